Context: an optimization exercise on an open-source flow, tuned for small area. The choices shown serve that exercise and are no tape-out recipe.
Function was checked by simulation only, so behaviour that the tests miss may differ from the original.
The runs stand in the order in which they began. Some may have run side by side, so a run need not build on the results above it, and the first need not be the original design.
Not every run is shown, and edits may drop behaviour that the tests do not exercise.
Power is estimated from default activity; no workload was simulated.

File: flow/constraint.sdc
create_clock -name core_clock -period 10.0 [get_ports {clk}]
set_input_delay 2.0000 -clock core_clock [delete_from_list [all_inputs] [get_ports {clk}]]
set_output_delay 2.0000 -clock core_clock [all_outputs]
set_load 0.01 [all_outputs]
File: flow/run.sh
#!/bin/bash
# synth_recipe.tcl (not shown) runs the flow's synth.tcl, then flattens the netlist and writes it again
# the make line also repeats each setting of config.mk as NAME=value (left out here)
make -C /OpenROAD-flow-scripts/flow DESIGN_CONFIG=/design/flow/config.mk WORK_HOME=/design/flow/orfs CLKGATE_MAP_FILE= SYNTH_SCRIPT=/design/flow/synth_recipe.tcl finish
File: flow/config.mk
export PLATFORM = sky130hd
export DESIGN_NAME = top
export DESIGN_NICKNAME = top
export VERILOG_FILES = /design/flow/design.v
export SDC_FILE = /design/flow/constraint.sdc
export NUM_CORES = 4
export LEC_CHECK = 0
export CAP_MARGIN = 20
export CORE_MARGIN = 2
export CORE_UTILIZATION = 40
export SLEW_MARGIN = 20
File: flow/design.v
module controller #(
    parameter [19:0] IDLE_CYCLES = 20'd351832    
)(
    input logic clk, 
    input logic rst, 
    output logic load_sreg, 
    output logic transmit_pixel, 
    output logic [5:0] pixel, 
    output logic [4:0] frame,
    output logic idle
);
    localparam TRANSMIT_FRAME       = 1'b0;
    localparam IDLE                 = 1'b1;
    localparam [2:0] READ_CH_VALS   = 3'b001;
    localparam [2:0] LOAD_SREG      = 3'b010;
    localparam [2:0] TRANSMIT_PIXEL = 3'b100;
    localparam [8:0] TRANSMIT_CYCLES    = 9'd360;        
    logic state;
    logic next_state;
    logic [2:0] transmit_phase;
    logic [2:0] next_transmit_phase;
    logic [5:0] pixel_counter;
    logic [4:0] frame_counter;
    logic [8:0] transmit_counter;
    logic [19:0] idle_counter;
    logic transmit_pixel_done;
    logic idle_done;
    assign transmit_pixel_done = (transmit_counter == TRANSMIT_CYCLES - 1);
    assign idle_done = (idle_counter == IDLE_CYCLES - 1);
    always_ff @(negedge clk) begin
        if (rst) begin
            state <= TRANSMIT_FRAME;
            transmit_phase <= READ_CH_VALS;
        end
        else begin
            state <= next_state;
            transmit_phase <= next_transmit_phase;
        end
    end
    always_comb begin
        next_state = 1'bx;
        unique case (state)
            TRANSMIT_FRAME:
                if ((pixel_counter == 6'd0) && (transmit_pixel_done))
                    next_state = IDLE;
                else
                    next_state = TRANSMIT_FRAME;
            IDLE:
                if (idle_done)
                    next_state = TRANSMIT_FRAME;
                else
                    next_state = IDLE;
        endcase
    end
    always_comb begin
        next_transmit_phase = READ_CH_VALS;
        if (state == TRANSMIT_FRAME) begin
            case (transmit_phase)
                READ_CH_VALS:
                    next_transmit_phase = LOAD_SREG;
                LOAD_SREG:
                    next_transmit_phase = TRANSMIT_PIXEL;
                TRANSMIT_PIXEL:
                    next_transmit_phase = transmit_pixel_done ? READ_CH_VALS : TRANSMIT_PIXEL;
            endcase
        end
    end
    always_ff @(negedge clk) begin
        if (rst) begin
            pixel_counter <= 6'd63;
        end
        else if ((state == TRANSMIT_FRAME) && transmit_pixel_done) begin
            pixel_counter <= pixel_counter - 1;
        end
    end
    always_ff @(negedge clk) begin
        if (rst) begin
            frame_counter <= 5'd0;
        end
        else if (idle_done) begin
            frame_counter <= frame_counter + 1;
        end
    end
    always_ff @(negedge clk) begin
        if (rst) begin
            transmit_counter <= 9'd0;
        end
        else if (transmit_phase == TRANSMIT_PIXEL) begin
            transmit_counter <= transmit_counter + 1;
        end
        else begin
            transmit_counter <= 9'd0;
        end
    end
    always_ff @(negedge clk) begin
        if (rst) begin
            idle_counter <= 20'd0;
        end
        else if (state == IDLE) begin
            idle_counter <= idle_counter + 1;
        end
        else begin
            idle_counter <= 20'd0;
        end
    end
    assign pixel = pixel_counter;
    assign frame = frame_counter;
    assign load_sreg = (transmit_phase == LOAD_SREG);
    assign transmit_pixel = (transmit_phase == TRANSMIT_PIXEL);
    assign idle = (state == IDLE);
endmodule
module ws2812b(
    input logic clk, 
    input logic rst, 
    input logic serial_in, 
    input logic transmit, 
    output logic ws2812b_out, 
    output logic shift
);
    localparam IDLE = 1'b0;
    localparam TRANSMITTING = 1'b1;
    localparam T0_CYCLE_COUNT = 4'd5;
    localparam T1_CYCLE_COUNT = 4'd10;
    localparam MAX_CYCLE_COUNT = 4'd15;
    logic state;
    logic [3:0] cycle_count;
    logic bit_being_sent;
    always_ff @(posedge clk) begin
        if (rst) begin
            state <= IDLE;
            cycle_count <= 4'd0;
            bit_being_sent <= 1'b0;
        end
        else unique case (state)
            IDLE:
                if (transmit == 1'b1) begin
                    state <= TRANSMITTING;
                    cycle_count <= 4'd0;
                    bit_being_sent <= serial_in;
                end
            TRANSMITTING:
                if (transmit == 1'b0) begin
                    state <= IDLE;
                end
                else if (cycle_count == MAX_CYCLE_COUNT - 1) begin
                    cycle_count <= 4'd0;
                    bit_being_sent <= serial_in;
                end
                else begin
                    cycle_count <= cycle_count + 1;
                end
        endcase
    end
    always_comb begin
        if (state == TRANSMITTING)
            if (bit_being_sent == 1'b0)
                ws2812b_out = (cycle_count < T0_CYCLE_COUNT);
            else
                ws2812b_out = (cycle_count < T1_CYCLE_COUNT);
        else
            ws2812b_out = 1'b0;
    end
    assign shift = (state == TRANSMITTING) && (cycle_count == 4'd0);
endmodule
module game_of_life (
    input logic clk,
    input logic update,
    input logic [63:0] current_bits,
    output logic [63:0] next_bits
);
    localparam num_rows = 8;
    localparam num_cols = 8;
    int idx;
    int neighbors;
    logic alive;
    int neighbor_row;
    int neighbor_col;
    int nidx;
    always_ff @(posedge clk) begin
        if (update) begin
            for (int row = 0; row < num_rows; row++) begin
                for (int col = 0; col < num_cols; col++) begin
                    idx = row * num_cols + col;
                    neighbors = 0;
                    for (int delta_row = -1; delta_row <= 1; delta_row++) begin
                        for (int delta_col = -1; delta_col <= 1; delta_col++) begin
                            if (!(delta_row == 0 && delta_col == 0)) begin
                                neighbor_row = (row + delta_row + num_rows) % num_rows;
                                neighbor_col = (col + delta_col + num_cols) % num_cols;
                                nidx = neighbor_row * num_cols + neighbor_col;
                                if (current_bits[nidx])
                                    neighbors = neighbors + 1;
                            end
                        end
                    end
                    alive = current_bits[idx];
                    if (alive) begin
                        if ((neighbors == 2) || (neighbors == 3))
                            next_bits[idx] <= 1'b1;
                        else
                            next_bits[idx] <= 1'b0;
                    end
                    else begin
                        if (neighbors == 3)
                            next_bits[idx] <= 1'b1;
                        else
                            next_bits[idx] <= 1'b0;
                    end
                end
            end
        end
    end
endmodule
module top(
    input logic clk,
    input logic rst,
    input logic [63:0] init_r,
    input logic [63:0] init_g,
    input logic [63:0] init_b,
    output logic _48b,
    output logic _45a
);
    logic [5:0] pixel;
    logic [4:0] frame;
    logic [10:0] address;
    logic [23:0] shift_reg;
    logic load_sreg;
    logic transmit_pixel;
    logic shift;
    logic ws2812b_out;
    logic ctrl_idle;
    localparam clock_rate = 12000000;
    assign address = { 5'd0, pixel };
    logic [7:0] frame_buffer_R [0:63];
    logic [7:0] frame_buffer_G [0:63];
    logic [7:0] frame_buffer_B [0:63];
    ws2812b u_ws (
        .clk                (clk),
        .rst                (rst),
        .serial_in          (shift_reg[23]),
        .transmit           (transmit_pixel),
        .ws2812b_out        (ws2812b_out),
        .shift              (shift)
    );
    controller #(
        .IDLE_CYCLES        (20'd1000)
    ) u_ctrl (
        .clk                (clk),
        .rst                (rst),
        .load_sreg          (load_sreg),
        .transmit_pixel     (transmit_pixel),
        .pixel              (pixel),
        .frame              (frame),
        .idle               (ctrl_idle)
    );
    localparam UPDATE_CYCLES = 30000;
    localparam logic [7:0] BRIGHTNESS = 8'h05;
    logic [63:0] frame_bits_R, frame_bits_G, frame_bits_B;
    logic [63:0] next_bits_R, next_bits_G, next_bits_B;
    logic auto_update_sig;
    always_comb begin
        for (int i = 0; i < 64; i++) begin
            frame_bits_R[i] = frame_buffer_R[i];
            frame_bits_G[i] = frame_buffer_G[i];
            frame_bits_B[i] = frame_buffer_B[i];
        end
    end
    game_of_life u_gol_R (
        .clk            (clk),
        .update         (auto_update_sig),
        .current_bits   (frame_bits_R),
        .next_bits      (next_bits_R)
    );
    game_of_life u_gol_G (
        .clk            (clk),
        .update         (auto_update_sig),
        .current_bits   (frame_bits_G),
        .next_bits      (next_bits_G)
    );
    game_of_life u_gol_B (
        .clk            (clk),
        .update         (auto_update_sig),
        .current_bits   (frame_bits_B),
        .next_bits      (next_bits_B)
    );
    logic [$clog2(clock_rate) - 1:0] copy_counter;
    logic update_pending;
    always_ff @(posedge clk) begin
        if (rst) begin
            copy_counter <= 0;
            auto_update_sig <= 1'b0;
            update_pending <= 1'b0;
            for (int i = 0; i < 64; i++) begin
                frame_buffer_R[i] <= init_r[i] ? BRIGHTNESS : 8'h00;
                frame_buffer_G[i] <= init_g[i] ? BRIGHTNESS : 8'h00;
                frame_buffer_B[i] <= init_b[i] ? BRIGHTNESS : 8'h00;
            end
        end
        else begin
            if (UPDATE_CYCLES != 0) begin
                if (copy_counter == UPDATE_CYCLES - 1) begin
                    copy_counter <= 0;
                    auto_update_sig <= 1'b1;
                    update_pending <= 1'b1;
                end else begin
                    copy_counter <= copy_counter + 1;
                    auto_update_sig <= 1'b0;
                end
            end else begin
                auto_update_sig <= 1'b0;
            end
            if (update_pending && ctrl_idle && !auto_update_sig) begin
                update_pending <= 1'b0;
                for (int i = 0; i < 64; i++) begin
                    frame_buffer_R[i] <= next_bits_R[i] ? BRIGHTNESS : 8'h00;
                    frame_buffer_G[i] <= next_bits_G[i] ? BRIGHTNESS : 8'h00;
                    frame_buffer_B[i] <= next_bits_B[i] ? BRIGHTNESS : 8'h00;
                end
            end
        end
    end
    always_ff @(posedge clk) begin
        if (rst) begin
            shift_reg <= 24'd0;
        end
        else if (load_sreg) begin
            shift_reg <= { frame_buffer_G[address], frame_buffer_R[address], frame_buffer_B[address] };
        end
        else if (shift) begin
            shift_reg <= { shift_reg[22:0], 1'b0 };
        end
    end
    assign _48b = ws2812b_out;
    assign _45a = ~ws2812b_out;
endmodule
==> out/qor.txt, run 1 <==
largest net degree at the start of global routing = 109
Final Net Count = 13600
Slew Viols, Final = 0
Synthesis Warnings = 7
global placement routability congestion = 0.869
post-synthesis register bit count = 479
Worst-Margin Slew = 1.06 ns
max-cap viol count = 0
Initial Util = 40.2%
I/O pin count = 196
Post-synth EDFFs = 384
Worst EP arrival = 9.05 ns
switch share = 45.7%
Req. time, crit path = 10.60 ns
syn_nets = 13700
Compound-Gate Fraction of Synth Area = 14.2%
DR pass1 iterations = 6
Critical Path Sink Type = flop
Syn Inst Count = 12200
Adder-Cell Fraction of Synth Area = 17.4%
main combinational cell family by area after synthesis = XOR/XNOR gates
die footprint = 0.248 mm²
DRC Markers = 0
Setup-failing EPs final = 0
Synth Area in Simple Gates = 20.1%
Final Hold Vio Count = 0
status = timing/DRC/antenna clean
cell total after placement = 15200
P_sw = 7.53 mW
post-synthesis xor/xnor area fraction = 21.1%
Pleak = 42.7 nW
initial drt markers = 6595
non-filler cells, final = 15300
# clock sinks = 479
Overall Power = 16.5 mW
Die W = 498 µm
Avg Cell Area, Syn = 8.01 µm²
type of origin of the critical path = flop
post-route cell area = 0.105 mm²
Die Y = 498 µm
fillers = 24400
Reg area = 0.0134 mm²
CTS Hold Bufs = 0
commonest non-fill, non-tap cell in the layout = nand2_1
Multi-input gate area = 0.0791 mm²
pwr dens = 156 mW/mm²
VDD IR-drop max = 0.119 mV
Worst-Skew Late Latency = 0.75 ns
gr usage total = 22.7%
dpl hpwl = 212 mm
Via Count = 86900
site row count = 181
register area share after synthesis = 13.8%
Placed Area = 0.103 mm²
Detail Route Antenna Nets = 0
vias in the first global route = 79900
mux cell area share after synthesis = 8.38%
Routed WL = 292 mm
first-pass GRT wire length = 454 mm
RSZ-0062 raised after global routing = false
htree depth = 3
CP Max Fanout = 73
Logic pwr share = 67.9%
clock tree root buffer cell = clkbuf_16
Slew HR = 29.6%
CTS tree = yes
Worst Hold Class = flop to flop
P&R area growth vs syn = 8.08%
TNS Setup = 0 ns
IO Port Bufs = 195
CTS buffer count = 74
ys flop type = edfxtp_1
Clk pwr share = 17.8%
Synth async-reset ratio = 0%
share of cells above drive strength 1 = 9.20%
setup repair bufs after CTS = 0
Seq pwr share = 14.3%
synthesized area = 0.0975 mm²
post-CTS sizing = 0
DR vias/cell = 5.66
most frequent cells in the layout = 1653 x nand2_1, 1386 x xnor2_1, 1348 x ha_1, 715 x nor2_1, 684 x xor2_1
clk buf depth = 3
total core area = 0.243 mm²
Worst-path clk slew = 0.06 ns
initial antenna violation count = 19
synth unique cells = 98
WL/cell = 19.0 µm
critical path class = flop to flop
cell-internal power = 8.96 mW
skew final = 0.0590 ns
total gr overflow = 0
==> layout make-up <==
type,instances,area share [%]
clock inverters,84,0.652
repair buffers,411,3.43
flip-flops and latches,479,12.8
clock buffers,91,1.93
well taps,3202,3.80
inverters,662,2.36
multi-input cells,10400,75.1
diodes,2,0.00475
==> power by group through the flow <==
| stage | sequential (mW) | clock (mW) | combinational [mW] |
|---|---|---|---|
| 2_1_floorplan | 2.44 | 0.0244 | 8.99 |
| 3_3_place_gp | 2.40 | 0.0244 | 10.9 |
| 3_5_place_dp | 2.40 | 0.0244 | 11.1 |
| 4_1_cts | 2.36 | 3.01 | 11.1 |
| 5_1_grt | 2.37 | 3.07 | 12.7 |
| 6_report | 2.36 | 2.93 | 11.2 |
==> critical path, cell delays in order (launching register included) <==
cell,delay [ns]
dfxtp_4,0.79
nor2b_2,0.75
nand2_1,0.17
a21oi_1,0.19
a2111oi_0,0.08
o2111ai_1,0.65
o2111ai_1,0.34
o211ai_1,0.19
o21ai_0,0.12
==> metal layers <==
metal	GRT usage [%]	vias to the layer above	wire length [µm]	share of wire, %
li1	-	43200	-	-
met1	31.6	41100	137000	47
met2	37.0	2208	129000	44
met3	2.11	361	15600	5.4
met4	7.06	2	9520	3.3
met5	0	-	13	0.0045
==> cells in the mapped netlist, types with 75 or more instances <==
cell type	number	area [µm²]
nand2_1	1653	6200
xnor2_1	1386	12100
ha_1	1352	16900
nor2_1	715	2680
xor2_1	684	5990
mux2_2	523	5890
inv_1	520	1950
nand3_1	485	2430
edfxtp_1	384	11500
clkbuf_1	338	1270
o21ai_0	335	1680
a21oi_1	294	1470
o31ai_1	231	1730
nor3_1	225	1130
mux2i_1	223	2230
nand4_1	172	1080
a31oi_1	171	1070
and2_1	169	1060
buf_1	147	552
nand2b_1	133	832
buf_2	123	616
nor2b_1	121	757
and3_1	115	719
inv_2	97	364
dfxtp_1	95	1900
a211oi_1	87	653
o211ai_1	76	571
nor4_1	75	469
==> cell families (layout without fill, tap and decap cells) <==
logic type	count (synthesis)	count (layout)
flip-flops	479	479
multiplexers	748	748
AO/OA/AOI/OAI	1972	1972
XOR/XNOR	2180	2180
other	0	2
AND/OR/NAND/NOR	4162	4162
adder cells (fa/ha/maj)	1354	1354
buffers and inverters	1280	1248
==> path summary, 6_finish.rpt <==
check / startpoint / slack, ns / cells past startpoint / endpoint
hold / removal: u_ctrl.transmit_counter[0]$_SDFF_NP0_ / 0.44 / 1 / u_ctrl.transmit_counter[0]$_SDFF_NP0_
hold reg to reg: u_ctrl.transmit_counter[0]$_SDFF_NP0_ / 0.44 / 1 / u_ctrl.transmit_counter[0]$_SDFF_NP0_
setup / recovery: u_ctrl.pixel_counter[5]$_SDFFE_NP1P_ / 1.55 / 8 / shift_reg[0]$_SDFFE_PP0P_
setup reg to reg: u_ctrl.pixel_counter[5]$_SDFFE_NP1P_ / 1.55 / 8 / shift_reg[0]$_SDFFE_PP0P_
==> per-stage QoR <==
step / hold slack [ns] / utilization, % / setup WS (ns)
4_1_cts: 0.445 / 43.4 / 1.70
2_1_floorplan: 0.418 / - / -5.03
3_3_place_gp: 0.430 / 42.3 / 1.39
3_5_place_dp: 0.438 / 42.3 / 1.34
5_1_grt: 0.466 / 43.4 / 1.38
6_report: 0.444 / 43.4 / 1.55
==> inputs of run 2 (changes only) <==
==> flow/design.v (replaced) <==
module top(
    input  logic        clk,
    input  logic        rst,
    input  logic [63:0] init_r,
    input  logic [63:0] init_g,
    input  logic [63:0] init_b,
    output logic        _48b,
    output logic        _45a
);
    logic [3:0] m;       
    logic [4:0] b;       
    logic [5:0] p;       
    logic       idle;
    logic m_end, b_last, jump;
    assign m_end  = (m == 4'd14);
    assign b_last = (b == 5'd23);
    assign jump   = idle && (p == 6'd61) && (b == 5'd18) && (m == 4'd3);
    always_ff @(posedge clk) begin
        if (rst || jump) begin
            m <= 4'd13; b <= 5'd24; p <= 6'd63; idle <= 1'b0;
        end else if (m_end) begin
            if (b_last) begin
                m <= 4'd13; b <= 5'd24; p <= p - 6'd1;
                if (p == 6'd0) idle <= 1'b1;
            end else begin
                m <= 4'd0;
                b <= (b == 5'd24) ? 5'd0 : b + 5'd1;
            end
        end else begin
            m <= m + 4'd1;
        end
    end
    logic [14:0] uc;
    logic pend, nxt, w;
    logic uc_end;
    assign uc_end = (uc == 15'd29999);
    logic [5:0] ct;
    logic wr;
    assign wr = nxt && idle && (w || ct == 6'd63);
    always_ff @(posedge clk) begin
        if (rst) begin
            uc <= 15'd0; pend <= 1'b0; nxt <= 1'b0; w <= 1'b0; ct <= 6'd63;
        end else begin
            uc <= uc_end ? 15'd0 : uc + 15'd1;
            ct <= ct - 6'd1;
            w  <= wr && (ct != 6'd0);
            if (uc_end) pend <= 1'b1;
            else if (jump) pend <= 1'b0;
            if (jump) nxt <= pend;
            else if (wr && ct == 6'd0) nxt <= 1'b0;
        end
    end
    logic [2:0] k, r;
    assign k = ct[2:0];
    assign r = ct[5:3];
    logic [63:0] S  [3];
    logic [14:0] D  [3];
    logic [7:0]  R8 [3];
    logic [2:0]  nw;         
    logic [2:0]  L;          
    logic [63:0] init [3];
    assign init[0] = init_g;
    assign init[1] = init_r;
    assign init[2] = init_b;
    for (genvar c = 0; c < 3; c++) begin : ch
        logic n1, n2, n3, n4, n5, n6, n7, n8;
        assign n1 = (k == 3'd0) ? D[c][6]  : S[c][62];
        assign n2 = (k == 3'd7) ? S[c][56] : D[c][0];
        assign n3 = D[c][7];
        assign n4 = (k == 3'd0) ? D[c][14] : D[c][6];
        assign n5 = (k == 3'd7) ? D[c][0]  : D[c][8];
        assign n6 = (r == 3'd0) ? R8[c][7] : S[c][55];
        assign n7 = (r == 3'd0) ? R8[c][6] : ((k == 3'd0) ? S[c][62] : S[c][54]);
        assign n8 = (r == 3'd0) ? R8[c][0] : ((k == 3'd7) ? S[c][48] : S[c][56]);
        logic [3:0] cnt;
        assign cnt = n1 + n2 + n3 + n4 + n5 + n6 + n7 + n8;
        assign nw[c] = (cnt == 4'd3) || (S[c][63] && cnt == 4'd2);
        always_ff @(posedge clk) begin
            if (rst) S[c] <= init[c];
            else     S[c] <= {S[c][62:0], wr ? nw[c] : S[c][63]};
            D[c]  <= {D[c][13:0], S[c][63]};
            R8[c] <= {R8[c][6:0], (r == 3'd7) ? S[c][63] : R8[c][7]};
            if (ct == p) L[c] <= nxt ? nw[c] : S[c][63];
        end
    end
    logic bitval, o;
    always_comb begin
        case (b[4:3])
            2'd0:    bitval = L[0];
            2'd1:    bitval = L[1];
            default: bitval = L[2];
        endcase
        bitval = bitval && b[2] && b[0];
        o = !idle && (b != 5'd24) && ((m < 4'd5) || ((m < 4'd10) && bitval));
    end
    assign _48b = o;
    assign _45a = ~o;
endmodule
==> out/qor.txt, run 2 <==
DR pass1 iterations = 4 (was 6)
Die W = 166 µm (was 498 µm)
VDD IR-drop max = 0.148 mV (was 0.119 mV)
total core area = 0.0260 mm² (was 0.243 mm²)
dpl hpwl = 14.2 mm (was 212 mm)
Worst EP arrival = 5.20 ns (was 9.05 ns)
fillers = 2286 (was 24400)
Detail Route Antenna Nets = 0 (unchanged)
initial antenna violation count = 1 (was 19)
dpl ws = 4.83 ns (was 1.34 ns)
Max Clk Rate = 0.209 GHz
most frequent cells in the layout = 301 x dfxtp_1, 210 x mux2_2, 194 x clkdlybuf4s50_1, 35 x clkbuf_16, 28 x nor2_1 (was 1653 x nand2_1, 1386 x xnor2_1, 1348 x ha_1, 715 x nor2_1, 684 x xor2_1)
gr usage total = 15.0% (was 22.7%)
post-CTS sizing = 0 (unchanged)
max-cap viol count = 0 (unchanged)
ys flop type = dfxtp_1 (was edfxtp_1)
site row count = 59 (was 181)
Reg area = 0.00612 mm² (was 0.0134 mm²)
I/O pin count = 196 (unchanged)
share of cells above drive strength 1 = 26.6% (was 9.20%)
Via Count = 6327 (was 86900)
biggest regs = S (192), D (45), R8 (24)
post-route cell area = 0.0139 mm² (was 0.105 mm²)
Synth top area share = 57.2% (was 17.4%)
first-pass GRT wire length = 33.8 mm (was 454 mm)
Core Util, Final = 53.6% (was 43.4%)
pwr dens = 217 mW/mm² (was 156 mW/mm²)
synth unique cells = 52 (was 98)
Worst-path clk slew = 0.06 ns (about the same)
Clk pwr share = 42.3% (was 17.8%)
setup repair bufs after CTS = 0 (unchanged)
fin crit share = 47.9%
initial drt markers = 230 (was 6595)
Synthesis Warnings = 5 (was 7)
RSZ-0062 raised after global routing = false (unchanged)
clk buf depth = 3 (unchanged)
Synth async-reset ratio = 0% (unchanged)
total gr overflow = 0 (unchanged)
synthesized area = 0.0105 mm² (was 0.0975 mm²)
cell-internal power = 2.36 mW (was 8.96 mW)
clock tree root buffer cell = clkbuf_16 (unchanged)
number of flip-flops in the largest register = 192
Initial Util = 40.5% (was 40.2%)
Final min period = 4.79 ns
Final Hold Vio Count = 0 (unchanged)
global placement routability congestion = 0.784 (was 0.869)
Req. time, crit path = 10.41 ns (was 10.60 ns)
Hold Crit Start = R8[0][2]$_DFF_P_ (was u_ctrl.transmit_counter[0]$_SDFF_NP0_)
vias in the first global route = 6698 (was 79900)
TNS Setup = 0 ns (unchanged)
# clock sinks = 304 (was 479)
Syn Inst Count = 811 (was 12200)
Worst R2R Path Depth = 15 (was 8)
die footprint = 0.0276 mm² (was 0.248 mm²)
DRC Markers = 0 (unchanged)
Critical Path Sink Type = flop (unchanged)
htree depth = 2 (was 3)
switch share = 21.8% (was 45.7%)
Logic pwr share = 12.0% (was 67.9%)
largest net degree at the start of global routing = 138 (was 109)
DR vias/cell = 4.62 (was 5.66)
RR Endpoint = S[2][0]$_DFF_P_ (was shift_reg[0]$_SDFFE_PP0P_)
post-synthesis register bit count = 304 (was 479)
synth top area cells = dfxtp_1 57%, mux2_2 22%, ha_1 2.5% (was ha_1 17%, xnor2_1 12%, edfxtp_1 12%)
Commonest cells post-synth = 301 x dfxtp_1, 210 x mux2_2, 28 x nor2_1 (was 1653 x nand2_1, 1386 x xnor2_1, 1352 x ha_1)
IO Port Bufs = 195 (unchanged)
cell taking the most area after synthesis = dfxtp_1 (was ha_1)
commonest non-fill, non-tap cell in the layout = dfxtp_1 (was nand2_1)
reg-to-reg startpoint = ct[0]$_SDFF_PP1_ (was u_ctrl.pixel_counter[5]$_SDFFE_NP1P_)
final setup margin = 5.21 ns (was 1.55 ns)
Seq pwr share = 45.7% (was 14.3%)
Hold Path Depth = 0 (was 1)
Avg Cell Area, Syn = 13.0 µm² (was 8.01 µm²)
syn_nets = 1038 (was 13700)
most flop-heavy register = S
status = timing/DRC/antenna clean (unchanged)
P_sw = 659 µW (was 7.53 mW)
critical path class = flop to flop (unchanged)
P&R area growth vs syn = 32.3% (was 8.08%)
Final Net Count = 1237 (was 13600)
Slew Viols, Final = 0 (unchanged)
Post-synth EDFFs = 3 (was 384)
Slew HR = 27.8% (was 29.6%)
type of origin of the critical path = flop (unchanged)
CP Max Fanout = 11 (was 73)
skew final = 0.0197 ns (was 0.0590 ns)
Worst-Margin Slew = 1.08 ns (was 1.06 ns)
R2R setup slack = 5.21 ns (was 1.55 ns)
register area share after synthesis = 58.1% (was 13.8%)
Overall Power = 3.02 mW (was 16.5 mW)
Multi-input gate area = 0.00417 mm² (was 0.0791 mm²)
Placed Area = 0.0128 mm² (was 0.103 mm²)
CTS Hold Bufs = 0 (unchanged)
Die Y = 166 µm (was 498 µm)
Worst Hold Class = flop to flop (unchanged)
Setup-failing EPs final = 0 (unchanged)
WL/cell = 15.0 µm (was 19.0 µm)
Pleak = 5.49 nW (was 42.7 nW)
Routed WL = 20.5 mm (was 292 mm)
Worst-Skew Late Latency = 0.50 ns (was 0.75 ns)
CTS buffer count = 34 (was 74)
top-count cell post-synth = dfxtp_1 (was nand2_1)
CTS tree = yes (unchanged)
hold path endpoint = R8[0][3]$_DFF_P_ (was u_ctrl.transmit_counter[0]$_SDFF_NP0_)
==> run 2: kinds of logic after synthesis <==
| logic type | count (synthesis) | synth area share (%) |
|---|---|---|
| DFF | 304 | 58.1 |
| muxes | 216 | 23.0 |
| and+or+nand+nor | 125 | 6.48 |
| buffers and inverters | 56 | 2.37 |
| AOI/OAI and AO/OA | 50 | 3.01 |
| adders and majority gates | 33 | 4.78 |
| xor gates and xnor gates | 27 | 2.25 |
==> run 2: power by group through the flow <==
stage | Combinational (mW) | Sequential (mW) | Clock, mW
detailed placement | 0.363 | 1.41 | 0
finish | 0.362 | 1.38 | 1.28
global route | 0.414 | 1.39 | 1.37
floorplan | 0.250 | 1.38 | 0
global placement | 0.352 | 1.41 | 0
CTS | 0.366 | 1.38 | 1.31
==> run 2: critical path, cell delays in order (launching register included) <==
cell      delay, ns
dfxtp_1        0.35
inv_1          0.09
ha_1           0.14
nor2b_2        0.56
mux2_2         0.42
fa_1           0.54
inv_1          0.06
fa_1           0.52
inv_1          0.05
fa_1           0.45
ha_1           0.24
fa_1           0.40
or2_2          0.31
a211oi_1       0.31
mux2i_1        0.12
o21ai_0        0.15
==> run 2: metrics by stage <==
step,hold WS (ns),std cells
floorplan,0.310,811
global placement,0.310,1309
detailed placement,0.312,1309
CTS,0.310,1369
global route,0.317,1370
finish,0.312,1370
==> run 2: area by class of cell <==
cell class	count	share of cell area, %
repair buffers	197	14.2
inverters	22	0.593
well taps	335	3.01
diodes	1	0.0180
flip-flops and latches	304	43.9
multi-input cells	451	29.9
clock buffers	49	7.24
clock inverters	11	1.14
==> run 2: metal layers <==
layer | track usage [%] | vias up | wire [µm]
li1 | - | 3224 | -
met1 | 18.0 | 2922 | 8840
met2 | 24.5 | 149 | 9490
met3 | 6.24 | 32 | 1780
met4 | 5.06 | 0 | 426
met5 | 0 | - | 0
==> run 2: worst max-delay path by stage <==
stage / cells past startpoint / end / slack (ns) / from
4_1_cts: 15 / S[2][0]$_DFF_P_ / 4.84 / ct[0]$_SDFF_PP1_
6_report: 15 / S[2][0]$_DFF_P_ / 5.21 / ct[0]$_SDFF_PP1_
5_1_grt: 15 / S[2][0]$_DFF_P_ / 4.95 / ct[0]$_SDFF_PP1_
3_3_place_gp: 15 / S[1][0]$_DFF_P_ / 5.04 / ct[0]$_SDFF_PP1_
2_1_floorplan: 15 / L[2]$_DFFE_PN_ / 5.53 / ct[0]$_SDFF_PP1_
3_5_place_dp: 15 / S[2][0]$_DFF_P_ / 4.83 / ct[0]$_SDFF_PP1_
==> inputs of run 3 (changes only) <==
==> flow/design.v (replaced) <==
module top(
    input  logic        clk,
    input  logic        rst,
    input  logic [63:0] init_r,
    input  logic [63:0] init_g,
    input  logic [63:0] init_b,
    output logic        _48b,
    output logic        _45a
);
    logic [3:0] m;       
    logic [4:0] b;       
    logic [5:0] p;       
    logic       idle;
    logic jump, frame_end;
    assign jump = idle && (p == 6'd61) && (b == 5'd18) && (m == 4'd3);
    assign frame_end = !idle && (p == 6'd0) && (b == 5'd23) && (m == 4'd14);
    always_ff @(posedge clk) begin
        if (rst || jump) begin
            m <= 4'd13; b <= 5'd24; p <= 6'd63; idle <= 1'b0;
        end else if (m == 4'd14) begin
            if (b == 5'd23) begin
                m <= 4'd13; b <= 5'd24; p <= p - 6'd1;
                if (p == 6'd0) idle <= 1'b1;
            end else begin
                m <= 4'd0;
                b <= (b == 5'd24) ? 5'd0 : b + 5'd1;
            end
        end else begin
            m <= m + 4'd1;
        end
    end
    logic [14:0] uc;
    logic uc_end;
    assign uc_end = (uc == 15'h32a6);
    logic due;           
    logic a;             
    logic [2:0] q;       
    logic [5:0] ct;      
    always_ff @(posedge clk) begin
        if (rst) begin
            uc <= 15'h4cf5; due <= 1'b0; a <= 1'b0; q <= 3'd0;
            ct <= 6'd63;
        end else begin
            uc <= uc_end ? 15'd0 : {uc[13:0], ~(uc[14] ^ uc[13])};
            ct <= ct - 6'd1;
            if (frame_end && due) begin
                due <= 1'b0;
                a <= 1'b1;
                q <= 3'd1;
            end else begin
                if (uc_end) due <= 1'b1;
                if (a && ct == 6'd0) begin
                    if (q == 3'd7) a <= 1'b0;
                    q <= q + 3'd1;
                end
            end
        end
    end
    localparam logic [63:0] POL = 64'hAAAA_AAAA_AAAA_AAAA;
    logic [2:0] k, r;
    assign k = ct[2:0];
    assign r = ct[5:3];
    logic [2:0] sel;
    logic wr;
    assign sel = {q[2] & q[1], q[2] & ~q[1], ~q[2] & q[1]};
    assign wr  = a && q[0] && (q[2] || q[1]);
    logic [63:0] Sp [3];     
    logic [63:0] S  [3];     
    logic [63:0] Ss;         
    logic [63:0] init [3];
    assign init[0] = init_g;
    assign init[1] = init_r;
    assign init[2] = init_b;
    logic nw;                
    logic [2:0] L;           
    for (genvar c = 0; c < 3; c++) begin : ch
        assign S[c] = Sp[c] ^ POL;
        logic feed;
        assign feed = (wr && sel[c]) ? nw : S[c][63];
        ring64 u_ring (
            .clk(clk), .rst(rst), .rstn(~rst), .init(init[c]), .feed(feed), .Sp(Sp[c])
        );
        always_ff @(posedge clk) begin
            if (ct == p) L[c] <= S[c][63];
        end
    end
    assign Ss = ({64{sel[0]}} & S[0]) | ({64{sel[1]}} & S[1]) | ({64{sel[2]}} & S[2]);
    logic [8:0] D;
    logic E1, E2;
    logic [7:0] R8;
    always_ff @(posedge clk) begin
        D  <= {D[7:0], Ss[63]};
        R8 <= {R8[6:0], (r == 3'd7) ? Ss[63] : R8[7]};
        if (k == 3'd7) begin
            E1 <= Ss[63];
            E2 <= E1;
        end
    end
    logic n1, n2, n3, n4, n5, n6, n7, n8;
    logic r0;
    assign r0 = (r == 3'd0);
    assign n1 = (k == 3'd0) ? D[6] : Ss[62];
    assign n2 = (k == 3'd7) ? Ss[56] : D[0];
    assign n3 = D[7];
    assign n4 = (k == 3'd0) ? E2 : D[6];
    assign n5 = (k == 3'd7) ? D[0] : D[8];
    assign n6 = r0 ? R8[7] : Ss[55];
    assign n7 = r0 ? R8[6] : ((k == 3'd0) ? Ss[62] : Ss[54]);
    assign n8 = r0 ? R8[0] : ((k == 3'd7) ? Ss[48] : Ss[56]);
    logic [3:0] cnt;
    assign cnt = n1 + n2 + n3 + n4 + n5 + n6 + n7 + n8;
    assign nw = (cnt == 4'd3) || (Ss[63] && cnt == 4'd2);
    logic bitval, o;
    always_comb begin
        case (b[4:3])
            2'd0:    bitval = L[0];
            2'd1:    bitval = L[1];
            default: bitval = L[2];
        endcase
        bitval = bitval && b[2] && b[0];
        o = !idle && (b != 5'd24) && ((m < 4'd5) || ((m < 4'd10) && bitval));
    end
    assign _48b = o;
    assign _45a = ~o;
endmodule
module ring64 (
    input  logic        clk,
    input  logic        rst,
    input  logic        rstn,
    input  logic [63:0] init,
    input  logic        feed,
    output logic [63:0] Sp
);
    logic [63:0] d;
    always_comb begin
        d[0] = rst ? init[0] : feed;
        for (int i = 1; i < 64; i++) begin
            if (i % 2 == 1)
                d[i] = ~((rst | Sp[i-1]) & (rstn | init[i]));
            else
                d[i] = (rst & init[i]) | ~(rst | Sp[i-1]);
        end
    end
    always_ff @(posedge clk) Sp <= d;
endmodule
==> flow/flow/run.sh (new file) <==
#!/bin/bash
# Layout: the standard flow (standard.sh: standard synthesis, floorplan,
# placement, CTS, routing), with two changes to how cells are chosen:
#  - the buffer that every input and output port gets is buf_1;
#  - CTS clusters up to 10 sinks within 50 um per clkbuf_4 and adds no
#    dummy loads.
# make's full output goes to flow_make.log in this folder; ORFS's per-step
# logs stay under orfs/logs/.
set -euo pipefail
bash standard.sh \
  "BUFFER_PORTS_ARGS=-buffer_cell sky130_fd_sc_hd__buf_1" \
  "CTS_ARGS=-sink_clustering_enable -repair_clock_nets -dont_use_dummy_load -sink_clustering_size 10 -sink_clustering_max_diameter 50 -buf_list sky130_fd_sc_hd__clkbuf_4" \
  finish > flow_make.log 2>&1
==> flow/standard.sh (new file) <==
#!/bin/bash
# synth_recipe.tcl (not shown) runs the flow's synth.tcl, then flattens the netlist and writes it again
# the make line also repeats each setting of config.mk as NAME=value (left out here)
make -C /OpenROAD-flow-scripts/flow DESIGN_CONFIG=/design/flow/config.mk WORK_HOME=/design/flow/orfs CLKGATE_MAP_FILE= SYNTH_SCRIPT=/design/flow/synth_recipe.tcl "${@:-finish}"
--- a/flow/config.mk
+++ b/flow/config.mk
@@ -9,3 +9,4 @@
 export CORE_MARGIN = 2
 export CORE_UTILIZATION = 40
 export SLEW_MARGIN = 20
+export SYNTH_HIERARCHICAL = 1
removed: flow/run.sh
==> out/qor.txt, run 3 <==
status = timing/DRC/antenna clean (unchanged)
Synth async-reset ratio = 0% (unchanged)
DR vias/cell = 4.82 (was 4.62)
ys flop type = dfxtp_1 (unchanged)
Die W = 150 µm (was 166 µm)
biggest regs = ch.u_ring.Sp (192), uc (15), D (9) (was S (192), D (45), R8 (24))
post-CTS sizing = 0 (unchanged)
Logic pwr share = 8.0% (was 12.0%)
M2 GR Usage = 24.1% (was 24.5%)
pwr dens = 181 mW/mm² (was 217 mW/mm²)
total core area = 0.0210 mm² (was 0.0260 mm²)
CP Max Fanout = 12 (was 11)
Worst-path clk slew = 0.10 ns (was 0.06 ns)
Placed Area = 0.00927 mm² (was 0.0128 mm²)
number of flip-flops in the largest register = 192 (unchanged)
# clock sinks = 256 (was 304)
non-filler cells, final = 1262 (was 1370)
most flop-heavy register = ch.u_ring.Sp (was S)
busiest grt layer = met2 (unchanged)
vias in the first global route = 5740 (was 6698)
Slew Viols, Final = 0 (unchanged)
final setup margin = 5.39 ns (was 5.21 ns)
site row count = 53 (was 59)
Multi-input gate area = 0.00290 mm² (was 0.00417 mm²)
Commonest cells post-synth = 251 x dfxtp_1, 125 x nand2_1, 96 x o22ai_1 (was 301 x dfxtp_1, 210 x mux2_2, 28 x nor2_1)
die footprint = 0.0225 mm² (was 0.0276 mm²)
grt met3 use = 5.15% (was 6.24%)
Pleak = 3.69 nW (was 5.49 nW)
skew final = 0.0567 ns (was 0.0197 ns)
CTS buffer count = 31 (was 34)
crit-path most repeated cell = fa_1 (unchanged)
cell total after placement = 1230 (was 1309)
cell taking the most area after synthesis = dfxtp_1 (unchanged)
CTS tree = yes (unchanged)
Avg Cell Area, Syn = 10.6 µm² (was 13.0 µm²)
VDD IR-drop max = 0.0963 mV (was 0.148 mV)
post-synthesis register bit count = 256 (was 304)
total gr overflow = 0 (unchanged)
initial drt markers = 247 (was 230)
clk buf depth = 3 (unchanged)
post-route cell area = 0.00952 mm² (was 0.0139 mm²)
gr usage total = 15.4% (was 15.0%)
type of origin of the critical path = flop (unchanged)
htree depth = 1 (was 2)
clock tree root buffer cell = clkbuf_4 (was clkbuf_16)
most frequent cells in the layout = 251 x dfxtp_1, 194 x buf_1, 125 x nand2_1, 96 x o22ai_1, 85 x o21ai_0 (was 301 x dfxtp_1, 210 x mux2_2, 194 x clkdlybuf4s50_1, 35 x clkbuf_16, 28 x nor2_1)
critical path cell sequence = nor2b_1, a22oi_1, mux2_2, fa_1, fa_1, fa_1, inv_1, ha_1, fa_1, and3_1, o221ai_1, o21ai_0, mux2_2 (was inv_1, ha_1, nor2b_2, mux2_2, fa_1, inv_1, fa_1, inv_1, fa_1, ha_1, fa_1, or2_2, a211oi_1, mux2i_1, o21ai_0)
DR pass1 iterations = 5 (was 4)
largest net degree at the start of global routing = 130 (was 138)
Bufs and invs on worst path = 1 (was 3)
GR Util met1 = 20.1% (was 18.0%)
WL/cell = 13.9 µm (was 15.0 µm)
share of cells above drive strength 1 = 5.98% (was 26.6%)
cell-internal power = 1.32 mW (was 2.36 mW)
dpl ws = 5.42 ns (was 4.83 ns)
RSZ-0062 raised after global routing = false (unchanged)
P_sw = 409 µW (was 659 µW)
Detail Route Antenna Nets = 0 (unchanged)
synth top area cells = dfxtp_1 59%, o22ai_1 7.0%, nand2_1 5.5% (was dfxtp_1 57%, mux2_2 22%, ha_1 2.5%)
critical path's largest stage delay = 0.60 ns (was 0.56 ns)
Worst-Margin Slew = 1.04 ns (was 1.08 ns)
Clk pwr share = 25.8% (was 42.3%)
Worst EP arrival = 5.18 ns (was 5.20 ns)
I/O pin count = 196 (unchanged)
Setup-failing EPs final = 0 (unchanged)
register area share after synthesis = 60.6% (was 58.1%)
Seq pwr share = 66.2% (was 45.7%)
initial antenna violation count = 2 (was 1)
setup repair bufs after CTS = 0 (unchanged)
Initial Util = 40.7% (was 40.5%)
CTS Hold Bufs = 0 (unchanged)
switch share = 23.7% (was 21.8%)
Slowest-stage cell, CP = dfxtp_1 (was nor2b_2)
TNS Setup = 0 ns (unchanged)
Via Count = 6088 (was 6327)
Worst Hold Class = flop to flop (unchanged)
P&R area growth vs syn = 11.5% (was 32.3%)
syn_nets = 1023 (was 1038)
synth unique cells = 54 (was 52)
first-pass GRT wire length = 28.1 mm (was 33.8 mm)
critical path class = flop to flop (unchanged)
crit-path leading delay family = adder cells (unchanged)
DRC Markers = 0 (unchanged)
Synthesis Warnings = 13 (was 5)
synthesized area = 0.00854 mm² (was 0.0105 mm²)
fin crit share = 46.1% (was 47.9%)
dpl hpwl = 11.7 mm (was 14.2 mm)
Max Clk Rate = 0.217 GHz (was 0.209 GHz)
top-count cell post-synth = dfxtp_1 (unchanged)
Final Hold Vio Count = 0 (unchanged)
Post-synth EDFFs = 5 (was 3)
Synth top area share = 58.9% (was 57.2%)
commonest non-fill, non-tap cell in the layout = dfxtp_1 (unchanged)
max-cap viol count = 0 (unchanged)
Reg area = 0.00517 mm² (was 0.00612 mm²)
Final min period = 4.61 ns (was 4.79 ns)
Core Util, Final = 45.4% (was 53.6%)
Syn Inst Count = 809 (was 811)
Routed WL = 17.5 mm (was 20.5 mm)
Worst-Skew Late Latency = 0.68 ns (was 0.50 ns)
Final Net Count = 1202 (was 1237)
global placement routability congestion = 0.756 (was 0.784)
Critical Path Sink Type = flop (unchanged)
Slew HR = 30.6% (was 27.8%)
fillers = 2130 (was 2286)
IO Port Bufs = 195 (unchanged)
Die Y = 150 µm (was 166 µm)
Req. time, crit path = 10.57 ns (was 10.41 ns)
==> run 3: final timing paths <==
path / start / end / slack, ns / cells after the start
worst max register to register: q[2]$_SDFFE_PP0P_ / ch[1].u_ring.Sp[0]$_DFF_P_ / 5.39 / 13
worst min register to register: R8[5]$_DFF_P_ / R8[6]$_DFF_P_ / 0.34 / 0
worst min-delay path: R8[5]$_DFF_P_ / R8[6]$_DFF_P_ / 0.34 / 0
worst max-delay path: q[2]$_SDFFE_PP0P_ / ch[1].u_ring.Sp[0]$_DFF_P_ / 5.39 / 13
==> run 3: stage by stage <==
| stage | total power, mW | hold WS [ns] |
|---|---|---|
| after CTS | 1.76 | 0.336 |
| after floorplan | 1.25 | 0.310 |
| after detailed placement | 1.31 | 0.312 |
| final | 1.73 | 0.336 |
| after global placement | 1.30 | 0.310 |
| after global routing | 1.83 | 0.329 |
==> run 3: modules after synthesis (local to each module, per instance) <==
module,copies in the design,cells,flip-flops and latches
ring64,3,172,64
top,1,293,64
==> run 3: metal layers <==
metal	wire (µm)	vias to the layer above	share of wire [%]
met2	7600	146	43
met4	340	2	1.9
met1	8220	2724	47
met5	13	-	0.074
met3	1360	29	7.8
li1	-	3187	-
==> run 3: final cells by class <==
class / count / area share (%)
Clock buffer: 31 / 2.45
Antenna cell: 1 / 0.0263
Inverter: 22 / 0.881
Sequential cell: 256 / 54.4
Timing Repair Buffer: 199 / 8.13
Tap cell: 275 / 3.62
Multi-Input combinational cell: 478 / 30.5
==> run 3: logic make-up after synthesis <==
logic type / count (synthesis) / synth area share (%)
AO/OA/AOI/OAI: 228 / 15.6
XOR/XNOR: 17 / 1.74
adder cells (fa/ha/maj): 20 / 3.28
buffers and inverters: 75 / 5.35
flip-flops: 256 / 60.6
multiplexers: 17 / 2.14
AND/OR/NAND/NOR: 196 / 11.3
==> run 3: power groups by stage <==
stage	sequential [mW]	clock, mW	combinational [mW]
after CTS	1.14	0.473	0.140
after global placement	1.17	0	0.137
final	1.14	0.446	0.138
after detailed placement	1.17	0	0.140
after floorplan	1.15	0	0.103
after global routing	1.15	0.514	0.159
==> run 3: worst register-to-register path: stages, from the launching register on <==
cell      delay [ns]
dfxtp_1         0.60
nor2b_1         0.40
a22oi_1         0.17
mux2_2          0.30
fa_1            0.49
fa_1            0.53
fa_1            0.55
inv_1           0.04
ha_1            0.21
fa_1            0.38
and3_1          0.18
o221ai_1        0.25
o21ai_0         0.15
mux2_2          0.27
==> inputs of run 4 (changes only) <==
--- a/flow/design.v
+++ b/flow/design.v
@@ -11,20 +11,19 @@
     logic [4:0] b;       
     logic [5:0] p;       
     logic       idle;
-    logic jump, frame_end;
-    assign jump = idle && (p == 6'd61) && (b == 5'd18) && (m == 4'd3);
-    assign frame_end = !idle && (p == 6'd0) && (b == 5'd23) && (m == 4'd14);
+    logic jump, bend, pend, frame_end;
+    assign jump = idle && !p[1] && b[4] && b[1] && (m == 4'd3);
+    assign bend = (m == 4'd14);                  
+    assign pend = bend && (b == 5'd23);          
+    assign frame_end = pend && !idle && (p == 6'd0);
     always_ff @(posedge clk) begin
         if (rst || jump) begin
-            m <= 4'd13; b <= 5'd24; p <= 6'd63; idle <= 1'b0;
-        end else if (m == 4'd14) begin
-            if (b == 5'd23) begin
-                m <= 4'd13; b <= 5'd24; p <= p - 6'd1;
-                if (p == 6'd0) idle <= 1'b1;
-            end else begin
-                m <= 4'd0;
-                b <= (b == 5'd24) ? 5'd0 : b + 5'd1;
-            end
+            m <= 4'd13; b <= 5'd31; p <= 6'd63; idle <= 1'b0;
+        end else if (pend) begin
+            m <= 4'd13; b <= 5'd31; p <= p - 6'd1;
+            if (p == 6'd0) idle <= 1'b1;
+        end else if (bend) begin
+            m <= 4'd0; b <= b + 5'd1;
         end else begin
             m <= m + 4'd1;
         end
@@ -33,26 +32,21 @@
     logic uc_end;
     assign uc_end = (uc == 15'h32a6);
     logic due;           
-    logic a;             
     logic [2:0] q;       
     logic [5:0] ct;      
     always_ff @(posedge clk) begin
         if (rst) begin
-            uc <= 15'h4cf5; due <= 1'b0; a <= 1'b0; q <= 3'd0;
+            uc <= 15'h4cf5; due <= 1'b0; q <= 3'd0;
             ct <= 6'd63;
         end else begin
             uc <= uc_end ? 15'd0 : {uc[13:0], ~(uc[14] ^ uc[13])};
             ct <= ct - 6'd1;
             if (frame_end && due) begin
                 due <= 1'b0;
-                a <= 1'b1;
                 q <= 3'd1;
             end else begin
                 if (uc_end) due <= 1'b1;
-                if (a && ct == 6'd0) begin
-                    if (q == 3'd7) a <= 1'b0;
-                    q <= q + 3'd1;
-                end
+                if (q != 3'd0 && ct == 6'd0) q <= q + 3'd1;
             end
         end
     end
@@ -63,7 +57,7 @@
     logic [2:0] sel;
     logic wr;
     assign sel = {q[2] & q[1], q[2] & ~q[1], ~q[2] & q[1]};
-    assign wr  = a && q[0] && (q[2] || q[1]);
+    assign wr  = q[0] && (q[2] || q[1]);
     logic [63:0] Sp [3];     
     logic [63:0] S  [3];     
     logic [63:0] Ss;         
@@ -118,7 +112,7 @@
             default: bitval = L[2];
         endcase
         bitval = bitval && b[2] && b[0];
-        o = !idle && (b != 5'd24) && ((m < 4'd5) || ((m < 4'd10) && bitval));
+        o = !idle && ((m < 4'd5) || ((m < 4'd10) && bitval));    
     end
     assign _48b = o;
     assign _45a = ~o;
==> out/qor.txt, run 4 <==
status = timing/DRC/antenna clean (unchanged)
crit-path leading delay family = adder cells (unchanged)
Adder-Cell Fraction of Synth Area = 2.90% (was 3.28%)
Max Clk Rate = 0.213 GHz (was 0.217 GHz)
Routed WL = 17.8 mm (was 17.5 mm)
die footprint = 0.0221 mm² (was 0.0225 mm²)
total gr overflow = 0 (unchanged)
reg-to-reg startpoint = q[2]$_SDFFE_PP0P_ (unchanged)
Synth async-reset ratio = 0% (unchanged)
Worst Hold Class = flop to flop (unchanged)
WL/cell = 14.4 µm (was 13.9 µm)
Slowest-stage cell, CP = dfxtp_1 (unchanged)
Pleak = 3.65 nW (was 3.69 nW)
max-cap viol count = 0 (unchanged)
Overall Power = 1.73 mW (about the same)
P_sw = 415 µW (was 409 µW)
vias in the first global route = 5907 (was 5740)
I/O pin count = 196 (unchanged)
Slew HR = 38.3% (was 30.6%)
site row count = 52 (was 53)
ys flop type = dfxtp_1 (unchanged)
P&R area growth vs syn = 11.9% (was 11.5%)
Clk pwr share = 25.5% (was 25.8%)
initial antenna violation count = 1 (was 2)
dpl hpwl = 12.1 mm (was 11.7 mm)
syn_nets = 998 (was 1023)
Syn Inst Count = 787 (was 809)
Req. time, crit path = 10.57 ns (about the same)
gr usage total = 16.1% (was 15.4%)
total core area = 0.0204 mm² (was 0.0210 mm²)
commonest non-fill, non-tap cell in the layout = dfxtp_1 (unchanged)
synth top area cells = dfxtp_1 60%, o22ai_1 7.2%, o21ai_0 5.3% (was dfxtp_1 59%, o22ai_1 7.0%, nand2_1 5.5%)
Slew Viols, Final = 0 (unchanged)
Worst-Margin Slew = 0.925 ns (was 1.04 ns)
Logic pwr share = 8.4% (was 8.0%)
critical path class = flop to flop (unchanged)
critical path's largest stage delay = 0.62 ns (was 0.60 ns)
CP Max Fanout = 13 (was 12)
critical path cell sequence = nor2b_1, a22oi_1, mux2_2, fa_1, fa_1, fa_1, inv_1, ha_1, fa_1, and3_1, o221ai_1, o21ai_0, mux2_2 (unchanged)
cell-internal power = 1.31 mW (was 1.32 mW)
Final min period = 4.69 ns (was 4.61 ns)
Seq pwr share = 66.1% (was 66.2%)
clk buf depth = 3 (unchanged)
crit path from = q[2]$_SDFFE_PP0P_ (unchanged)
top-count cell post-synth = dfxtp_1 (unchanged)
post-synthesis register bit count = 255 (was 256)
Critical Path Sink Type = flop (unchanged)
Placed Area = 0.00913 mm² (was 0.00927 mm²)
main combinational cell family by area after synthesis = compound AO/OA/AOI/OAI gates (unchanged)
DR vias/cell = 4.84 (was 4.82)
Die W = 149 µm (was 150 µm)
Detail Route Antenna Nets = 0 (unchanged)
Crit. path cell count = 13 (unchanged)
Worst-path clk slew = 0.11 ns (was 0.10 ns)
mux cell area share after synthesis = 2.29% (was 2.14%)
biggest regs = ch.u_ring.Sp (192), uc (15), D (9) (unchanged)
Critical Path End = ch[0].u_ring.Sp[0]$_DFF_P_ (was ch[1].u_ring.Sp[0]$_DFF_P_)
Compound-Gate Fraction of Synth Area = 16.0% (was 15.6%)
R2R setup slack = 5.31 ns (was 5.39 ns)
htree depth = 1 (unchanged)
skew final = 0.0474 ns (was 0.0567 ns)
Synth Area in Simple Gates = 10.3% (was 11.3%)
setup repair bufs after CTS = 0 (unchanged)
most flop-heavy register = ch.u_ring.Sp (unchanged)
fin crit share = 46.9% (was 46.1%)
# clock sinks = 255 (was 256)
register area share after synthesis = 61.6% (was 60.6%)
VDD IR-drop max = 0.107 mV (was 0.0963 mV)
CTS tree = yes (unchanged)
Bufs and invs on worst path = 1 (unchanged)
switch share = 24.0% (was 23.7%)
Avg Cell Area, Syn = 10.6 µm² (about the same)
first-pass GRT wire length = 29.1 mm (was 28.1 mm)
Worst EP arrival = 5.27 ns (was 5.18 ns)
TNS Setup = 0 ns (unchanged)
Setup-failing EPs final = 0 (unchanged)
Via Count = 5982 (was 6088)
fillers = 2011 (was 2130)
RR Endpoint = ch[0].u_ring.Sp[0]$_DFF_P_ (was ch[1].u_ring.Sp[0]$_DFF_P_)
Die Y = 149 µm (was 150 µm)
Worst-Skew Late Latency = 0.67 ns (was 0.68 ns)
share of cells above drive strength 1 = 5.49% (was 5.98%)
synth unique cells = 50 (was 54)
DRC Markers = 0 (unchanged)
most frequent cells in the layout = 250 x dfxtp_1, 194 x buf_1, 112 x nand2_1, 96 x o22ai_1, 88 x o21ai_0 (was 251 x dfxtp_1, 194 x buf_1, 125 x nand2_1, 96 x o22ai_1, 85 x o21ai_0)
CTS buffer count = 30 (was 31)
number of flip-flops in the largest register = 192 (unchanged)
Initial Util = 41.1% (was 40.7%)
type of origin of the critical path = flop (unchanged)
post-route cell area = 0.00936 mm² (was 0.00952 mm²)
crit-path most repeated cell = fa_1 (unchanged)
Synthesis Warnings = 13 (unchanged)
post-synthesis xor/xnor area fraction = 1.89% (was 1.74%)
Worst R2R Path Depth = 13 (unchanged)
Synth top area share = 59.8% (was 58.9%)
global placement routability congestion = 0.783 (was 0.756)
largest net degree at the start of global routing = 111 (was 130)
pwr dens = 185 mW/mm² (was 181 mW/mm²)
synthesized area = 0.00836 mm² (was 0.00854 mm²)
clock tree root buffer cell = clkbuf_4 (unchanged)
DR pass1 iterations = 4 (was 5)
Post-synth EDFFs = 5 (unchanged)
Commonest cells post-synth = 250 x dfxtp_1, 112 x nand2_1, 96 x o22ai_1 (was 251 x dfxtp_1, 125 x nand2_1, 96 x o22ai_1)
post-CTS sizing = 0 (unchanged)
cell taking the most area after synthesis = dfxtp_1 (unchanged)
Final Net Count = 1179 (was 1202)
RSZ-0062 raised after global routing = false (unchanged)
CTS Hold Bufs = 0 (unchanged)
Final Hold Vio Count = 0 (unchanged)
initial drt markers = 265 (was 247)
IO Port Bufs = 195 (unchanged)
[run 4: through the flow]
stage               hold WS [ns]  cells  setup WS [ns]  util [%]
finish                     0.327   1237           5.31      45.9
floorplan                  0.310    787           5.85         -
detailed placement         0.314   1206           4.97      44.8
global route               0.343   1237           5.04      45.9
CTS                        0.333   1236           5.31      45.9
global placement           0.311   1206           5.00      44.8
[run 4: metal layers]
metal	wire length (µm)	GRT usage [%]	vias up
met5	0	0	-
met2	7490	24.2	176
met1	8270	21.9	2665
li1	-	-	3107
met4	337	4.43	0
met3	1680	6.01	34
[run 4: worst min-delay path by stage]
stage,startpoint,cells after the start,endpoint,slack (ns)
after floorplan,D[1]$_DFF_P_,0,D[2]$_DFF_P_,0.31
after global placement,R8[3]$_DFF_P_,0,R8[4]$_DFF_P_,0.31
after detailed placement,D[5]$_DFF_P_,0,D[6]$_DFF_P_,0.31
after CTS,D[5]$_DFF_P_,0,D[6]$_DFF_P_,0.33
after global routing,R8[4]$_DFF_P_,0,R8[5]$_DFF_P_,0.34
final,D[3]$_DFF_P_,0,D[4]$_DFF_P_,0.33
[run 4: per-module statistics from Yosys, one instance, submodules excluded]
module | cells | flops+latches
top | 271 | 63
ring64 | 172 | 64
[run 4: cell families after synthesis]
logic type      after synthesis
flops                       255
compound gates              230
simple gates                177
buf+inv                      72
xor+xnor                     18
mux                          18
fa+ha+maj                    17
[run 4: final cells by class]
type | count | area [µm²] | share of cell area [%]
antenna | 1 | 2.50 | 0.0267
clock buffer | 30 | 225 | 2.41
sequential | 255 | 5150 | 55.1
multi-input combinational | 460 | 2790 | 29.8
tap | 270 | 338 | 3.61
timing repair buffer | 199 | 766 | 8.19
inverter | 22 | 83.8 | 0.896
[run 4: power by group through the flow]
stage	logic, mW	registers [mW]	clock network [mW]
after detailed placement	0.146	1.17	0
after CTS	0.147	1.14	0.469
final	0.144	1.14	0.441
after global placement	0.143	1.17	0
after global routing	0.169	1.15	0.511
after floorplan	0.105	1.15	0
==> inputs of run 5 (changes only) <==
--- a/flow/design.v
+++ b/flow/design.v
@@ -50,29 +50,28 @@
             end
         end
     end
-    localparam logic [63:0] POL = 64'hAAAA_AAAA_AAAA_AAAA;
     logic [2:0] k, r;
-    assign k = ct[2:0];
-    assign r = ct[5:3];
+    logic ph;            
+    assign k  = ct[2:0];
+    assign r  = ct[5:3];
+    assign ph = ct[0];
     logic [2:0] sel;
     logic wr;
     assign sel = {q[2] & q[1], q[2] & ~q[1], ~q[2] & q[1]};
     assign wr  = q[0] && (q[2] || q[1]);
-    logic [63:0] Sp [3];     
-    logic [63:0] S  [3];     
+    logic [63:0] S [3];      
     logic [63:0] Ss;         
     logic [63:0] init [3];
     assign init[0] = init_g;
     assign init[1] = init_r;
     assign init[2] = init_b;
-    logic nw;                
+    logic xw;                
     logic [2:0] L;           
     for (genvar c = 0; c < 3; c++) begin : ch
-        assign S[c] = Sp[c] ^ POL;
         logic feed;
-        assign feed = (wr && sel[c]) ? nw : S[c][63];
+        assign feed = (wr && sel[c]) ? xw : S[c][63];
         ring64 u_ring (
-            .clk(clk), .rst(rst), .rstn(~rst), .init(init[c]), .feed(feed), .Sp(Sp[c])
+            .clk(clk), .rst(rst), .rstn(~rst), .init(init[c]), .feed(feed), .S(S[c])
         );
         always_ff @(posedge clk) begin
             if (ct == p) L[c] <= S[c][63];
@@ -90,20 +89,24 @@
             E2 <= E1;
         end
     end
-    logic n1, n2, n3, n4, n5, n6, n7, n8;
+    logic n1, n2, n3, n4, n5, n6, n7, n8, ns;
     logic r0;
     assign r0 = (r == 3'd0);
-    assign n1 = (k == 3'd0) ? D[6] : Ss[62];
-    assign n2 = (k == 3'd7) ? Ss[56] : D[0];
+    assign n1 = (k == 3'd0) ? ~D[6] : Ss[62];
+    assign n2 = (k == 3'd7) ? Ss[56] : ~D[0];
     assign n3 = D[7];
-    assign n4 = (k == 3'd0) ? E2 : D[6];
-    assign n5 = (k == 3'd7) ? D[0] : D[8];
+    assign n4 = (k == 3'd0) ? ~E2 : ~D[6];
+    assign n5 = (k == 3'd7) ? ~D[0] : ~D[8];
     assign n6 = r0 ? R8[7] : Ss[55];
-    assign n7 = r0 ? R8[6] : ((k == 3'd0) ? Ss[62] : Ss[54]);
-    assign n8 = r0 ? R8[0] : ((k == 3'd7) ? Ss[48] : Ss[56]);
+    assign n7 = r0 ? ~R8[6] : ((k == 3'd0) ? Ss[62] : Ss[54]);
+    assign n8 = r0 ? ~R8[0] : ((k == 3'd7) ? Ss[48] : Ss[56]);
+    assign ns = Ss[63];
     logic [3:0] cnt;
+    logic nw0, nw1;
     assign cnt = n1 + n2 + n3 + n4 + n5 + n6 + n7 + n8;
-    assign nw = (cnt == 4'd3) || (Ss[63] && cnt == 4'd2);
+    assign nw0 = (cnt == 4'd3) || ( ns && cnt == 4'd2);
+    assign nw1 = (cnt == 4'd5) || (!ns && cnt == 4'd6);
+    assign xw = ph ? ~nw1 : nw0;
     logic bitval, o;
     always_comb begin
         case (b[4:3])
@@ -111,7 +114,7 @@
             2'd1:    bitval = L[1];
             default: bitval = L[2];
         endcase
-        bitval = bitval && b[2] && b[0];
+        bitval = (bitval ^ p[0]) && b[2] && b[0];
         o = !idle && ((m < 4'd5) || ((m < 4'd10) && bitval));    
     end
     assign _48b = o;
@@ -123,17 +126,9 @@
     input  logic        rstn,
     input  logic [63:0] init,
     input  logic        feed,
-    output logic [63:0] Sp
+    output logic [63:0] S
 );
     logic [63:0] d;
-    always_comb begin
-        d[0] = rst ? init[0] : feed;
-        for (int i = 1; i < 64; i++) begin
-            if (i % 2 == 1)
-                d[i] = ~((rst | Sp[i-1]) & (rstn | init[i]));
-            else
-                d[i] = (rst & init[i]) | ~(rst | Sp[i-1]);
-        end
-    end
-    always_ff @(posedge clk) Sp <= d;
+    assign d = ~((({64{rst}}) | {S[62:0], feed}) & (({64{rstn}}) | init));
+    always_ff @(posedge clk) S <= d;
 endmodule
==> flow/flow/run.sh (replaced) <==
#!/bin/bash
# Layout: the standard flow (standard.sh: standard synthesis, floorplan,
# placement, CTS, routing), with three changes to how cells are chosen:
#  - after floorplanning, combinational cells that synthesis sized up are
#    put back at their smallest drive strength (flow/downsize.tcl); the
#    later repair steps size up again where slew or load needs it;
#  - the buffer that every input and output port gets is buf_1;
#  - CTS clusters up to 10 sinks within 50 um per clkbuf_4 and adds no
#    dummy loads.
# make's full output goes to flow_make.log in this folder; ORFS's per-step
# logs stay under orfs/logs/.
set -euo pipefail
bash standard.sh \
  "POST_FLOORPLAN_TCL=$PWD/flow/downsize.tcl" \
  "BUFFER_PORTS_ARGS=-buffer_cell sky130_fd_sc_hd__buf_1" \
  "CTS_ARGS=-sink_clustering_enable -repair_clock_nets -dont_use_dummy_load -sink_clustering_size 10 -sink_clustering_max_diameter 50 -buf_list sky130_fd_sc_hd__clkbuf_4" \
  finish > flow_make.log 2>&1
==> flow/flow/downsize.tcl (new file) <==
# Swap each combinational cell that synthesis gave a larger drive strength
# for the same function at its smallest drive strength; flip-flops keep
# theirs. Later repair steps size cells up again where slew or load needs it.
set db [ord::get_db]
set lib [lindex [$db getLibs] 0]
set n 0
foreach inst [[ord::get_db_block] getInsts] {
  set mname [[$inst getMaster] getName]
  if {![regexp {^(sky130_fd_sc_hd__([a-z0-9]+))_([0-9]+)$} $mname -> base func drive]} { continue }
  if {[regexp {^(df|edf|sdf|sedf|dl|sdl|clk|tap|fill|decap|diode|conb|lpflow|macro|probe)} $func]} { continue }
  set best ""
  foreach d {0 1 2} {
    if {$d >= $drive} { break }
    set cand [$db findMaster ${base}_$d]
    if {$cand != "NULL"} { set best $cand; break }
  }
  if {$best != ""} {
    set lc [get_lib_cells */[$best getName]]
    if {[llength $lc] > 0} {
      replace_cell [get_cells [$inst getName]] [lindex $lc 0]
      incr n
    }
  }
}
puts "downsize: $n cells swapped to a smaller drive strength"
==> out/qor.txt, run 5 <==
most flop-heavy register = ch.u_ring.S (was ch.u_ring.Sp)
top-count cell post-synth = dfxtp_1 (unchanged)
non-filler cells, final = 1156 (was 1237)
max-cap viol count = 0 (unchanged)
Worst-Skew Late Latency = 0.71 ns (was 0.67 ns)
Core Util, Final = 43.8% (was 45.9%)
Hold Path Depth = 0 (unchanged)
number of flip-flops in the largest register = 192 (unchanged)
most frequent cells in the layout = 250 x dfxtp_1, 194 x buf_1, 192 x o22ai_1, 31 x clkbuf_4, 25 x nand2_1 (was 250 x dfxtp_1, 194 x buf_1, 112 x nand2_1, 96 x o22ai_1, 88 x o21ai_0)
Via Count = 5861 (was 5982)
syn_nets = 917 (was 998)
Worst-Margin Slew = 0.970 ns (was 0.925 ns)
TNS Setup = 0 ns (unchanged)
Synth top area share = 59.2% (was 59.8%)
Worst Hold Class = flop to flop (unchanged)
CTS buffer count = 30 (unchanged)
RR Endpoint = ch[0].u_ring.S[0]$_DFF_P_ (was ch[0].u_ring.Sp[0]$_DFF_P_)
Routed WL = 18.1 mm (was 17.8 mm)
Initial Util = 40.4% (was 41.1%)
die footprint = 0.0223 mm² (was 0.0221 mm²)
site row count = 53 (was 52)
htree depth = 1 (unchanged)
first-pass GRT wire length = 28.3 mm (was 29.1 mm)
Critical Path Sink Type = flop (unchanged)
Detail Route Antenna Nets = 0 (unchanged)
Die Y = 149 µm (about the same)
Final min period = 5.23 ns (was 4.69 ns)
Avg Cell Area, Syn = 12.0 µm² (was 10.6 µm²)
global placement routability congestion = 0.798 (was 0.783)
Req. time, crit path = 10.48 ns (was 10.57 ns)
cell total after placement = 1125 (was 1206)
type of origin of the critical path = flop (unchanged)
share of cells above drive strength 1 = 3.98% (was 5.49%)
synthesized area = 0.00845 mm² (was 0.00836 mm²)
I/O pin count = 196 (unchanged)
P&R area growth vs syn = 8.21% (was 11.9%)
skew final = 0.116 ns (was 0.0474 ns)
CP Max Fanout = 14 (was 13)
vias in the first global route = 5654 (was 5907)
Post-synth EDFFs = 5 (unchanged)
initial antenna violation count = 3 (was 1)
critical path class = flop to flop (unchanged)
final setup margin = 4.77 ns (was 5.31 ns)
hold path endpoint = R8[3]$_DFF_P_ (was D[4]$_DFF_P_)
CTS tree = yes (unchanged)
Die W = 149 µm (about the same)
DR pass1 iterations = 6 (was 4)
Commonest cells post-synth = 250 x dfxtp_1, 159 x o22ai_1, 33 x o22ai_2 (was 250 x dfxtp_1, 112 x nand2_1, 96 x o22ai_1)
ys flop type = dfxtp_1 (unchanged)
status = timing/DRC/antenna clean (unchanged)
clk buf depth = 3 (unchanged)
# clock sinks = 255 (unchanged)
dpl ws = 4.85 ns (was 4.97 ns)
DRC Markers = 0 (unchanged)
total core area = 0.0209 mm² (was 0.0204 mm²)
largest net degree at the start of global routing = 121 (was 111)
crit path from = q[2]$_SDFFE_PP0P_ (unchanged)
Worst EP arrival = 5.71 ns (was 5.27 ns)
biggest regs = ch.u_ring.S (192), uc (15), D (9) (was ch.u_ring.Sp (192), uc (15), D (9))
fin crit share = 52.3% (was 46.9%)
post-synthesis register bit count = 255 (unchanged)
Worst-path clk slew = 0.11 ns (about the same)
Synth async-reset ratio = 0% (unchanged)
WL/cell = 15.7 µm (was 14.4 µm)
Final Hold Vio Count = 0 (unchanged)
Reg area = 0.00515 mm² (unchanged)
Synthesis Warnings = 11 (was 13)
Multi-input gate area = 0.00257 mm² (was 0.00279 mm²)
VDD IR-drop max = 0.110 mV (was 0.107 mV)
Worst R2R Path Depth = 14 (was 13)
Hold Crit Start = R8[2]$_DFF_P_ (was D[3]$_DFF_P_)
Final Net Count = 1093 (was 1179)
Slew Viols, Final = 0 (unchanged)
Syn Inst Count = 706 (was 787)
gr usage total = 15.6% (was 16.1%)
clock tree root buffer cell = clkbuf_4 (unchanged)
commonest non-fill, non-tap cell in the layout = dfxtp_1 (unchanged)
Setup-failing EPs final = 0 (unchanged)
Worst Hold Slack = 0.329 ns (was 0.327 ns)
Pleak = 3.40 nW (was 3.65 nW)
synth top area cells = dfxtp_1 59%, o22ai_1 12%, o22ai_2 4.9% (was dfxtp_1 60%, o22ai_1 7.2%, o21ai_0 5.3%)
setup repair bufs after CTS = 0 (unchanged)
Slew HR = 35.3% (was 38.3%)
RSZ-0062 raised after global routing = false (unchanged)
CTS Hold Bufs = 0 (unchanged)
reg-to-reg startpoint = q[2]$_SDFFE_PP0P_ (unchanged)
post-CTS sizing = 0 (unchanged)
fillers = 2025 (was 2011)
register area share after synthesis = 61.0% (was 61.6%)
initial drt markers = 243 (was 265)
DR vias/cell = 5.07 (was 4.84)
Max Clk Rate = 0.191 GHz (was 0.213 GHz)
synth unique cells = 57 (was 50)
dpl hpwl = 12.2 mm (was 12.1 mm)
pwr dens = 190 mW/mm² (was 185 mW/mm²)
IO Port Bufs = 195 (unchanged)
R2R setup slack = 4.77 ns (was 5.31 ns)
cell taking the most area after synthesis = dfxtp_1 (unchanged)
total gr overflow = 0 (unchanged)
==> run 5: cell types whose count changed after synthesis, sizes merged, moves of 3 or more <==
cell and delta:
o22ai +96, and3 -3, o21ai -92, clkbuf -13, nand3 +3, o2bb2ai +3
nand2 -87, buf +17, a21o -3
==> run 5: cell type report <==
type	count	area share (%)
Sequential cell	255	56.4
Multi-Input combinational cell	377	28.1
Timing Repair Buffer	198	8.34
Tap cell	275	3.76
Clock buffer	30	2.46
Inverter	20	0.876
Antenna cell	1	0.0274
==> run 5: per-layer routing <==
layer / wire [µm] / GRT usage, %
met1: 8010 / 20.4
met2: 8300 / 24.8
met3: 1270 / 4.89
met4: 479 / 5.19
met5: 30 / 0
==> run 5: report_power, final <==
group	leakage, nW	internal, mW	switching (mW)
registers	2.14	1.11	0.0380
logic	1.12	0.0758	0.0772
clock network	0.138	0.137	0.305
total	3.40	1.32	0.420
==> run 5: stage by stage <==
step | area, µm² | power, mW
finish | 9140 | 1.74
global route | 9140 | 1.83
detailed placement | 8910 | 1.32
global placement | 8910 | 1.32
CTS | 9140 | 1.76
floorplan | 8450 | 1.28
==> run 5: worst max-delay path by stage <==
stage	to	cells after the start	slack (ns)
after floorplan	ch[1].u_ring.S[0]$_DFF_P_	16	5.27
after detailed placement	ch[0].u_ring.S[0]$_DFF_P_	15	4.85
after global routing	ch[0].u_ring.S[0]$_DFF_P_	14	4.40
final	ch[0].u_ring.S[0]$_DFF_P_	14	4.77
after global placement	ch[0].u_ring.S[0]$_DFF_P_	14	4.95
after CTS	ch[0].u_ring.S[0]$_DFF_P_	14	4.78
==> run 5: cells by family after synthesis <==
kind of cell / synth area share (%)
flops: 61.0
compound gates: 20.0
fa+ha+maj: 2.87
xor+xnor: 1.97
buf+inv: 5.88
mux: 2.00
simple gates: 6.28
==> run 5: critical path, cell delays in order, from the launching register on <==
cell	delay (ns)
dfxtp_1	0.65
nor2b_1	0.40
o2bb2ai_1	0.18
o21ai_0	0.14
fa_1	0.52
fa_1	0.54
fa_1	0.55
inv_1	0.04
ha_1	0.21
fa_1	0.56
nor3b_1	0.07
and3_1	0.18
or4_1	0.47
o41ai_1	0.37
o22ai_1	0.11
==> run 5: modules after synthesis (local to each module, per instance) <==
module | copies in the design | cells inside | area (µm²)
ring64 | 3 | 142 | 1870
top | 1 | 280 | 2840
==> inputs of run 6 (changes only) <==
--- a/flow/design.v
+++ b/flow/design.v
@@ -30,23 +30,30 @@
     end
     logic [14:0] uc;
     logic uc_end;
-    assign uc_end = (uc == 15'h32a6);
+    assign uc_end = (uc == 15'h5589);
     logic due;           
-    logic [2:0] q;       
+    logic wb;            
+    logic w;             
+    logic [5:0] cu;      
     logic [5:0] ct;      
+    assign ct = ~cu;
+    logic win, wr;
+    assign win = (b[4:2] == 3'b001) || (b == 5'd8 && m[3:2] == 2'b00);
+    assign wr  = idle && wb && (w || (win && ct == 6'd63));
     always_ff @(posedge clk) begin
         if (rst) begin
-            uc <= 15'h4cf5; due <= 1'b0; q <= 3'd0;
-            ct <= 6'd63;
+            uc <= 15'h0e0a; due <= 1'b0; wb <= 1'b0; w <= 1'b0;
+            cu <= 6'd0;
         end else begin
-            uc <= uc_end ? 15'd0 : {uc[13:0], ~(uc[14] ^ uc[13])};
-            ct <= ct - 6'd1;
+            uc <= uc_end ? 15'h2e0a : {uc[13:0], ~(uc[14] ^ uc[13])};
+            cu <= cu + 6'd1;
+            w  <= wr && (ct != 6'd0);
             if (frame_end && due) begin
                 due <= 1'b0;
-                q <= 3'd1;
+                wb <= 1'b1;
             end else begin
                 if (uc_end) due <= 1'b1;
-                if (q != 3'd0 && ct == 6'd0) q <= q + 3'd1;
+                if (jump) wb <= 1'b0;
             end
         end
     end
@@ -56,9 +63,7 @@
     assign r  = ct[5:3];
     assign ph = ct[0];
     logic [2:0] sel;
-    logic wr;
-    assign sel = {q[2] & q[1], q[2] & ~q[1], ~q[2] & q[1]};
-    assign wr  = q[0] && (q[2] || q[1]);
+    assign sel = {~p[1], p[1] & ~p[0], p[1] & p[0]};
     logic [63:0] S [3];      
     logic [63:0] Ss;         
     logic [63:0] init [3];
@@ -90,16 +95,18 @@
         end
     end
     logic n1, n2, n3, n4, n5, n6, n7, n8, ns;
-    logic r0;
+    logic r0, k0, k7;
     assign r0 = (r == 3'd0);
-    assign n1 = (k == 3'd0) ? ~D[6] : Ss[62];
-    assign n2 = (k == 3'd7) ? Ss[56] : ~D[0];
-    assign n3 = D[7];
-    assign n4 = (k == 3'd0) ? ~E2 : ~D[6];
-    assign n5 = (k == 3'd7) ? ~D[0] : ~D[8];
-    assign n6 = r0 ? R8[7] : Ss[55];
-    assign n7 = r0 ? ~R8[6] : ((k == 3'd0) ? Ss[62] : Ss[54]);
-    assign n8 = r0 ? ~R8[0] : ((k == 3'd7) ? Ss[48] : Ss[56]);
+    assign k0 = (k == 3'd0);
+    assign k7 = (k == 3'd7);
+    assign n1 = ~D[6];
+    assign n2 = r0 ? ~R8[6] : Ss[62];
+    assign n3 = k0 ? ~E2 : (r0 ? Ss[62] : Ss[54]);
+    assign n4 = D[7];
+    assign n5 = r0 ? R8[7] : Ss[55];
+    assign n6 = ~D[0];
+    assign n7 = r0 ? ~R8[0] : Ss[56];
+    assign n8 = k7 ? (r0 ? Ss[56] : Ss[48]) : ~D[8];
     assign ns = Ss[63];
     logic [3:0] cnt;
     logic nw0, nw1;
==> out/qor.txt, run 6 <==
Commonest cells post-synth = 249 x dfxtp_1, 159 x o22ai_1, 33 x o22ai_2 (was 250 x dfxtp_1, 159 x o22ai_1, 33 x o22ai_2)
CTS tree = yes (unchanged)
synth top area cells = dfxtp_1 60%, o22ai_1 12%, o22ai_2 4.9% (was dfxtp_1 59%, o22ai_1 12%, o22ai_2 4.9%)
global placement routability congestion = 0.838 (was 0.798)
Clk pwr share = 23.9% (was 25.4%)
Max Clk Rate = 0.200 GHz (was 0.191 GHz)
Post-synth EDFFs = 5 (unchanged)
Reg area = 0.00513 mm² (was 0.00515 mm²)
Routed WL = 18.1 mm (about the same)
initial antenna violation count = 1 (was 3)
Die Y = 149 µm (about the same)
CP Max Fanout = 11 (was 14)
R2R setup slack = 5.00 ns (was 4.77 ns)
post-synthesis register bit count = 254 (was 255)
final setup margin = 5.00 ns (was 4.77 ns)
cell taking the most area after synthesis = dfxtp_1 (unchanged)
Critical Path Sink Type = flop (unchanged)
total core area = 0.0204 mm² (was 0.0209 mm²)
RR Endpoint = ch[1].u_ring.S[0]$_DFF_P_ (was ch[0].u_ring.S[0]$_DFF_P_)
Pleak = 3.43 nW (was 3.40 nW)
die footprint = 0.0221 mm² (was 0.0223 mm²)
post-CTS sizing = 0 (unchanged)
Final Net Count = 1089 (was 1093)
P_sw = 454 µW (was 420 µW)
Worst-Margin Slew = 1.08 ns (was 0.970 ns)
most frequent cells in the layout = 249 x dfxtp_1, 194 x buf_1, 192 x o22ai_1, 30 x clkbuf_4, 22 x inv_1 (was 250 x dfxtp_1, 194 x buf_1, 192 x o22ai_1, 31 x clkbuf_4, 25 x nand2_1)
fin crit share = 50.0% (was 52.3%)
crit-path leading delay family = adder cells (unchanged)
Worst Hold Slack = 0.326 ns (was 0.329 ns)
clk buf depth = 3 (unchanged)
dpl ws = 5.01 ns (was 4.85 ns)
Syn Inst Count = 700 (was 706)
Synthesis Warnings = 11 (unchanged)
switch share = 25.2% (was 24.2%)
IO Port Bufs = 195 (unchanged)
Die W = 149 µm (about the same)
Avg Cell Area, Syn = 11.9 µm² (was 12.0 µm²)
post-route cell area = 0.00907 mm² (was 0.00914 mm²)
Worst-path clk slew = 0.11 ns (about the same)
Worst Hold Class = flop to flop (unchanged)
RSZ-0062 raised after global routing = false (unchanged)
Critical Path End = ch[1].u_ring.S[0]$_DFF_P_ (was ch[0].u_ring.S[0]$_DFF_P_)
DR vias/cell = 5.11 (was 5.07)
fillers = 2000 (was 2025)
Slowest-stage cell, CP = dfxtp_1 (unchanged)
Via Count = 5851 (was 5861)
number of flip-flops in the largest register = 192 (unchanged)
critical path's largest stage delay = 0.59 ns (was 0.65 ns)
Seq pwr share = 64.0% (was 65.8%)
DR pass1 iterations = 7 (was 6)
site row count = 52 (was 53)
Detail Route Antenna Nets = 0 (unchanged)
CTS buffer count = 29 (was 30)
critical path cell sequence = ha_1, a222oi_1, mux2i_1, o21ai_0, fa_1, inv_1, fa_1, inv_1, fa_1, inv_1, ha_1, fa_1, nor3b_1, a31o_1, a211o_1, o41ai_1, o22ai_1 (was nor2b_1, o2bb2ai_1, o21ai_0, fa_1, fa_1, fa_1, inv_1, ha_1, fa_1, nor3b_1, and3_1, or4_1, o41ai_1, o22ai_1)
Crit. path cell count = 17 (was 14)
Setup-failing EPs final = 0 (unchanged)
Synth top area share = 59.6% (was 59.2%)
critical path class = flop to flop (unchanged)
most flop-heavy register = ch.u_ring.S (unchanged)
Slew Viols, Final = 0 (unchanged)
top-count cell post-synth = dfxtp_1 (unchanged)
ys flop type = dfxtp_1 (unchanged)
register area share after synthesis = 61.4% (was 61.0%)
Placed Area = 0.00884 mm² (was 0.00891 mm²)
skew final = 0.0761 ns (was 0.116 ns)
Worst EP arrival = 5.52 ns (was 5.71 ns)
Worst R2R Path Depth = 17 (was 14)
TNS Setup = 0 ns (unchanged)
synthesized area = 0.00836 mm² (was 0.00845 mm²)
VDD IR-drop max = 0.101 mV (was 0.110 mV)
Slew HR = 27.1% (was 35.3%)
max-cap viol count = 0 (unchanged)
Synth async-reset ratio = 0% (unchanged)
htree depth = 1 (unchanged)
synth unique cells = 55 (was 57)
setup repair bufs after CTS = 0 (unchanged)
type of origin of the critical path = flop (unchanged)
I/O pin count = 196 (unchanged)
Bufs and invs on worst path = 3 (was 1)
vias in the first global route = 5793 (was 5654)
syn_nets = 913 (was 917)
cell-internal power = 1.35 mW (was 1.32 mW)
Logic pwr share = 12.1% (was 8.8%)
Overall Power = 1.80 mW (was 1.74 mW)
crit-path most repeated cell = fa_1 (unchanged)
status = timing/DRC/antenna clean (unchanged)
P&R area growth vs syn = 8.39% (was 8.21%)
WL/cell = 15.8 µm (was 15.7 µm)
DRC Markers = 0 (unchanged)
Final min period = 5.00 ns (was 5.23 ns)
dpl hpwl = 12.3 mm (was 12.2 mm)
total gr overflow = 0 (unchanged)
gr usage total = 15.9% (was 15.6%)
clock tree root buffer cell = clkbuf_4 (unchanged)
# clock sinks = 254 (was 255)
biggest regs = ch.u_ring.S (192), uc (15), D (9) (unchanged)
reg-to-reg startpoint = p[1]$_SDFFE_PP1P_ (was q[2]$_SDFFE_PP0P_)
share of cells above drive strength 1 = 3.89% (was 3.98%)
largest net degree at the start of global routing = 106 (was 121)
first-pass GRT wire length = 28.8 mm (was 28.3 mm)
commonest non-fill, non-tap cell in the layout = dfxtp_1 (unchanged)
Worst-Skew Late Latency = 0.67 ns (was 0.71 ns)
CTS Hold Bufs = 0 (unchanged)
initial drt markers = 239 (was 243)
pwr dens = 199 mW/mm² (was 190 mW/mm²)
Final Hold Vio Count = 0 (unchanged)
Multi-input gate area = 0.00252 mm² (was 0.00257 mm²)
Req. time, crit path = 10.52 ns (was 10.48 ns)
crit path from = p[1]$_SDFFE_PP1P_ (was q[2]$_SDFFE_PP0P_)
Initial Util = 41.1% (was 40.4%)
[run 6: cell count changes in the layout (fill, tap and decap cells not counted), moves of 3 or more]
cell / previous run / this run
xnor2_1: 11 / 7
or3_1: 2 / 6
inv_1: 19 / 22
nor2_1: 4 / 9
o2bb2ai_1: 3 / 0
nand2_1: 25 / 20
a222oi_1: 0 / 5
mux2i_1: 9 / 5
a21o_1: 4 / 0
xor2_1: 8 / 11
mux2_1: 7 / 1
[run 6: final cells by class]
class / count / share of cell area (%)
multi-input combinational: 370 / 27.8
clock buffer: 29 / 2.40
sequential: 254 / 56.6
antenna: 2 / 0.0552
inverter: 23 / 1.01
tap: 270 / 3.73
timing repair buffer: 198 / 8.36
[run 6: how the worst min path moves through the flow]
stage	from	end	slack, ns	cells after the start
floorplan	D[1]$_DFF_P_	D[2]$_DFF_P_	0.31	0
CTS	D[5]$_DFF_P_	D[6]$_DFF_P_	0.33	0
detailed placement	D[4]$_DFF_P_	D[5]$_DFF_P_	0.31	0
finish	D[5]$_DFF_P_	D[6]$_DFF_P_	0.33	0
global route	D[5]$_DFF_P_	D[6]$_DFF_P_	0.33	0
global placement	R8[5]$_DFF_P_	R8[6]$_DFF_P_	0.31	0
[run 6: logic make-up after synthesis]
group | Yosys count | synth area share [%]
fa+ha+maj | 19 | 3.20
xor+xnor | 18 | 1.88
mux | 6 | 0.733
compound gates | 239 | 20.8
buf+inv | 76 | 5.80
flops | 254 | 61.4
simple gates | 88 | 6.22
[run 6: Yosys stat by module, one instance, submodules excluded]
module | cells | copies in the design | flops+latches | cell area [µm²]
top | 274 | 1 | 62 | 2760
ring64 | 142 | 3 | 64 | 1870
[run 6: power by group through the flow]
stage | Combinational [mW] | Sequential [mW] | Clock [mW]
after floorplan | 0.176 | 1.16 | 0
after global placement | 0.210 | 1.18 | 0
after detailed placement | 0.215 | 1.18 | 0
after CTS | 0.217 | 1.15 | 0.453
after global routing | 0.247 | 1.16 | 0.491
final | 0.217 | 1.15 | 0.431
[run 6: per-stage QoR]
stage / util (%) / std cells
2_1_floorplan: - / 700
3_3_place_gp: 43.4 / 1115
3_5_place_dp: 43.4 / 1115
4_1_cts: 44.5 / 1144
5_1_grt: 44.5 / 1145
6_report: 44.5 / 1146
[run 6: layer usage]
metal  routed length (µm)  vias up  global-route usage (%)
li1                     -     2957                       -
met1                 8130     2687                    21.3
met2                 8070      176                    24.4
met3                 1500       31                    5.18
met4                  388        0                    5.19
met5                    0        -                       0
==> inputs of run 7 (changes only) <==
--- a/flow/design.v
+++ b/flow/design.v
@@ -71,16 +71,12 @@
     assign init[1] = init_r;
     assign init[2] = init_b;
     logic xw;                
-    logic [2:0] L;           
     for (genvar c = 0; c < 3; c++) begin : ch
         logic feed;
         assign feed = (wr && sel[c]) ? xw : S[c][63];
         ring64 u_ring (
             .clk(clk), .rst(rst), .rstn(~rst), .init(init[c]), .feed(feed), .S(S[c])
         );
-        always_ff @(posedge clk) begin
-            if (ct == p) L[c] <= S[c][63];
-        end
     end
     assign Ss = ({64{sel[0]}} & S[0]) | ({64{sel[1]}} & S[1]) | ({64{sel[2]}} & S[2]);
     logic [8:0] D;
@@ -114,16 +110,20 @@
     assign nw0 = (cnt == 4'd3) || ( ns && cnt == 4'd2);
     assign nw1 = (cnt == 4'd5) || (!ns && cnt == 4'd6);
     assign xw = ph ? ~nw1 : nw0;
-    logic bitval, o;
+    logic L, tap;
     always_comb begin
         case (b[4:3])
-            2'd0:    bitval = L[0];
-            2'd1:    bitval = L[1];
-            default: bitval = L[2];
+            2'd0:    tap = S[0][63];
+            2'd1:    tap = S[1][63];
+            default: tap = S[2][63];
         endcase
-        bitval = (bitval ^ p[0]) && b[2] && b[0];
-        o = !idle && ((m < 4'd5) || ((m < 4'd10) && bitval));    
     end
+    always_ff @(posedge clk) begin
+        if (ct == p && !(b[2] && (b[1] || b[0]))) L <= tap;
+    end
+    logic bitval, o;
+    assign bitval = (L ^ p[0]) && b[2] && b[0];
+    assign o = !idle && ((m < 4'd5) || ((m < 4'd10) && bitval));    
     assign _48b = o;
     assign _45a = ~o;
 endmodule
==> out/qor.txt, run 7 <==
Overall Power = 1.79 mW (was 1.80 mW)
WL/cell = 15.9 µm (was 15.8 µm)
Worst-path clk slew = 0.11 ns (about the same)
die footprint = 0.0219 mm² (was 0.0221 mm²)
initial antenna violation count = 1 (unchanged)
VDD IR-drop max = 0.107 mV (was 0.101 mV)
RR Endpoint = ch[2].u_ring.S[0]$_DFF_P_ (was ch[1].u_ring.S[0]$_DFF_P_)
post-CTS sizing = 0 (unchanged)
syn_nets = 913 (unchanged)
Synthesis Warnings = 11 (unchanged)
Pleak = 3.40 nW (was 3.43 nW)
first-pass GRT wire length = 28.9 mm (was 28.8 mm)
non-filler cells, final = 1148 (was 1146)
Synth top area share = 60.1% (was 59.6%)
pwr dens = 198 mW/mm² (was 199 mW/mm²)
Die W = 148 µm (was 149 µm)
synthesized area = 0.00830 mm² (was 0.00836 mm²)
total gr overflow = 0 (unchanged)
max-cap viol count = 0 (unchanged)
Final Hold Vio Count = 0 (unchanged)
CTS buffer count = 29 (unchanged)
Worst-Skew Late Latency = 0.70 ns (was 0.67 ns)
Worst Hold Class = flop to flop (unchanged)
vias in the first global route = 5706 (was 5793)
biggest regs = ch.u_ring.S (192), uc (15), D (9) (unchanged)
total core area = 0.0203 mm² (was 0.0204 mm²)
type of origin of the critical path = flop (unchanged)
clock tree root buffer cell = clkbuf_4 (unchanged)
Detail Route Antenna Nets = 0 (unchanged)
Critical Path Sink Type = flop (unchanged)
CTS tree = yes (unchanged)
site row count = 52 (unchanged)
initial drt markers = 303 (was 239)
synth top area cells = dfxtp_1 60%, o22ai_1 12%, o22ai_2 5.0% (was dfxtp_1 60%, o22ai_1 12%, o22ai_2 4.9%)
Hold Crit Start = R8[3]$_DFF_P_ (was D[5]$_DFF_P_)
R2R setup slack = 4.85 ns (was 5.00 ns)
status = timing/DRC/antenna clean (unchanged)
clk buf depth = 3 (unchanged)
commonest non-fill, non-tap cell in the layout = dfxtp_1 (unchanged)
Die Y = 148 µm (was 149 µm)
DR pass1 iterations = 6 (was 7)
Post-synth EDFFs = 3 (was 5)
Hold Path Depth = 0 (unchanged)
register area share after synthesis = 61.1% (was 61.4%)
largest net degree at the start of global routing = 108 (was 106)
cell total after placement = 1116 (was 1115)
IO Port Bufs = 195 (unchanged)
Worst Hold Slack = 0.325 ns (was 0.326 ns)
Worst-Margin Slew = 1.08 ns (about the same)
RSZ-0062 raised after global routing = false (unchanged)
reg-to-reg startpoint = p[0]$_SDFFE_PP1P_ (was p[1]$_SDFFE_PP1P_)
ys flop type = dfxtp_1 (unchanged)
Syn Inst Count = 700 (unchanged)
Via Count = 5803 (was 5851)
Multi-input gate area = 0.00251 mm² (was 0.00252 mm²)
Req. time, crit path = 10.54 ns (was 10.52 ns)
Slew HR = 28.2% (was 27.1%)
P&R area growth vs syn = 8.47% (was 8.39%)
htree depth = 1 (unchanged)
post-synthesis register bit count = 252 (was 254)
TNS Setup = 0 ns (unchanged)
I/O pin count = 196 (unchanged)
Core Util, Final = 44.4% (was 44.5%)
Final Net Count = 1090 (was 1089)
cell taking the most area after synthesis = dfxtp_1 (unchanged)
Avg Cell Area, Syn = 11.9 µm² (about the same)
Slew Viols, Final = 0 (unchanged)
CTS Hold Bufs = 0 (unchanged)
DR vias/cell = 5.05 (was 5.11)
critical path class = flop to flop (unchanged)
global placement routability congestion = 0.811 (was 0.838)
Reg area = 0.00507 mm² (was 0.00513 mm²)
Routed WL = 18.3 mm (was 18.1 mm)
most flop-heavy register = ch.u_ring.S (unchanged)
DRC Markers = 0 (unchanged)
number of flip-flops in the largest register = 192 (unchanged)
Final min period = 5.15 ns (was 5.00 ns)
Initial Util = 40.9% (was 41.1%)
fin crit share = 51.5% (was 50.0%)
Max Clk Rate = 0.194 GHz (was 0.200 GHz)
share of cells above drive strength 1 = 3.89% (about the same)
Setup-failing EPs final = 0 (unchanged)
dpl hpwl = 12.3 mm (about the same)
gr usage total = 16.1% (was 15.9%)
setup repair bufs after CTS = 0 (unchanged)
top-count cell post-synth = dfxtp_1 (unchanged)
skew final = 0.0906 ns (was 0.0761 ns)
most frequent cells in the layout = 249 x dfxtp_1, 194 x buf_1, 192 x o22ai_1, 30 x clkbuf_4, 24 x inv_1 (was 249 x dfxtp_1, 194 x buf_1, 192 x o22ai_1, 30 x clkbuf_4, 22 x inv_1)
Worst EP arrival = 5.69 ns (was 5.52 ns)
CP Max Fanout = 7 (was 11)
Worst R2R Path Depth = 18 (was 17)
fillers = 1994 (was 2000)
Synth async-reset ratio = 0% (unchanged)
hold path endpoint = R8[4]$_DFF_P_ (was D[6]$_DFF_P_)
# clock sinks = 252 (was 254)
synth unique cells = 57 (was 55)
Commonest cells post-synth = 249 x dfxtp_1, 159 x o22ai_1, 33 x o22ai_2 (unchanged)
==> run 7: power by group <==
part / total [mW] / switching [mW] / internal, mW
registers: 1.14 / 0.0416 / 1.10
logic: 0.208 / 0.109 / 0.0985
clock network: 0.436 / 0.303 / 0.133
total: 1.79 / 0.454 / 1.33
==> run 7: Yosys stat by module, one instance, submodules excluded <==
| module | flops+latches | cells inside | area [µm²] |
|---|---|---|---|
| ring64 | 64 | 142 | 1870 |
| top | 60 | 274 | 2690 |
==> run 7: layout make-up <==
class / instances / share of cell area, %
Clock buffer: 29 / 2.42
Tap cell: 270 / 3.75
Antenna cell: 3 / 0.0834
Sequential cell: 252 / 56.4
Inverter: 25 / 1.10
Timing Repair Buffer: 198 / 8.42
Multi-Input combinational cell: 371 / 27.9
==> run 7: critical path, stage by stage (launching register included) <==
cell      delay, ns
dfxtp_1        0.49
inv_1          0.15
ha_1           0.31
a222oi_1       0.46
mux2i_1        0.14
o21ai_0        0.21
fa_1           0.20
inv_1          0.05
fa_1           0.49
inv_1          0.05
fa_1           0.53
inv_1          0.04
ha_1           0.22
fa_1           0.58
nor3b_1        0.07
and3_1         0.18
or4_1          0.46
o41ai_1        0.30
o22ai_1        0.13
==> run 7: cell families after synthesis <==
kind of cell	synth area share, %
AOI/OAI and AO/OA	20.8
muxes	0.739
DFF	61.1
adders and majority gates	3.23
buffers and inverters	5.92
and+or+nand+nor	6.59
xor gates and xnor gates	1.58
==> run 7: how the worst max path moves through the flow <==
stage                                      endpoint  cells past startpoint  slack (ns)               from
after floorplan           ch[0].u_ring.S[0]$_DFF_P_                     18        5.46  p[0]$_SDFFE_PP1P_
after global placement    ch[2].u_ring.S[0]$_DFF_P_                     18        5.00  p[0]$_SDFFE_PP1P_
after detailed placement  ch[2].u_ring.S[0]$_DFF_P_                     18        4.86  p[0]$_SDFFE_PP1P_
after CTS                 ch[2].u_ring.S[0]$_DFF_P_                     18        4.91  p[0]$_SDFFE_PP1P_
after global routing      ch[2].u_ring.S[0]$_DFF_P_                     18        4.52  p[0]$_SDFFE_PP1P_
final                     ch[2].u_ring.S[0]$_DFF_P_                     18        4.85  p[0]$_SDFFE_PP1P_
==> run 7: metal layers <==
metal / up-vias / part of all wire, % / track usage, %
li1: 2949 / - / -
met2: 171 / 44 / 24.8
met5: - / 0 / 0
met3: 34 / 8.5 / 6.07
met1: 2649 / 44 / 20.8
met4: 0 / 2.8 / 5.95
==> run 7: through the flow <==
stage | worst slack [ns] | cell area [µm²]
after floorplan | 5.46 | 8300
after global placement | 5.00 | 8780
after detailed placement | 4.86 | 8780
after CTS | 4.91 | 9000
after global routing | 4.52 | 9000
final | 4.85 | 9000
==> inputs of run 8 (changes only) <==
--- a/flow/design.v
+++ b/flow/design.v
@@ -80,15 +80,12 @@
     end
     assign Ss = ({64{sel[0]}} & S[0]) | ({64{sel[1]}} & S[1]) | ({64{sel[2]}} & S[2]);
     logic [8:0] D;
-    logic E1, E2;
+    logic Z;
     logic [7:0] R8;
     always_ff @(posedge clk) begin
         D  <= {D[7:0], Ss[63]};
         R8 <= {R8[6:0], (r == 3'd7) ? Ss[63] : R8[7]};
-        if (k == 3'd7) begin
-            E1 <= Ss[63];
-            E2 <= E1;
-        end
+        if (k == 3'd6) Z <= D[8];
     end
     logic n1, n2, n3, n4, n5, n6, n7, n8, ns;
     logic r0, k0, k7;
@@ -97,7 +94,7 @@
     assign k7 = (k == 3'd7);
     assign n1 = ~D[6];
     assign n2 = r0 ? ~R8[6] : Ss[62];
-    assign n3 = k0 ? ~E2 : (r0 ? Ss[62] : Ss[54]);
+    assign n3 = k0 ? ~Z : (r0 ? Ss[62] : Ss[54]);
     assign n4 = D[7];
     assign n5 = r0 ? R8[7] : Ss[55];
     assign n6 = ~D[0];
==> out/qor.txt, run 8 <==
status = timing/DRC/antenna clean (unchanged)
biggest regs = ch.u_ring.S (192), uc (15), D (9) (unchanged)
synth top area cells = dfxtp_1 60%, o22ai_1 12%, o22ai_2 5.0% (unchanged)
reg-to-reg startpoint = p[0]$_SDFFE_PP1P_ (unchanged)
Worst Hold Class = flop to flop (unchanged)
Synthesis Warnings = 11 (unchanged)
clock tree root buffer cell = clkbuf_4 (unchanged)
most flop-heavy register = ch.u_ring.S (unchanged)
DRC Markers = 0 (unchanged)
fin crit share = 49.2% (was 51.5%)
WL/cell = 15.7 µm (was 15.9 µm)
Via Count = 5778 (was 5803)
cell total after placement = 1104 (was 1116)
Detail Route Antenna Nets = 0 (unchanged)
Die W = 148 µm (about the same)
setup repair bufs after CTS = 0 (unchanged)
synthesized area = 0.00825 mm² (was 0.00830 mm²)
initial antenna violation count = 1 (unchanged)
total gr overflow = 0 (unchanged)
dpl hpwl = 12.1 mm (was 12.3 mm)
final setup margin = 5.08 ns (was 4.85 ns)
Slew Viols, Final = 0 (unchanged)
initial drt markers = 347 (was 303)
I/O pin count = 196 (unchanged)
type of origin of the critical path = flop (unchanged)
dpl ws = 5.05 ns (was 4.86 ns)
Max Clk Rate = 0.203 GHz (was 0.194 GHz)
first-pass GRT wire length = 28.4 mm (was 28.9 mm)
share of cells above drive strength 1 = 4.49% (was 3.89%)
htree depth = 2 (was 1)
cell taking the most area after synthesis = dfxtp_1 (unchanged)
Routed WL = 17.9 mm (was 18.3 mm)
P&R area growth vs syn = 9.03% (was 8.47%)
# clock sinks = 251 (was 252)
IO Port Bufs = 195 (unchanged)
Hold Crit Start = D[2]$_DFF_P_ (was R8[3]$_DFF_P_)
Post-synth EDFFs = 2 (was 3)
crit path from = p[0]$_SDFFE_PP1P_ (unchanged)
Critical Path Sink Type = flop (unchanged)
site row count = 52 (unchanged)
Commonest cells post-synth = 249 x dfxtp_1, 159 x o22ai_1, 33 x o22ai_2 (unchanged)
post-CTS sizing = 0 (unchanged)
non-filler cells, final = 1139 (was 1148)
Final Net Count = 1084 (was 1090)
Syn Inst Count = 688 (was 700)
Req. time, crit path = 10.46 ns (was 10.54 ns)
Worst-Skew Late Latency = 0.59 ns (was 0.70 ns)
Setup-failing EPs final = 0 (unchanged)
total core area = 0.0202 mm² (was 0.0203 mm²)
top-count cell post-synth = dfxtp_1 (unchanged)
largest net degree at the start of global routing = 113 (was 108)
commonest non-fill, non-tap cell in the layout = dfxtp_1 (unchanged)
max-cap viol count = 0 (unchanged)
die footprint = 0.0218 mm² (was 0.0219 mm²)
vias in the first global route = 5683 (was 5706)
most frequent cells in the layout = 249 x dfxtp_1, 194 x buf_1, 192 x o22ai_1, 35 x clkbuf_4, 23 x inv_1 (was 249 x dfxtp_1, 194 x buf_1, 192 x o22ai_1, 30 x clkbuf_4, 24 x inv_1)
Final Hold Vio Count = 0 (unchanged)
DR pass1 iterations = 4 (was 6)
Worst-Margin Slew = 0.899 ns (was 1.08 ns)
Worst-path clk slew = 0.11 ns (about the same)
CTS buffer count = 34 (was 29)
DR vias/cell = 5.07 (was 5.05)
gr usage total = 16.0% (was 16.1%)
Final min period = 4.92 ns (was 5.15 ns)
pwr dens = 200 mW/mm² (was 198 mW/mm²)
Core Util, Final = 44.4% (about the same)
number of flip-flops in the largest register = 192 (unchanged)
Synth async-reset ratio = 0% (unchanged)
Avg Cell Area, Syn = 12.0 µm² (was 11.9 µm²)
TNS Setup = 0 ns (unchanged)
Die Y = 148 µm (about the same)
Pleak = 3.39 nW (was 3.40 nW)
CTS tree = yes (unchanged)
syn_nets = 902 (was 913)
fillers = 1949 (was 1994)
clk buf depth = 3 (unchanged)
Synth top area share = 60.5% (was 60.1%)
Slew HR = 40.0% (was 28.2%)
VDD IR-drop max = 0.117 mV (was 0.107 mV)
skew final = 0.0579 ns (was 0.0906 ns)
RSZ-0062 raised after global routing = false (unchanged)
critical path class = flop to flop (unchanged)
global placement routability congestion = 0.856 (was 0.811)
post-synthesis register bit count = 251 (was 252)
Initial Util = 40.7% (was 40.9%)
register area share after synthesis = 61.2% (was 61.1%)
CP Max Fanout = 7 (unchanged)
ys flop type = dfxtp_1 (unchanged)
Worst EP arrival = 5.38 ns (was 5.69 ns)
synth unique cells = 52 (was 57)
CTS Hold Bufs = 0 (unchanged)
==> run 8: per-stage QoR <==
stage | hold slack, ns | total power, mW | cell area [µm²]
after floorplan | 0.310 | 1.31 | 8250
after global placement | 0.311 | 1.35 | 8730
after detailed placement | 0.312 | 1.36 | 8730
after CTS | 0.326 | 1.82 | 8980
after global routing | 0.337 | 1.90 | 8990
final | 0.325 | 1.80 | 8990
==> run 8: power by group <==
group          switching (mW)  total, mW  internal [mW]
registers              0.0414       1.14           1.09
logic                   0.103      0.198         0.0953
clock network           0.305      0.462          0.157
total                   0.449       1.80           1.35
==> run 8: area by class of cell <==
cell class / count / area, µm² / area share [%]
Clock buffer: 34 / 255 / 2.84
Multi-Input combinational cell: 361 / 2490 / 27.7
Sequential cell: 251 / 5040 / 56.1
Inverter: 24 / 95.1 / 1.06
Antenna cell: 1 / 2.50 / 0.0278
Timing Repair Buffer: 198 / 762 / 8.48
Tap cell: 270 / 338 / 3.76
==> run 8: cell families (layout without fill, tap and decap cells) <==
group	count (synthesis)	after routing	share of synthesized area [%]
other	0	1	0
AND/OR/NAND/NOR	82	82	5.81
multiplexers	6	6	0.744
adder cells (fa/ha/maj)	20	20	3.40
flip-flops	251	251	61.2
AO/OA/AOI/OAI	237	237	21.2
XOR/XNOR	16	16	1.70
buffers and inverters	76	256	5.99
==> run 8: worst max-delay path: stages, from the launching register on <==
cell and delay, ns:
dfxtp_1 0.44, inv_1 0.14, ha_1 0.31, a222oi_1 0.42
mux2i_1 0.13, o21ai_0 0.21, fa_1 0.44, inv_1 0.09
fa_1 0.42, inv_1 0.10, fa_1 0.38, inv_1 0.07
ha_1 0.19, fa_1 0.44, nor2_1 0.15, nor3b_1 0.07
o31a_1 0.31, o41ai_1 0.37, o22ai_1 0.11
==> run 8: routing by layer <==
metal  vias up  wire (µm)  GRT usage [%]  part of all wire (%)
li1       2912          -              -                     -
met2       152       8010           24.3                    45
met4         0        631           7.16                   3.5
met1      2670       8070           21.0                    45
met3        44       1150           4.91                   6.4
met5         -          0              0                     0
==> run 8: final timing paths <==
check        slack, ns  depth (start not counted)                         to
min reg2reg       0.33                          0               D[3]$_DFF_P_
max reg2reg       5.08                         18  ch[1].u_ring.S[0]$_DFF_P_
max               5.08                         18  ch[1].u_ring.S[0]$_DFF_P_
min               0.33                          0               D[3]$_DFF_P_
==> run 8: modules after synthesis, one instance, submodules excluded <==
module	cell area [µm²]	times used	cells
top	2640	1	262
ring64	1870	3	142

port drivers added, routing unchanged:
No port has a modelled driver above. Below, the same layouts with a new extraction and two added sets of constraints.
Step 1 (the two cells are an assumption about what drives the block):
set clk [get_ports {clk}]
set_driving_cell -lib_cell sky130_fd_sc_hd__clkbuf_16 $clk
set_driving_cell -lib_cell sky130_fd_sc_hd__buf_2 [delete_from_list [all_inputs] $clk]
Step 2 times the ports against the registers' clock, not the clock port: input delays grow and output delays shrink by t, the midpoint of the rising clock arrivals with the driver on.
a / b / c = no drivers / after step 1 / after step 2; a / b = the first two.
| run | t, ns | slack for setup (ns) | latest minus earliest clock arrival (ns) |
|---|---|---|---|
| run 2 | 0.535 | 5.207 / 5.207 / 5.207 | 0.021 / 0.022 |
| run 3 | 0.679 | 5.390 / 5.390 / 5.390 | 0.070 / 0.070 |
| run 4 | 0.671 | 5.305 / 5.305 / 5.032 | 0.078 / 0.079 |
| run 5 | 0.690 | 4.766 / 4.766 / 4.766 | 0.116 / 0.116 |
| run 6 | 0.678 | 5.002 / 5.002 / 5.002 | 0.076 / 0.076 |
| run 7 | 0.685 | 4.853 / 4.853 / 4.853 | 0.111 / 0.110 |
| run 8 | 0.609 | 5.081 / 5.081 / 5.081 | 0.072 / 0.073 |
After both steps setup and hold are still met in every run listed. For run 4, which loses most, drivers alone change the setup slack by 0.000 ns; drivers and shift together by -0.273 ns.
